What follows belongs to an exercise in optimizing a design on an open flow for small area and a short achievable clock period; a production flow would make more cautious choices. Function was checked by simulation only, so behaviour that the tests miss may differ from the original. Runs are listed by start time; runs that overlapped did not see each other's results, and the first one shown may already differ from the original design. The series may have gaps, and a smaller design here may also do less where the tests do not look.

--- design/flow/design.v ---
module fetch(output reg [31:0] instr,
             output reg [1:0]  op,
             input [31:0]      instr_in,
             input [1:0]       op_in,
             input             rst,
             input             clk);
   always @(posedge clk) begin
      if (rst) begin
         instr <= 32'd0;
         op    <= 2'b00;
      end else begin
         instr <= instr_in;
         op    <= op_in;
      end
   end
endmodule  
module decode (output reg [4:0]  write_dest,
               output reg [31:0] read_reg_1,
               output reg [31:0] read_reg_2,
               output reg [1:0]  op_out,
               input [31:0]      instr,
               input [1:0]       op,
               input [1023:0]    regfile,
               input             rst,
               input             clk);
   always @ (posedge clk) begin
      if (rst) begin
         read_reg_1 <= 32'd0;
         read_reg_2 <= 32'd0;
         write_dest <= 5'd0;
         op_out     <= 2'b00;
      end else if (instr != 32'd0) begin
         read_reg_1 <= regfile[instr[25:21]*32 +: 32];
         read_reg_2 <= regfile[instr[20:16]*32 +: 32];
         write_dest <= instr[15:11];
         op_out     <= op;
      end
   end
endmodule  
module execute(output reg [31:0] aluresult,
               input [31:0] reg_a,
               input [31:0] reg_b,
               input [1:0]  opcode,
               input        rst,
               input        clk);
   always @ (posedge clk) begin
      if (rst)
        aluresult <= 32'd0;
      else
        case (opcode)
          2'b00: aluresult <= reg_a + reg_b;
          2'b01: aluresult <= reg_a - reg_b;
          2'b10: aluresult <= reg_a * reg_b;
          default: aluresult <= (reg_b == 32'd0) ? 32'hffffffff : reg_a / reg_b;
        endcase  
   end
endmodule  
module writeback(output [1023:0] regfile,
                 input [4:0]     write_addr,
                 input [31:0]    write_data,
                 input           rst,
                 input           clk);
   localparam [1023:0] INIT = {
      32'h45bafcea, 32'hee5789aa, 32'hea0c5a27, 32'h6f96f3f7,
      32'hf949358b, 32'h7542d788, 32'h0e2b660c, 32'hd2f99200,
      32'h9e5e40fb, 32'haf87bfe2, 32'h011635f4, 32'h786740fd,
      32'ha44e5587, 32'h87bbdd41, 32'hc75a7602, 32'hf3b1fbfa,
      32'h16de2d22, 32'h40b81c62, 32'he8064845, 32'h505200eb,
      32'h49afad3b, 32'hd369366a, 32'h5d7358e9, 32'h93d13470,
      32'h6604223b, 32'h187dfe03, 32'ha3c8a3e3, 32'haf33e6a0,
      32'h7b3cee55, 32'h2411d091, 32'h5db58acc, 32'h00000000};
   reg [1023:0] rf;
   assign regfile = rf;
   genvar i;
   generate
      for (i = 0; i < 32; i = i + 1) begin : g_reg
         always @ (posedge clk) begin
            if (rst)
              rf[i*32 +: 32] <= INIT[i*32 +: 32];
            else if (write_addr == i)
              rf[i*32 +: 32] <= write_data;
         end
      end
   endgenerate
endmodule  
module inter_reg_32b(output reg [31:0] val_out,
                     input [31:0] val_in,
                     input        rst,
                     input        clk);
   always @ (posedge clk) begin
      if (rst) val_out <= 32'd0;
      else     val_out <= val_in;
   end
endmodule  
module inter_reg_5b(output reg [4:0] val_out,
                    input [4:0] val_in,
                    input       rst,
                    input       clk);
   always @ (posedge clk) begin
      if (rst) val_out <= 5'd0;
      else     val_out <= val_in;
   end
endmodule  
module inter_reg_2b(output reg [1:0] val_out,
                    input [1:0] val_in,
                    input       rst,
                    input       clk);
   always @ (posedge clk) begin
      if (rst) val_out <= 2'd0;
      else     val_out <= val_in;
   end
endmodule  
module pa_pipeline(input         clk,
                   input         rst,
                   input [31:0]  instr_in,
                   input [1:0]   op_in,
                   output [4:0]  wb_addr,
                   output [31:0] wb_data);
   wire [31:0]   instr;
   wire [1:0]    op;
   wire [31:0]   instr_out;
   wire [1:0]    op_out;
   wire [4:0]    write_dest;
   wire [31:0]   read_reg_1;
   wire [31:0]   read_reg_2;
   wire [1:0]    dec_op;
   wire [4:0]    rd_out;
   wire [31:0]   ra_out;
   wire [31:0]   rb_out;
   wire [1:0]    opc_out;
   wire [31:0]   aluresult;
   wire [31:0]   res_out;
   wire [4:0]    rdd_out;
   wire [4:0]    rde_out;
   wire [1023:0] regfile;
   fetch m0(instr, op, instr_in, op_in, rst, clk);
   inter_reg_32b r0(instr_out, instr, rst, clk);
   inter_reg_2b  r1(op_out, op, rst, clk);
   decode m1(write_dest, read_reg_1, read_reg_2, dec_op, instr_out, op_out,
             regfile, rst, clk);
   inter_reg_5b  rd(rd_out, write_dest, rst, clk);
   inter_reg_32b rs(ra_out, read_reg_1, rst, clk);
   inter_reg_32b rt(rb_out, read_reg_2, rst, clk);
   inter_reg_2b  ro_op(opc_out, dec_op, rst, clk);
   execute m2(aluresult, ra_out, rb_out, opc_out, rst, clk);
   inter_reg_5b  rde(rde_out, rd_out, rst, clk);
   inter_reg_32b ro(res_out, aluresult, rst, clk);
   inter_reg_5b  rdd(rdd_out, rde_out, rst, clk);
   writeback m3(regfile, rdd_out, res_out, rst, clk);
   assign wb_addr = rdd_out;
   assign wb_data = res_out;
endmodule  
--- design/flow/run.sh ---
#!/bin/bash
# synth_recipe.tcl (not shown) runs the flow's synth.tcl, then flattens the netlist and writes it again
# the make line also repeats each setting of config.mk as NAME=value (left out here)
make -C /OpenROAD-flow-scripts/flow DESIGN_CONFIG=/design/flow/config.mk WORK_HOME=/design/flow/orfs CLKGATE_MAP_FILE= SYNTH_SCRIPT=/design/flow/synth_recipe.tcl finish
--- design/flow/config.mk ---
export PLATFORM = sky130hd
export DESIGN_NAME = pa_pipeline
export DESIGN_NICKNAME = pa_pipeline
export VERILOG_FILES = /design/flow/design.v
export SDC_FILE = /design/flow/constraint.sdc
export NUM_CORES = 4
export LEC_CHECK = 0
export CAP_MARGIN = 20
export CORE_MARGIN = 2
export CORE_UTILIZATION = 40
export SLEW_MARGIN = 20
--- design/flow/constraint.sdc ---
create_clock -name core_clock -period 80.0 [get_ports {clk}]
set_input_delay 16.0000 -clock core_clock [delete_from_list [all_inputs] [get_ports {clk}]]
set_output_delay 16.0000 -clock core_clock [all_outputs]
set_load 0.01 [all_outputs]
==> results of run 1 <==
## flip-flops by register name (all words and copies together) (netlist names)
| signal | flops |
|---|---|
| m1.write_dest | 5 |
| r1.val_out | 2 |
| m1.read_reg_1 | 32 |
| m3.rf | 1024 |
| m0.instr | 32 |
| m1.op_out | 2 |
| ro_op.val_out | 2 |
| ro.val_out | 32 |
| rs.val_out | 32 |
| rt.val_out | 32 |
| rd.val_out | 5 |
| m0.op | 2 |
| m1.read_reg_2 | 32 |
| r0.val_out | 32 |
| rdd.val_out | 5 |
| rde.val_out | 5 |
| m2.aluresult | 32 |
## Yosys cell counts, types with 44 or more instances
| master | instances |
|---|---|
| or2_2 | 53 |
| a221oi_1 | 55 |
| or3_1 | 78 |
| ha_1 | 687 |
| o21a_1 | 152 |
| dfxtp_1 | 1308 |
| a211oi_1 | 109 |
| nand3b_1 | 508 |
| a21oi_1 | 983 |
| mux2_2 | 57 |
| nand4_1 | 49 |
| clkbuf_1 | 780 |
| buf_1 | 99 |
| o21ai_0 | 255 |
| inv_1 | 654 |
| fa_1 | 409 |
| nor3_1 | 179 |
| nor4_1 | 44 |
| nand2_1 | 2941 |
| and2_1 | 112 |
| xnor2_1 | 309 |
| nor2_1 | 692 |
| nand2b_1 | 68 |
| nand3_1 | 128 |
| a21o_1 | 186 |
| o211ai_1 | 77 |
| mux4_2 | 551 |
| a31oi_1 | 83 |
| o31ai_1 | 52 |
| mux2i_1 | 203 |
| nor2b_1 | 254 |
| xor2_1 | 156 |
## per-stage QoR
stage	instance area [um2]	instances	setup WS, ns	utilization (%)
2_1_floorplan	107000	12840	7.01	-
3_3_place_gp	112000	15918	0.861	42.0
3_5_place_dp	112000	15919	-0.268	42.0
4_1_cts	117000	16186	0.247	43.8
5_1_grt	118000	16198	-0.0494	44.0
6_report	118000	16201	4.53	44.0
## cells by family (layout without fill, tap and decap cells)
logic type	after synthesis	after routing	synth area share, %
xor gates and xnor gates	465	465	3.79
other	0	4	0
and+or+nand+nor	5225	5226	22.4
adders and majority gates	1096	1096	15.6
AOI/OAI and AO/OA	2381	2382	14.3
muxes	811	811	14.0
DFF	1308	1308	24.4
buffers and inverters	1554	1357	5.48
## cell type report
cell class	count	area, um2
inverters	657	2470
repair buffers	433	3520
clock inverters	51	537
well taps	3552	4440
flip-flops and latches	1308	26200
diodes	4	10.0
multi-input cells	9980	76100
fillers	26382	150000
clock buffers	216	4330
## critical path, delay by kind of cell, from the launching register on
kind / cells / cell delay [ns]
muxes: 1 / 0.38
DFF: 1 / 0.62
adders and majority gates: 31 / 9.29
AOI/OAI and AO/OA: 163 / 40.86
and+or+nand+nor: 81 / 19.18
buffers and inverters: 24 / 4.76
## how the worst min path moves through the flow
| stage | endpoint | slack [ns] | from |
|---|---|---|---|
| after global routing | r0.val_out[16]$_SDFF_PP0_ | 0.44 | m0.instr[16]$_SDFF_PP0_ |
| after CTS | r0.val_out[12]$_SDFF_PP0_ | 0.43 | m0.instr[12]$_SDFF_PP0_ |
| after floorplan | r0.val_out[0]$_SDFF_PP0_ | 0.41 | m0.instr[0]$_SDFF_PP0_ |
| final | r0.val_out[26]$_SDFF_PP0_ | 0.43 | m0.instr[26]$_SDFF_PP0_ |
| after detailed placement | ro.val_out[6]$_SDFF_PP0_ | 0.43 | m2.aluresult[6]$_SDFF_PP0_ |
| after global placement | r0.val_out[2]$_SDFF_PP0_ | 0.42 | m0.instr[2]$_SDFF_PP0_ |
## metal layers
metal	part of all wire [%]	track usage, %	vias up
met2	45	48.6	5232
li1	-	-	44024
met5	0.012	0	-
met3	9.9	5.53	1219
met4	5.9	15.6	8
met1	39	39.8	47589
## timing repair
| item | CTS | global route |
|---|---|---|
| endpoints found under the setup margin | 1 | 3 |
| hold buffers | 0 | 0 |
| pin swaps | 0 | 7 |
| gates resized for setup | 3 | 73 |
| cloned | 0 | 2 |
| buffers inserted | 0 | 9 |
==> impl_results.md, run 1 <==
- Hold Fails Final Rpt: 0
- First-pass GRT wire length: 628 mm
- Initial Util: 40.2%
- Clock transition at path regs: 0.06 ns
- Max_slew headroom: roughly 15%
- Most used DFF post-synth: dfxtp_1
- CP max FO: 43
- Worst path max stage delay: around 0.77 ns
- CTS tree: built
- Commonest cells after routing, fill and taps aside: nand2_1, dfxtp_1, a21oi_1
- Post-Synthesis Cell Area: around 0.11 mm2
- Die width: 522 um
- Reg2reg setup slack: 4.53 ns
- # rows: 190
- DR pass1 iterations: 8
- Setup_tns: 0 ns
- CTS buffer count: around 150
- Share of cells above drive strength 1: 11.9%
- Synth area leaders: dfxtp_1, mux4_2, nand2_1
- Clock latency on the worst-skew pair: about 0.8 ns
- Vias: ~98k
- Slowest-stage cell, CP: or4b_2
- Area Growth Syn to Fin: 9.52%
- DRT iter0 DRCs: 12.0k
- Seq/Total Area, Yosys: 24.4%
- R2R depth: 300
- Worst R2R End: m2.aluresult[0]$_SDFF_PP0_
- Clock sinks: around 1.3k
- Commonest non-fill, non-tap cell in the layout: nand2_1
- I/O pin count: 73
- Final period util: a little over nine tenths
- Worst hold stages: 1
- Detailed Route WL: between 400 and 500 mm
- Critical path required time: ~80 ns
- Max Fclk: approximately 0.013 GHz
- EDFF count, synth: 0
- FF-to-FF Start: rt.val_out[18]$_SDFF_PP0_
- Setup-failing EPs final: 0
- Cell mode on critical path: ha_1
- Synth top area share: about 24%
- CP startpoint kind: register
- Gpl congestion: 1.03
- CTS max path bufs: 3
- IO buf count: approximately 70
- Crit end category: register
- Vias in the first global route: 93.4k
- Max_cap viols: 0
- Core ar.: 0.267 mm2
- Worst Hold Class: reg2reg
- Post-synthesis async set-or-reset flop share: 0%
- GRT overflow: 0
- Post-route ant nets: 0
- DRC viols: 0
- Vias/cell: around 6.1
- CP endpoint: m2.aluresult[0]$_SDFF_PP0_
- H-tree depth: 4
- Crit path kind: reg2reg
- Setup crit start: rt.val_out[18]$_SDFF_PP0_
- DPL Wire Length: around 280 mm
- Final hold slack: between 0.4 and 0.5 ns
- Die ar.: between 0.2 and 0.3 mm2
- Final Max Tran Viols: 0
- Die Height: about 520 um
- Clk_skew: between 0.04 and 0.05 ns
- Largest net degree at the start of global routing: around 230
- Clk root buf: clkbuf_16
- Status: finished clean
- CP arrival: roughly 76 ns
- Slew @ Worst Pin: roughly 1.3 ns
- Synth Area per Inst: approximately 8.4 um2
- Post-synth cell types: between 100 and 150
- Wire per inst: roughly 26 um
- Cells after Synth: about 13k
- Crit path time final: ~75 ns
- Synth warn: 7
- Initial antenna violation count: 17
- Final nets: around 14k
- Synth Net Count: ~14k
- Register bit total from synthesis: about 1.3k
- Area leader, netlist: dfxtp_1
- Gr usage total: between 30 and 40%
Power of run 1 is left out: the tool's default activity adds up to more than one toggle a clock period on the data nets, which glitch-free logic cannot reach.
==> run 2: changes to the inputs <==
==> design/flow/design.v (replaced) <==
module fetch(output reg [4:0] rs,
             output reg [4:0] rt,
             output reg [4:0] rd,
             output reg [1:0] op,
             output reg       valid,
             input [31:0]     instr_in,
             input [1:0]      op_in,
             input            rst,
             input            clk);
   always @(posedge clk) begin
      valid <= ~rst & (instr_in != 32'd0);
      rs    <= instr_in[25:21];
      rt    <= instr_in[20:16];
      rd    <= instr_in[15:11];
      op    <= op_in;
   end
endmodule  
module decode (output reg [31:0] a,
               output reg [31:0] b,
               output reg [4:0]  rd,
               output reg [1:0]  op,
               output reg        zero,
               input [4:0]       f_rs,
               input [4:0]       f_rt,
               input [4:0]       f_rd,
               input [1:0]       f_op,
               input             f_valid,
               input [1023:0]    regfile,
               input             rst,
               input             clk);
   always @(posedge clk) begin
      if (rst)
        zero <= 1'b1;
      else if (f_valid)
        zero <= 1'b0;
      if (f_valid) begin
         a  <= regfile[f_rs*32 +: 32];
         b  <= regfile[f_rt*32 +: 32];
         rd <= f_rd;
         op <= f_op;
      end
   end
endmodule  
module execute(output reg [4:0]  out_rd,
               output reg [31:0] out_data,
               output [4:0]      wr_addr,
               output [31:0]     wr_data,
               input [31:0]      a,
               input [31:0]      b,
               input [4:0]       rd,
               input [1:0]       op,
               input             zero,
               input             rst,
               input             clk);
   localparam J1 = 20, J2 = 12, J3 = 5;
   function [32:0] div_row;    
      input [31:0] rem;
      input [31:0] d;
      input integer j;
      reg [32:0] t, diff;
      reg        dz, ge;
      integer    k;
      begin
         t  = {1'b0, rem} >> j;
         dz = 1'b1;
         for (k = 0; k < 32; k = k + 1)
           if (k >= 32 - j && d[k]) dz = 1'b0;
         diff = t - {1'b0, d & (32'hffffffff >> j)};
         ge = ~diff[32] & dz;
         div_row[31:0] = rem;
         for (k = 0; k < 32; k = k + 1)
           if (k >= j && ge) div_row[k] = diff[k - j];
         div_row[32] = ge;
      end
   endfunction
   reg [31:0] r1, q1, res1;
   always @* begin : c1
      reg [32:0] row;
      integer j;
      r1 = a;
      q1 = 32'd0;
      for (j = 31; j >= J1; j = j - 1) begin
         row = div_row(r1, b, j);
         r1 = row[31:0];
         q1[j] = row[32];
      end
      case (op)
        2'b00, 2'b01: res1 = a + (b ^ {32{op[0]}}) + op[0];
        2'b10: res1 = a * b;
        default: res1 = b;
      endcase
   end
   reg [31:0]      s2_rem, s2_d;
   reg [31:J1]     s2_q;
   reg             s2_div, s2_zero;
   reg [4:0]       s2_rd;
   always @(posedge clk) begin
      s2_rem  <= r1;
      s2_q    <= q1[31:J1];
      s2_d    <= res1;
      s2_div  <= op == 2'b11;
      s2_rd   <= rd;
      s2_zero <= rst | zero;
   end
   reg [31:0] r2, q2;
   always @* begin : c2
      reg [32:0] row;
      integer j;
      r2 = s2_rem;
      q2 = 32'd0;
      q2[31:J1] = s2_q;
      for (j = J1 - 1; j >= J2; j = j - 1) begin
         row = div_row(r2, s2_d, j);
         r2 = row[31:0];
         q2[j] = row[32];
      end
   end
   reg [31:0]      s3_rem, s3_d;
   reg [31:J2]     s3_q;
   reg             s3_div, s3_zero;
   reg [4:0]       s3_rd;
   always @(posedge clk) begin
      s3_rem  <= r2;
      s3_q    <= q2[31:J2];
      s3_d    <= s2_d;
      s3_div  <= s2_div;
      s3_rd   <= s2_rd;
      s3_zero <= rst | s2_zero;
   end
   reg [31:0] r3, q3;
   always @* begin : c3
      reg [32:0] row;
      integer j;
      r3 = s3_rem;
      q3 = 32'd0;
      q3[31:J2] = s3_q;
      for (j = J2 - 1; j >= J3; j = j - 1) begin
         row = div_row(r3, s3_d, j);
         r3 = row[31:0];
         q3[j] = row[32];
      end
   end
   reg [31:0]      s4_rem, s4_d;
   reg [31:J3]     s4_q;
   reg             s4_div, s4_zero;
   reg [4:0]       s4_rd;
   always @(posedge clk) begin
      s4_rem  <= r3;
      s4_q    <= q3[31:J3];
      s4_d    <= s3_d;
      s4_div  <= s3_div;
      s4_rd   <= s3_rd;
      s4_zero <= rst | s3_zero;
   end
   reg [31:0] r4, q4;
   always @* begin : c4
      reg [32:0] row;
      integer j;
      r4 = s4_rem;
      q4 = 32'd0;
      q4[31:J3] = s4_q;
      for (j = J3 - 1; j >= 0; j = j - 1) begin
         row = div_row(r4, s4_d, j);
         r4 = row[31:0];
         q4[j] = row[32];
      end
   end
   assign wr_addr = s4_zero ? 5'd0 : s4_rd;
   assign wr_data = s4_zero ? 32'd0 : (s4_div ? q4 : s4_d);
   always @(posedge clk) begin
      if (rst) begin
         out_rd   <= 5'd0;
         out_data <= 32'd0;
      end else begin
         out_rd   <= wr_addr;
         out_data <= wr_data;
      end
   end
endmodule  
module writeback(output [1023:0] regfile,
                 input [4:0]     write_addr,
                 input [31:0]    write_data,
                 input           rst,
                 input           clk);
   localparam [1023:0] INIT = {
      32'h45bafcea, 32'hee5789aa, 32'hea0c5a27, 32'h6f96f3f7,
      32'hf949358b, 32'h7542d788, 32'h0e2b660c, 32'hd2f99200,
      32'h9e5e40fb, 32'haf87bfe2, 32'h011635f4, 32'h786740fd,
      32'ha44e5587, 32'h87bbdd41, 32'hc75a7602, 32'hf3b1fbfa,
      32'h16de2d22, 32'h40b81c62, 32'he8064845, 32'h505200eb,
      32'h49afad3b, 32'hd369366a, 32'h5d7358e9, 32'h93d13470,
      32'h6604223b, 32'h187dfe03, 32'ha3c8a3e3, 32'haf33e6a0,
      32'h7b3cee55, 32'h2411d091, 32'h5db58acc, 32'h00000000};
   reg [1023:0] rf;
   assign regfile = rf;
   genvar i;
   generate
      for (i = 0; i < 32; i = i + 1) begin : g_reg
         always @ (posedge clk) begin
            if (rst)
              rf[i*32 +: 32] <= INIT[i*32 +: 32];
            else if (write_addr == i)
              rf[i*32 +: 32] <= write_data;
         end
      end
   endgenerate
endmodule  
module pa_pipeline(input         clk,
                   input         rst,
                   input [31:0]  instr_in,
                   input [1:0]   op_in,
                   output [4:0]  wb_addr,
                   output [31:0] wb_data);
   wire [4:0]    f_rs, f_rt, f_rd;
   wire [1:0]    f_op;
   wire          f_valid;
   wire [31:0]   a, b;
   wire [4:0]    rd;
   wire [1:0]    op;
   wire          zero;
   wire [4:0]    wr_addr;
   wire [31:0]   wr_data;
   wire [1023:0] regfile;
   fetch m0(f_rs, f_rt, f_rd, f_op, f_valid, instr_in, op_in, rst, clk);
   decode m1(a, b, rd, op, zero, f_rs, f_rt, f_rd, f_op, f_valid,
             regfile, rst, clk);
   execute m2(wb_addr, wb_data, wr_addr, wr_data, a, b, rd, op, zero,
              rst, clk);
   writeback m3(regfile, wr_addr, wr_data, rst, clk);
endmodule  
==> run 2 against run 1 <==
Still clean. Critical path depth is 196 lower. Sequential cell count is 115 higher. Area after synthesis grew 0.73%. Worst setup slack better by 49 ns. Cell count down 5.3%. Final area is essentially flat. Clock-buffer cell count down 7. First-iteration DRC count is 25% lower. Maximum frequency grew to 2.9 times the previous value. Clock skew increased by 0.013 ns. Via count decreased by 6.4%. Critical path type unchanged. Critical endpoint is now m2.s2_rem[22]$_DFF_P_. Largest cell class unchanged. Highest routed layer unchanged.
==> impl_results.md, run 2 <==
- Detailed Route WL: 375 mm
- Crit end category: register
- Slowest-stage cell, CP: o31ai_1
- DPL Wire Length: roughly 250 mm
- Worst path max stage delay: about 0.79 ns
- Gr usage total: 26.9%
- Top cells by count, synth: nand2_1, nor2_1, dfxtp_1
- Wire per inst: about 24 um
- Post-Layout Inst Area: approximately 0.12 mm2
- Area Growth Syn to Fin: 8.79%
- CP arrival: 26.91 ns
- Critical path required time: between 80 and 90 ns
- Seq/Total Area, Yosys: between 20 and 30%
- DR pass1 iterations: 7
- Largest net degree at the start of global routing: approximately 200
- Final period util: between 30% and 40%
- Clock sinks: 1423
- Crit path kind: reg2reg
- Setup-failing EPs final: 0
- Initial antenna violation count: 23
- First-pass GRT wire length: ~560 mm
- Synth area leaders: dfxtp_1, mux4_2, fa_1
- Max_slew headroom: between 10% and 20%
- CTS tree: built
- Post-Synthesis Cell Area: between 0.1 and 0.15 mm2
- Die Height: 524 um
- Final Max Tran Viols: 0
- Vias/cell: ~6.0
- Synth Area per Inst: 9.00 um2
- Buf/Inv on CP: 9
- Die width: between 500 and 600 um
- Largest Register: m3.rf
- Max_cap viols: 0
- Final hold slack: 0.310 ns
- Post-route ant nets: 0
- Clock transition at path regs: about 0.06 ns
- Core ar.: between 0.2 and 0.3 mm2
- H-tree depth: 4
- Status: finished clean
- Cell mode on critical path: o21ai_0
- Die ar.: 0.275 mm2
- Hold bufs inserted after CTS: 0
- Area leader, netlist: dfxtp_1
- Count leader, synth: nand2_1
- CTS max path bufs: 3
- Synth Net Count: between 10k and 15k
- Post-CTS sizing: 0
- CP top delay family: compound AO/OA/AOI/OAI gates
- Slew @ Worst Pin: between 1 and 1.5 ns
- DRT iter0 DRCs: 8968
- CTS buffer count: roughly 160
- Register bit total from synthesis: 1423
- Commonest cells after routing, fill and taps aside: nand2_1, nor2_1, dfxtp_1
- Share of cells above drive strength 1: around an eighth
- Vias: around 90k
- GRT overflow: 0
- Clock latency on the worst-skew pair: about 0.84 ns
- Max FFs per register: 1024
- Post-synth cell types: 100
- Worst Hold Class: reg2reg
- Most used DFF post-synth: dfxtp_1
- CP startpoint kind: register
- # rows: 190
- Post-placement cell area: about 0.11 mm2
- Synth top area share: around 25%
- IO buf count: between 70 and 80
- Initial Util: about two fifths
- EDFF count, synth: 71
- Clk root buf: clkbuf_16
- I/O pin count: 73
- Synth warn: 500
- Hold Fails Final Rpt: 0
- Clk_skew: roughly 0.055 ns
- Commonest non-fill, non-tap cell in the layout: nand2_1
- Setup_tns: 0 ns
- CP max FO: 22
- Crit path time final: ~26 ns
- Vias in the first global route: about 90k
- Max Fclk: about 0.038 GHz
- # Post-CTS Setup Buffers: 0
- Final nets: about 13k
- Post-synthesis async set-or-reset flop share: 0%
- Unrepaired setup endpoints after global routing: no
- Gpl congestion: 0.945
- Cells after Synth: 12.0k
- DRC viols: 0
run 2: cell count changes in the layout (fill, tap and decap cells not counted), moves of 89 or more:
cell      change
buf_4       -186
mux2i_1     -127
nand3b_1    -500
o21ai_0     +143
nor2_1      +696
nor2b_1     -165
nand2_1    -1479
inv_1       +230
a21oi_1      -91
mux4_2       +89
mux2_2      +194
o211ai_1    +433
run 2: layout make-up:
class	instances	area, um2
timing repair buffer	244	2090
inverter	882	3320
multi-input combinational	8948	73100
clock inverter	80	1030
antenna	11	27.5
sequential	1423	29200
tap	3552	4440
fill	25604	151000
clock buffer	209	4430
run 2: final timing paths:
path	startpoint	end	slack, ns	cells after the start
worst max-delay path	m1.b[13]$_DFFE_PP_	m2.s2_rem[22]$_DFF_P_	53.78	104
worst min-delay path	m2.s2_div$_DFF_P_	m2.s3_div$_DFF_P_	0.31	0
worst max register to register	m1.b[13]$_DFFE_PP_	m2.s2_rem[22]$_DFF_P_	53.78	104
worst min register to register	m2.s2_div$_DFF_P_	m2.s3_div$_DFF_P_	0.31	0
run 2: through the flow:
stage	util [%]	setup slack [ns]	instances
global placement	41.8	53.95	15048
global route	43.8	51.27	15339
CTS	43.8	53.90	15337
detailed placement	41.8	54.04	15048
finish	43.8	53.78	15349
floorplan	-	59.01	12015
run 2: cells by family (layout without fill, tap and decap cells):
group / after synthesis / in the layout / share of synthesized area, %
buf+inv: 1644 / 1415 / 5.74
simple gates: 3662 / 3662 / 14.5
xor+xnor: 448 / 448 / 3.63
flops: 1423 / 1423 / 27.0
other cells: 0 / 11 / 0
fa+ha+maj: 1130 / 1130 / 16.1
mux: 971 / 971 / 16.7
compound gates: 2737 / 2737 / 16.4
run 2: layer usage:
layer / vias to the layer above / global-route usage [%] / routed length [um]
li1: 41801 / - / -
met1: 45154 / 34.5 / 151000
met2: 3927 / 43.9 / 174000
met3: 897 / 4.45 / 29900
met4: 18 / 13.0 / 19700
met5: - / 0 / 124
run 2: worst reg2reg max path, delay by kind of cell, from the launching register on:
family	cells	cell delay [ns]
compound gates	55	12.98
simple gates	22	4.42
flops	1	0.77
fa+ha+maj	11	3.81
mux	7	2.79
buf+inv	9	1.42
Power of run 2 is not shown: the default activity estimate is doubtful for this run.
==> run 3: changes to the inputs <==
==> design/flow/design.v (replaced) <==
module fetch(output reg [4:0] rs,
             output reg [4:0] rt,
             output reg [4:0] rd,
             output reg [1:0] op,
             output reg       valid,
             input [31:0]     instr_in,
             input [1:0]      op_in,
             input            rst,
             input            clk);
   always @(posedge clk) begin
      valid <= ~rst & (instr_in != 32'd0);
      rs    <= instr_in[25:21];
      rt    <= instr_in[20:16];
      rd    <= instr_in[15:11];
      op    <= op_in;
   end
endmodule  
module decode (output [31:0]  read_a,
               output [31:0]  read_b,
               input [4:0]    f_rs,
               input [4:0]    f_rt,
               input [1023:0] regfile);
   reg [31:0] a, b;
   integer    i;
   always @* begin
      a = 32'd0;
      b = 32'd0;
      for (i = 0; i < 32; i = i + 1) begin
         a = a | (regfile[i*32 +: 32] & {32{f_rs == i}});
         b = b | (regfile[i*32 +: 32] & {32{f_rt == i}});
      end
   end
   assign read_a = a;
   assign read_b = b;
endmodule  
module execute(output reg [4:0]  out_rd,
               output reg [31:0] out_data,
               output [4:0]      wr_addr,
               output [31:0]     wr_data,
               input [31:0]      read_a,
               input [31:0]      read_b,
               input [4:0]       f_rd,
               input [1:0]       f_op,
               input             f_valid,
               input             rst,
               input             clk);
   localparam J0 = 24, J1 = 17, J2 = 11, J3 = 5;
   localparam WBK = 18;    
   function automatic [32:0] div_row;    
      input [31:0] rem;
      input [31:0] d;
      input integer j;
      input integer kind;
      reg [31:0] t, G, P, Gn, Pn;
      reg        dz, ge;
      integer    k, s, w, l;
      begin
         w = 32 - j;
         t = rem >> j;
         dz = 1'b1;
         for (k = 0; k < 32; k = k + 1)
           if (k >= w && d[k]) dz = 1'b0;
         for (k = 0; k < 32; k = k + 1) begin
            G[k] = ~t[k] & d[k];
            P[k] = ~t[k] | d[k];
         end
         if (kind == 0) begin
            for (s = 1; s < 32; s = s * 2) begin
               Gn = G; Pn = P;
               for (k = 0; k < 32; k = k + 1)
                 if (k >= s && k < w) begin
                    Gn[k] = G[k] | (P[k] & G[k-s]);
                    Pn[k] = P[k] & P[k-s];
                 end
               G = Gn; P = Pn;
            end
         end else if (kind == 1) begin
            for (s = 1; s < 32; s = s * 2)
              for (k = 2*s - 1; k < 32; k = k + 2*s)
                if (k < w) begin
                   G[k] = G[k] | (P[k] & G[k-s]);
                   P[k] = P[k] & P[k-s];
                end
            for (s = 8; s >= 1; s = s / 2)
              for (k = 3*s - 1; k < 32; k = k + 2*s)
                if (k < w) begin
                   G[k] = G[k] | (P[k] & G[k-s]);
                   P[k] = P[k] & P[k-s];
                end
         end else if (kind == 2) begin
            for (k = 1; k < 32; k = k + 1)
              if (k < w) begin
                 G[k] = G[k] | (P[k] & G[k-1]);
                 P[k] = P[k] & P[k-1];
              end
         end else begin
            for (s = 1; s < 32; s = s * 2)
              for (k = 0; k < 32; k = k + 1)
                if ((k & s) && k < w) begin
                   G[k] = G[k] | (P[k] & G[(k & ~(s-1)) - 1]);
                   P[k] = P[k] & P[(k & ~(s-1)) - 1];
                end
         end
         ge = dz & ~G[w-1];
         div_row[31:0] = rem;
         for (k = 0; k < 32; k = k + 1)
           if (k < w)
             div_row[j+k] = t[k] ^ (ge & (d[k] ^ (k == 0 ? 1'b0 : G[k-1])));
         div_row[32] = ge;
      end
   endfunction
   reg [31:0] r0, q0;
   always @* begin : c0
      reg [32:0] row;
      integer j;
      r0 = read_a;
      q0 = 32'd0;
      for (j = 31; j >= J0; j = j - 1) begin
         row = div_row(r0, read_b, j, 32 - j >= WBK ? 1 : 2);
         r0 = row[31:0];
         q0[j] = row[32];
      end
      if (f_op != 2'b11)
        r0 = read_a;
   end
   reg [31:0]  s1_rem, s1_b;
   reg [31:J0] s1_q;
   reg [1:0]   s1_op;
   reg [4:0]   s1_rd;
   reg         s1_zero;
   always @(posedge clk) begin
      if (rst)
        s1_zero <= 1'b1;
      else if (f_valid)
        s1_zero <= 1'b0;
      if (f_valid) begin
         s1_rem <= r0;
         s1_q   <= q0[31:J0];
         s1_b   <= read_b;
         s1_op  <= f_op;
         s1_rd  <= f_rd;
      end
   end
   reg [31:0] r1, q1, res1;
   always @* begin : c1
      reg [32:0] row;
      integer j;
      r1 = s1_rem;
      q1 = 32'd0;
      q1[31:J0] = s1_q;
      for (j = J0 - 1; j >= J1; j = j - 1) begin
         row = div_row(r1, s1_b, j, 32 - j >= WBK ? 1 : 2);
         r1 = row[31:0];
         q1[j] = row[32];
      end
      case (s1_op)
        2'b00, 2'b01: res1 = s1_rem + (s1_b ^ {32{s1_op[0]}}) + s1_op[0];
        2'b10: res1 = s1_rem * s1_b;
        default: res1 = s1_b;
      endcase
   end
   reg [31:0]  s2_rem, s2_d;
   reg [31:J1] s2_q;
   reg         s2_div, s2_zero;
   reg [4:0]   s2_rd;
   always @(posedge clk) begin
      s2_rem  <= r1;
      s2_q    <= q1[31:J1];
      s2_d    <= res1;
      s2_div  <= s1_op == 2'b11;
      s2_rd   <= s1_rd;
      s2_zero <= rst | s1_zero;
   end
   reg [31:0] r2, q2;
   always @* begin : c2
      reg [32:0] row;
      integer j;
      r2 = s2_rem;
      q2 = 32'd0;
      q2[31:J1] = s2_q;
      for (j = J1 - 1; j >= J2; j = j - 1) begin
         row = div_row(r2, s2_d, j, 32 - j >= WBK ? 1 : 2);
         r2 = row[31:0];
         q2[j] = row[32];
      end
   end
   reg [31:0]  s3_rem, s3_d;
   reg [31:J2] s3_q;
   reg         s3_div, s3_zero;
   reg [4:0]   s3_rd;
   always @(posedge clk) begin
      s3_rem  <= r2;
      s3_q    <= q2[31:J2];
      s3_d    <= s2_d;
      s3_div  <= s2_div;
      s3_rd   <= s2_rd;
      s3_zero <= rst | s2_zero;
   end
   reg [31:0] r3, q3;
   always @* begin : c3
      reg [32:0] row;
      integer j;
      r3 = s3_rem;
      q3 = 32'd0;
      q3[31:J2] = s3_q;
      for (j = J2 - 1; j >= J3; j = j - 1) begin
         row = div_row(r3, s3_d, j, 32 - j >= WBK ? 1 : 2);
         r3 = row[31:0];
         q3[j] = row[32];
      end
   end
   reg [31:0]  s4_rem, s4_d;
   reg [31:J3] s4_q;
   reg         s4_div, s4_zero;
   reg [4:0]   s4_rd;
   always @(posedge clk) begin
      s4_rem  <= r3;
      s4_q    <= q3[31:J3];
      s4_d    <= s3_d;
      s4_div  <= s3_div;
      s4_rd   <= s3_rd;
      s4_zero <= rst | s3_zero;
   end
   reg [31:0] r4, q4;
   always @* begin : c4
      reg [32:0] row;
      integer j;
      r4 = s4_rem;
      q4 = 32'd0;
      q4[31:J3] = s4_q;
      for (j = J3 - 1; j >= 0; j = j - 1) begin
         row = div_row(r4, s4_d, j, 32 - j >= WBK ? 1 : 2);
         r4 = row[31:0];
         q4[j] = row[32];
      end
   end
   assign wr_addr = s4_zero ? 5'd0 : s4_rd;
   assign wr_data = s4_zero ? 32'd0 : (s4_div ? q4 : s4_d);
   always @(posedge clk) begin
      if (rst) begin
         out_rd   <= 5'd0;
         out_data <= 32'd0;
      end else begin
         out_rd   <= wr_addr;
         out_data <= wr_data;
      end
   end
endmodule  
module writeback(output [1023:0] regfile,
                 input [4:0]     write_addr,
                 input [31:0]    write_data,
                 input           rst,
                 input           clk);
   localparam [1023:0] INIT = {
      32'h45bafcea, 32'hee5789aa, 32'hea0c5a27, 32'h6f96f3f7,
      32'hf949358b, 32'h7542d788, 32'h0e2b660c, 32'hd2f99200,
      32'h9e5e40fb, 32'haf87bfe2, 32'h011635f4, 32'h786740fd,
      32'ha44e5587, 32'h87bbdd41, 32'hc75a7602, 32'hf3b1fbfa,
      32'h16de2d22, 32'h40b81c62, 32'he8064845, 32'h505200eb,
      32'h49afad3b, 32'hd369366a, 32'h5d7358e9, 32'h93d13470,
      32'h6604223b, 32'h187dfe03, 32'ha3c8a3e3, 32'haf33e6a0,
      32'h7b3cee55, 32'h2411d091, 32'h5db58acc, 32'h00000000};
   reg          rst_q;
   reg [1023:0] rf;
   assign regfile = rf;
   always @(posedge clk)
     rst_q <= rst;
   wire [31:0] data1 = write_data | {32{rst_q}};
   wire [31:0] data0 = write_data & ~{32{rst_q}};
   genvar i, b;
   generate
      for (i = 0; i < 32; i = i + 1) begin : g_reg
         wire en = rst_q | (write_addr == i);
         for (b = 0; b < 32; b = b + 1) begin : g_bit
            always @(posedge clk)
              if (en)
                rf[i*32 + b] <= INIT[i*32 + b] ? data1[b] : data0[b];
         end
      end
   endgenerate
endmodule  
module pa_pipeline(input         clk,
                   input         rst,
                   input [31:0]  instr_in,
                   input [1:0]   op_in,
                   output [4:0]  wb_addr,
                   output [31:0] wb_data);
   wire [4:0]    f_rs, f_rt, f_rd;
   wire [1:0]    f_op;
   wire          f_valid;
   wire [31:0]   read_a, read_b;
   wire [4:0]    wr_addr;
   wire [31:0]   wr_data;
   wire [1023:0] regfile;
   fetch m0(f_rs, f_rt, f_rd, f_op, f_valid, instr_in, op_in, rst, clk);
   decode m1(read_a, read_b, f_rs, f_rt, regfile);
   execute m2(wb_addr, wb_data, wr_addr, wr_data, read_a, read_b, f_rd,
              f_op, f_valid, rst, clk);
   writeback m3(regfile, wr_addr, wr_data, rst, clk);
endmodule  
==> run 3 against run 2 <==
Hold slack lost 0.040 ns. Synthesized cell count shrank 9.8%. Clock skew grew 0.063 ns. Still clean. Critical path type unchanged. Clock-buffer cell count shrank 26.
==> impl_results.md, run 3 <==
- Clock latency on the worst-skew pair: just under 0.9 ns
- Final hold slack: around 0.27 ns
- Max FFs per register: a little over 1k
- Fillers: roughly 25k
- Synth Net Count: about 11k
- Crit path kind: reg2reg
- CP max FO: 30
- DR pass1 iterations: 12
- Worst hold stages: 0
- IO buf count: 72
- Post-Synthesis Cell Area: 0.105 mm2
- CTS buffer count: around 150
- Hold bufs inserted after CTS: 0
- Reg2reg setup slack: around 59 ns
- First-pass GRT wire length: approximately 650 mm
- Final period util: a little over a quarter
- Seq/Total Area, Yosys: between 30% and 40%
- Area Growth Syn to Fin: 9.52%
- Die Height: slightly above 500 um
- Top cells by count, synth: edfxtp_1, nand2_1, xnor2_1
- Worst Hold Class: reg2reg
- Synth top area share: about a third
- Worst path max stage delay: around 0.84 ns
- DRC viols: 0
- Vias in the first global route: 91.2k
- Most used DFF post-synth: edfxtp_1
- GRT overflow: 0
- Hold endpoint: m2.s3_q[27]$_DFF_P_
- Largest Register: m3.rf
- DPL Wire Length: between 200 and 300 mm
- Die width: just over 500 um
- Unrepaired setup endpoints after global routing: no
- CTS tree: built
- Detailed Route WL: between 400 and 500 mm
- Hold path start: m2.s2_q[27]$_DFF_P_
- Area leader, netlist: edfxtp_1
- Crit path time final: about 21 ns
- CTS max path bufs: 3
- Synth area leaders: edfxtp_1, fa_1, dfxtp_1
- Final Max Tran Viols: 0
- Max_cap viols: 0
- Max_slew headroom: around 5.4%
- Post-route ant nets: 0
- Post-synthesis async set-or-reset flop share: 0%
- Vias: 96.5k
- Status: finished clean
- Register bit total from synthesis: approximately 1.4k
- Clock transition at path regs: approximately 0.060 ns
- Largest net degree at the start of global routing: 66
- Die ar.: about 0.27 mm2
- Vias/cell: 6.74
- Cells after Synth: 10.8k
- R2R depth: ~60
- Initial antenna violation count: 36
- Synth warn: 1399
- Final nets: 11.2k
- Post-CTS sizing: 0
- CP startpoint kind: register
- FF-to-FF Start: m2.s4_d[2]$_DFF_P_
- Hold Fails Final Rpt: 0
- # Post-CTS Setup Buffers: 0
- Share of cells above drive strength 1: a little over a tenth
- Critical path required time: between 80 and 90 ns
- Commonest cells after routing, fill and taps aside: edfxtp_1, nand2_1, xnor2_1
- Commonest non-fill, non-tap cell in the layout: edfxtp_1
- I/O pin count: between 70 and 80
- Count leader, synth: edfxtp_1
- Gr usage total: 33.5%
- Slowest-stage cell, CP: a2111oi_2
- Core ar.: between 0.2 and 0.3 mm2
- EDFF count, synth: ~1.1k
- DRT iter0 DRCs: 15.3k
- Slew @ Worst Pin: between 1 and 1.5 ns
- CP arrival: 21.56 ns
- Setup-failing EPs final: 0
- Gpl congestion: between 0.9 and 1
- Wire per inst: roughly 32 um
- H-tree depth: 4
- Clk root buf: clkbuf_16
- Clk_skew: approximately 0.12 ns
- Post-synth cell types: 176
- Synth Area per Inst: ~9.7 um2
- Worst R2R End: m3.rf[640]$_DFFE_PP_
- Initial Util: between 40 and 50%
- Crit end category: register
- Max Fclk: between 0.04 and 0.05 GHz
- Setup_tns: 0 ns
- Clock sinks: roughly 1.4k
- # rows: approximately 190
run 3: stage by stage:
| stage | setup WS (ns) | utilization [%] | instance area (um2) | instances |
|---|---|---|---|---|
| finish | 58.87 | 44.0 | 115000 | 14330 |
| global route | 57.42 | 43.9 | 115000 | 14295 |
| CTS | 59.06 | 43.8 | 115000 | 14291 |
| detailed placement | 59.16 | 41.8 | 110000 | 14005 |
| global placement | 59.29 | 41.8 | 109000 | 14002 |
| floorplan | 63.02 | - | 105000 | 10838 |
run 3: worst max-delay path by stage:
| stage | startpoint | endpoint | slack, ns | cells past startpoint |
|---|---|---|---|---|
| global route | m2.s4_d[2]$_DFF_P_ | m3.rf[160]$_DFFE_PP_ | 57.42 | 62 |
| finish | m2.s4_d[2]$_DFF_P_ | m3.rf[640]$_DFFE_PP_ | 58.87 | 61 |
| global placement | m2.s4_d[2]$_DFF_P_ | m3.rf[224]$_DFFE_PP_ | 59.29 | 61 |
| CTS | m2.s4_d[2]$_DFF_P_ | m3.rf[160]$_DFFE_PP_ | 59.06 | 61 |
| detailed placement | m2.s4_d[2]$_DFF_P_ | m3.rf[224]$_DFFE_PP_ | 59.16 | 61 |
| floorplan | rst | m2.out_data[10]$_SDFF_PP0_ | 63.02 | 5 |
run 3: layout make-up:
type | instances | area [um2] | share of cell area [%]
flip-flops and latches | 1436 | 39800 | 34.6
clock inverters | 103 | 1280 | 1.11
multi-input cells | 7961 | 59800 | 51.9
diodes | 36 | 90.1 | 0.0782
clock buffers | 183 | 4090 | 3.55
well taps | 3515 | 4400 | 3.82
inverters | 716 | 2690 | 2.34
repair buffers | 380 | 3070 | 2.66
run 3: metal layers:
layer	track usage [%]	part of all wire (%)	up-vias
met4	20.9	7.9	22
met3	12.5	14	2185
met2	49.3	42	7816
met5	0.288	0.043	-
li1	-	-	39456
met1	41.4	36	47036
run 3: critical path: cells and delay by family (launching register included):
family | cells | cell delay (ns)
AOI/OAI and AO/OA | 37 | 12.40
and+or+nand+nor | 13 | 4.09
buffers and inverters | 6 | 1.87
adders and majority gates | 4 | 1.50
DFF | 1 | 0.64
xor gates and xnor gates | 1 | 0.15
run 3: kinds of logic (layout without fill, tap and decap cells):
group	after synthesis	in the layout	synth area share (%)
AND/OR/NAND/NOR	3445	3445	16.5
AO/OA/AOI/OAI	2754	2754	19.6
other	0	36	0
multiplexers	104	104	1.02
flip-flops	1436	1436	37.8
buffers and inverters	1441	1382	5.90
XOR/XNOR	888	888	7.47
adder cells (fa/ha/maj)	770	770	11.7
Power of run 3 is not shown: the default activity estimate is doubtful for this run.
==> run 4: changes to the inputs <==
--- a/design/flow/design.v
+++ b/design/flow/design.v
@@ -109,6 +109,31 @@
          div_row[32] = ge;
       end
    endfunction
+   function automatic [31:0] booth_mul;
+      input [31:0] a;
+      input [31:0] b;
+      reg [32:0] bx;
+      reg [31:0] pp, sum;
+      reg [2:0]  dig;
+      reg        one, two, neg;
+      integer    i, k;
+      begin
+         bx = {b, 1'b0};
+         sum = 32'd0;
+         for (i = 0; i < 16; i = i + 1) begin
+            dig = bx[2*i +: 3];
+            one = dig[0] ^ dig[1];
+            two = (dig == 3'b011) | (dig == 3'b100);
+            neg = dig[2] & ~(dig[1] & dig[0]);
+            pp = 32'd0;
+            for (k = 0; k < 32; k = k + 1)
+              if (k >= 2*i)
+                pp[k] = ((one & a[k-2*i]) | (two & (k > 2*i ? a[k-2*i-1] : 1'b0))) ^ neg;
+            sum = sum + pp + ({31'd0, neg} << (2*i));
+         end
+         booth_mul = sum;
+      end
+   endfunction
    reg [31:0] r0, q0;
    always @* begin : c0
       reg [32:0] row;
@@ -155,7 +180,7 @@
       end
       case (s1_op)
         2'b00, 2'b01: res1 = s1_rem + (s1_b ^ {32{s1_op[0]}}) + s1_op[0];
-        2'b10: res1 = s1_rem * s1_b;
+        2'b10: res1 = booth_mul(s1_rem, s1_b);
         default: res1 = s1_b;
       endcase
    end
==> design/flow/flow/run.sh (new file) <==
#!/bin/bash
# Own flow: the standard layout (standard synthesis, same clock and
# constraints), with the timing repair steps asked to leave 62 ns of setup
# slack at the 80 ns clock, so that they size and buffer the logic instead
# of stopping as soon as the 80 ns clock is met.
cp standard.sh standard_sh.txt
export SETUP_SLACK_MARGIN=62
echo "export SETUP_SLACK_MARGIN = 62" >> config.mk
bash standard.sh > standard.log 2>&1
status=$?
cp config.mk config_used.txt
exit $status
==> design/flow/standard.sh (new file) <==
#!/bin/bash
# synth_recipe.tcl (not shown) runs the flow's synth.tcl, then flattens the netlist and writes it again
# the make line also repeats each setting of config.mk as NAME=value (left out here)
make -C /OpenROAD-flow-scripts/flow DESIGN_CONFIG=/design/flow/config.mk WORK_HOME=/design/flow/orfs CLKGATE_MAP_FILE= SYNTH_SCRIPT=/design/flow/synth_recipe.tcl "${@:-finish}"
--- a/design/flow/config.mk
+++ b/design/flow/config.mk
@@ -7,5 +7,6 @@
 export LEC_CHECK = 0
 export CAP_MARGIN = 20
 export CORE_MARGIN = 2
-export CORE_UTILIZATION = 40
+export CORE_UTILIZATION = 50
 export SLEW_MARGIN = 20
+export SETUP_SLACK_MARGIN = 62
removed: design/flow/run.sh
==> run 4 against run 3 <==
Sequential share of layout area up 0.55 points. Critical path depth down 60. Hold slack better by 0.053 ns. Final area down 1.5%. Non-clock buffer count up 46. Routed wire length down 0.11%. Critical path type is now reg2out.
==> impl_results.md, run 4 <==
- Status: finished clean
- Hold Fails Final Rpt: 0
- Placed cell count: roughly 13k
- Core ar.: 0.206 mm2
- Largest net degree at the start of global routing: roughly 140
- CTS max path bufs: 3
- Gr usage total: a little over two fifths
- Clock sinks: ~1.4k
- Final Max Tran Viols: 0
- CTS buffer count: between 150 and 200
- Max Fclk: ~0.056 GHz
- Post-synthesis async set-or-reset flop share: 0%
- Die ar.: roughly 0.21 mm2
- I/O pin count: 73
- Largest family of logic cells by synthesized area: compound AO/OA/AOI/OAI gates
- Post-Synthesis Cell Area: approximately 0.10 mm2
- Commonest cells after routing, fill and taps aside: edfxtp_1, nand2_1, xnor2_1
- Worst path max stage delay: a little over 0.6 ns
- Worst Hold Class: reg2reg
- H-tree depth: 4
- Seq/Total Area, Yosys: 38.4%
- Area leader, netlist: edfxtp_1
- Clock transition at path regs: 0.06 ns
- Commonest non-fill, non-tap cell in the layout: edfxtp_1
- Crit end category: output port
- Die Height: around 460 um
- CP startpoint kind: register
- Post-placement cell area: 0.107 mm2
- Post-route ant nets: 0
- Final period util: ~22%
- DPL Wire Length: a little over 300 mm
- Register bit total from synthesis: between 1k and 1.5k
- Post-synth cell types: approximately 160
- Compound-Gate Fraction of Synth Area: between 20% and 30%
- DRC viols: 0
- Top cells by count, synth: edfxtp_1, nand2_1, xnor2_1
- Xor-xnor portion of the synthesized cell area: 8.37%
- IO buf count: 72
- Synth Area per Inst: 9.44 um2
- CP max FO: 1
- Vias in the first global route: 92.1k
- Synth warn: ~1.4k
- Synth Net Count: about 11k
- Clk root buf: clkbuf_16
- Post-Layout Inst Area: between 0.1 and 0.15 mm2
- Crit path time final: around 18 ns
- Multiplexer area fraction after synthesis: between 1 and 1.5%
- Slew @ Worst Pin: 1.30 ns
- Hold bufs inserted after CTS: 0
- Vias/cell: just over 7
- EDFF count, synth: 1103
- Final nets: between 10k and 15k
- Post-synthesis adder-cell area fraction: 7.64%
- DRT iter0 DRCs: about 15k
- Fillers: 18.4k
- Cells after Synth: ~11k
- Die width: about 460 um
- Simple-gate share of the synthesized area: 17.8%
- Max_cap viols: 0
- # rows: 167
- Critical Path, Cell by Cell: clkdlybuf4s50_1
- Most used DFF post-synth: edfxtp_1
- Detailed Route WL: about 460 mm
- Slowest-stage cell, CP: clkdlybuf4s50_1
- Max_slew headroom: between 10% and 20%
- CP top delay family: buffers and inverters
- Count leader, synth: edfxtp_1
- Initial antenna violation count: 25
- Initial Util: roughly half
- Gpl congestion: roughly 0.98
- Max FFs per register: 1024
- Setup_tns: 0 ns
- Critical path required time: roughly 64 ns
- Area Growth Syn to Fin: 9.57%
- CP arrival: roughly 1.9 ns
- Buf/Inv on CP: 1
- Share of cells above drive strength 1: approximately 11%
- GRT overflow: 0
- Crit path kind: reg2out
- Unrepaired setup endpoints after global routing: yes
- Wire per inst: approximately 34 um
- DR pass1 iterations: 7
- Vias: 98.2k
- Setup-failing EPs final: 0
- Synth area leaders: edfxtp_1, xnor2_1, dfxtp_1
- Clk_skew: roughly 0.071 ns
- Largest Register: m3.rf
- Clock latency on the worst-skew pair: about 0.89 ns
- Synth top area share: around a third
- Final non-filler cell total: ~14k
- CTS tree: built
- First-pass GRT wire length: around 660 mm
-- run 4: layout make-up --
type,instances,area (um2),area share (%)
multi-input combinational,8337,59800,52.7
sequential,1436,39800,35.1
clock buffer,207,4380,3.86
timing repair buffer,426,3420,3.02
tap,2704,3380,2.98
inverter,385,1470,1.30
clock inverter,90,1060,0.939
antenna,26,65.1,0.0574
-- run 4: per-stage QoR --
step                      hold slack [ns]  setup WS, ns  utilization, %
after floorplan                     0.310         62.75               -
after global placement              0.311         60.68            51.7
after detailed placement            0.312         60.22            51.7
after CTS                           0.323         61.85            54.4
after global routing                0.327         61.95            54.9
final                               0.323         62.06            54.9
-- run 4: final timing paths --
check	from	endpoint	slack, ns	depth (start not counted)
worst max register to register	m0.rt[4]$_DFF_P_	m2.s1_rem[25]$_DFFE_PP_	62.52	59
worst max-delay path	m2.out_data[21]$_SDFF_PP0_	wb_data[21]	62.06	1
worst min-delay path	m2.s2_rem[5]$_DFF_P_	m2.s3_rem[5]$_DFF_P_	0.32	0
worst min register to register	m2.s2_rem[5]$_DFF_P_	m2.s3_rem[5]$_DFF_P_	0.32	0
-- run 4: routing by layer --
layer  vias to the layer above  global-route usage [%]  routed length, um
met5                         -                   0.184                103
met4                        14                    27.1              37000
met3                      1922                    13.0              61300
met2                      7467                    64.3             198000
met1                     47602                    52.6             167000
li1                      41173                       -                  -
-- run 4: kinds of logic (layout without fill, tap and decap cells) --
logic type | Yosys count | count (layout)
mux | 129 | 129
compound gates | 2982 | 2984
other cells | 0 | 26
flops | 1436 | 1436
fa+ha+maj | 558 | 558
simple gates | 3677 | 3678
buf+inv | 1195 | 1108
xor+xnor | 988 | 988
-- run 4: repair_timing --
action                                 in CTS  in global routing
resized for setup                          39                117
pin swaps                                   4                 13
setup endpoints to repair                 111                108
endpoints found under the hold margin       0                  0
cloned                                      0                  3
setup buffers                              10                 27
Power of run 4 is not shown: the default activity estimate is doubtful for this run.
==> run 5: changes to the inputs <==
--- a/design/flow/design.v
+++ b/design/flow/design.v
@@ -1,19 +1,23 @@
-module fetch(output reg [4:0] rs,
-             output reg [4:0] rt,
-             output reg [4:0] rd,
+module fetch(output [4:0]     rs,
+             output [4:0]     rt,
+             output [4:0]     rd,
              output reg [1:0] op,
-             output reg       valid,
+             output           valid,
              input [31:0]     instr_in,
              input [1:0]      op_in,
              input            rst,
              input            clk);
+   reg [31:0] instr;
+   reg        live;
    always @(posedge clk) begin
-      valid <= ~rst & (instr_in != 32'd0);
-      rs    <= instr_in[25:21];
-      rt    <= instr_in[20:16];
-      rd    <= instr_in[15:11];
+      live  <= ~rst;
+      instr <= instr_in;
       op    <= op_in;
    end
+   assign valid = live & (instr != 32'd0);
+   assign rs = instr[25:21];
+   assign rt = instr[20:16];
+   assign rd = instr[15:11];
 endmodule  
 module decode (output [31:0]  read_a,
                output [31:0]  read_b,
@@ -35,6 +39,7 @@
 endmodule  
 module execute(output reg [4:0]  out_rd,
                output reg [31:0] out_data,
+               output            wr_en,
                output [4:0]      wr_addr,
                output [31:0]     wr_data,
                input [31:0]      read_a,
@@ -44,7 +49,7 @@
                input             f_valid,
                input             rst,
                input             clk);
-   localparam J0 = 24, J1 = 17, J2 = 11, J3 = 5;
+   localparam J0 = 25, J1 = 17, J2 = 11, J3 = 5;
    localparam WBK = 18;    
    function automatic [32:0] div_row;    
       input [31:0] rem;
@@ -152,19 +157,14 @@
    reg [31:J0] s1_q;
    reg [1:0]   s1_op;
    reg [4:0]   s1_rd;
-   reg         s1_zero;
+   reg         s1_v;
    always @(posedge clk) begin
-      if (rst)
-        s1_zero <= 1'b1;
-      else if (f_valid)
-        s1_zero <= 1'b0;
-      if (f_valid) begin
-         s1_rem <= r0;
-         s1_q   <= q0[31:J0];
-         s1_b   <= read_b;
-         s1_op  <= f_op;
-         s1_rd  <= f_rd;
-      end
+      s1_v   <= f_valid & ~rst;
+      s1_rem <= r0;
+      s1_q   <= q0[31:J0];
+      s1_b   <= read_b;
+      s1_op  <= f_op;
+      s1_rd  <= f_rd;
    end
    reg [31:0] r1, q1, res1;
    always @* begin : c1
@@ -186,7 +186,7 @@
    end
    reg [31:0]  s2_rem, s2_d;
    reg [31:J1] s2_q;
-   reg         s2_div, s2_zero;
+   reg         s2_div, s2_v;
    reg [4:0]   s2_rd;
    always @(posedge clk) begin
       s2_rem  <= r1;
@@ -194,7 +194,7 @@
       s2_d    <= res1;
       s2_div  <= s1_op == 2'b11;
       s2_rd   <= s1_rd;
-      s2_zero <= rst | s1_zero;
+      s2_v    <= s1_v & ~rst;
    end
    reg [31:0] r2, q2;
    always @* begin : c2
@@ -211,7 +211,7 @@
    end
    reg [31:0]  s3_rem, s3_d;
    reg [31:J2] s3_q;
-   reg         s3_div, s3_zero;
+   reg         s3_div, s3_v;
    reg [4:0]   s3_rd;
    always @(posedge clk) begin
       s3_rem  <= r2;
@@ -219,7 +219,7 @@
       s3_d    <= s2_d;
       s3_div  <= s2_div;
       s3_rd   <= s2_rd;
-      s3_zero <= rst | s2_zero;
+      s3_v    <= s2_v & ~rst;
    end
    reg [31:0] r3, q3;
    always @* begin : c3
@@ -236,7 +236,7 @@
    end
    reg [31:0]  s4_rem, s4_d;
    reg [31:J3] s4_q;
-   reg         s4_div, s4_zero;
+   reg         s4_div, s4_v;
    reg [4:0]   s4_rd;
    always @(posedge clk) begin
       s4_rem  <= r3;
@@ -244,7 +244,7 @@
       s4_d    <= s3_d;
       s4_div  <= s3_div;
       s4_rd   <= s3_rd;
-      s4_zero <= rst | s3_zero;
+      s4_v    <= s3_v & ~rst;
    end
    reg [31:0] r4, q4;
    always @* begin : c4
@@ -259,19 +259,21 @@
          q4[j] = row[32];
       end
    end
-   assign wr_addr = s4_zero ? 5'd0 : s4_rd;
-   assign wr_data = s4_zero ? 32'd0 : (s4_div ? q4 : s4_d);
+   assign wr_en   = s4_v;
+   assign wr_addr = s4_rd;
+   assign wr_data = s4_div ? q4 : s4_d;
    always @(posedge clk) begin
       if (rst) begin
          out_rd   <= 5'd0;
          out_data <= 32'd0;
-      end else begin
+      end else if (s4_v) begin
          out_rd   <= wr_addr;
          out_data <= wr_data;
       end
    end
 endmodule  
 module writeback(output [1023:0] regfile,
+                 input           write_en,
                  input [4:0]     write_addr,
                  input [31:0]    write_data,
                  input           rst,
@@ -295,7 +297,7 @@
    genvar i, b;
    generate
       for (i = 0; i < 32; i = i + 1) begin : g_reg
-         wire en = rst_q | (write_addr == i);
+         wire en = rst_q | (write_en & (write_addr == i));
          for (b = 0; b < 32; b = b + 1) begin : g_bit
             always @(posedge clk)
               if (en)
@@ -314,12 +316,13 @@
    wire [1:0]    f_op;
    wire          f_valid;
    wire [31:0]   read_a, read_b;
+   wire          wr_en;
    wire [4:0]    wr_addr;
    wire [31:0]   wr_data;
    wire [1023:0] regfile;
    fetch m0(f_rs, f_rt, f_rd, f_op, f_valid, instr_in, op_in, rst, clk);
    decode m1(read_a, read_b, f_rs, f_rt, regfile);
-   execute m2(wb_addr, wb_data, wr_addr, wr_data, read_a, read_b, f_rd,
+   execute m2(wb_addr, wb_data, wr_en, wr_addr, wr_data, read_a, read_b, f_rd,
               f_op, f_valid, rst, clk);
-   writeback m3(regfile, wr_addr, wr_data, rst, clk);
+   writeback m3(regfile, wr_en, wr_addr, wr_data, rst, clk);
 endmodule  
==> design/flow/flow/run.sh (replaced) <==
#!/bin/bash
# Own flow: the standard layout (standard synthesis, same clock and
# constraints), with the timing repair steps asked to leave 62.5 ns of
# setup slack at the 80 ns clock, so that they size and buffer the logic
# instead of stopping as soon as the 80 ns clock is met, and with plain
# buffers (buf_4) as the port buffers.
export SETUP_SLACK_MARGIN=62.5
echo "export SETUP_SLACK_MARGIN = 62.5" >> config.mk
echo "export BUFFER_PORTS_ARGS = -buffer_cell sky130_fd_sc_hd__buf_4" >> config.mk
cp config.mk config_used.txt
bash standard.sh > standard.log 2>&1
--- a/design/flow/config.mk
+++ b/design/flow/config.mk
@@ -5,8 +5,10 @@
 export SDC_FILE = /design/flow/constraint.sdc
 export NUM_CORES = 4
 export LEC_CHECK = 0
+export ABC_AREA = 1
 export CAP_MARGIN = 20
 export CORE_MARGIN = 2
 export CORE_UTILIZATION = 50
 export SLEW_MARGIN = 20
-export SETUP_SLACK_MARGIN = 62
+export SETUP_SLACK_MARGIN = 62.5
+export BUFFER_PORTS_ARGS = -buffer_cell sky130_fd_sc_hd__buf_4
==> run 5 against run 4 <==
Maximum frequency up 3.5%. Via count down 13%. Critical endpoint is now wb_data[4]. Largest cell class unchanged. Clock-buffer cell count up 11. Worst setup slack better by 0.61 ns. Still clean on timing, DRC and antenna.
==> impl_results.md, run 5 <==
- Status: finished clean
- Met2 Use GR: 60.5%
- Clk_skew: ~0.052 ns
- Die width: about 440 um
- Clock latency on the worst-skew pair: roughly 0.86 ns
- Max_cap viols: 0
- # rows: around 160
- EDFF count, synth: a little over 1k
- Post-synthesis async set-or-reset flop share: 0%
- Buf/Inv on CP: 1
- Vias/cell: around 6.2
- Commonest cells after routing, fill and taps aside: nand2_1, inv_1, edfxtp_1
- CP max FO: 2
- Die Height: roughly 440 um
- CTS tree: built
- Initial antenna violation count: 19
- Commonest non-fill, non-tap cell in the layout: nand2_1
- Clk root buf: clkbuf_16
- Max Fclk: ~0.058 GHz
- Final non-filler cell total: around 14k
- Multi-input combinational cell area: 0.0465 mm2
- CP top delay family: flip-flops
- Crit end category: output port
- Gpl congestion: 0.998
- Vias: between 80k and 90k
- CP startpoint kind: register
- Placed cell count: around 14k
- DPL Wire Length: about 270 mm
- Area leader, netlist: edfxtp_1
- Gr usage total: between 30 and 40%
- Register bit total from synthesis: ~1.5k
- Die ar.: around 0.19 mm2
- Final nets: ~12k
- Synth Area per Inst: about 8.3 um2
- Critical Path, Cell by Cell: buf_4
- Max_slew headroom: about 8.6%
- Top cells by count, synth: nand2_1, inv_1, edfxtp_1
- GRT busiest layer: met2
- Clock transition at path regs: approximately 0.06 ns
- IO buf count: 72
- Post-route ant nets: 0
- DRT iter0 DRCs: between 10k and 15k
- Post-Synthesis Cell Area: 0.0930 mm2
- Share of cells above drive strength 1: ~9%
- Worst path max stage delay: 0.34 ns
- DRC viols: 0
- Final period util: between 20% and 30%
- Unrepaired setup endpoints after global routing: no
- Setup-failing EPs final: 0
- Synth warn: around 1.4k
- Core ar.: between 0.15 and 0.2 mm2
- Final Max Tran Viols: 0
- Post-synth cell types: 84
- Largest net degree at the start of global routing: 65
- CTS max path bufs: 3
- I/O pin count: 73
- Crit path time final: approximately 17 ns
- Hold bufs inserted after CTS: 0
- Initial Util: 50.2%
- Count leader, synth: nand2_1
- DR pass1 iterations: 7
- Wire per inst: ~28 um
- Area Growth Syn to Fin: 10.3%
- Synth Net Count: about 12k
- Cells after Synth: 11.2k
- Worst Hold Class: reg2reg
- Slew @ Worst Pin: approximately 1.4 ns
- CTS buffer count: around 160
- Detailed Route WL: ~390 mm
- Fillers: 17.1k
- Setup_tns: 0 ns
- GRT overflow: 0
- CP arrival: around 1.3 ns
- H-tree depth: 4
- Synth area leaders: edfxtp_1, nand2_1, dfxtp_1
- Seq/Total Area, Yosys: a little over two fifths
- First-pass GRT wire length: between 500 and 600 mm
- Synth top area share: 33.1%
- Clock sinks: around 1.5k
- Most used DFF post-synth: edfxtp_1
- Max FFs per register: about 1.0k
- M3 GR Usage: ~9.8%
- FF+latch area: between 0.03 and 0.04 mm2
- Crit path kind: reg2out
- GR Layer Usage met1: 49.2%
- Hold Fails Final Rpt: 0
- Critical path required time: between 60 and 70 ns
- Largest Register: m3.rf
- Final hold slack: just over 0.3 ns
- Vias in the first global route: approximately 79k
- Slowest-stage cell, CP: dfxtp_1
run 5: final cells by class:
| type | count | share of cell area, % |
|---|---|---|
| repair buffers | 336 | 2.48 |
| flip-flops and latches | 1452 | 38.3 |
| well taps | 2480 | 3.02 |
| clock buffers | 218 | 4.31 |
| clock inverters | 71 | 0.770 |
| inverters | 1555 | 5.71 |
| multi-input cells | 7714 | 45.3 |
| diodes | 7 | 0.0171 |
run 5: final timing paths:
path	from	endpoint	slack [ns]	cells after the start
setup / recovery	m2.out_data[4]$_SDFFE_PP0P_	wb_data[4]	62.68	1
hold / removal	m2.s2_q[20]$_DFF_P_	m2.s3_q[20]$_DFF_P_	0.31	0
setup reg to reg	m2.s1_b[28]$_DFF_P_	m2.s2_rem[17]$_DFF_P_	64.10	110
hold reg to reg	m2.s2_q[20]$_DFF_P_	m2.s3_q[20]$_DFF_P_	0.31	0
run 5: cell families (layout without fill, tap and decap cells):
family / after synthesis / count (layout) / share of synthesized area (%)
buffers and inverters: 2000 / 2180 / 8.48
AOI/OAI and AO/OA: 1993 / 1994 / 14.3
and+or+nand+nor: 4541 / 4542 / 20.9
DFF: 1452 / 1452 / 42.3
adders and majority gates: 358 / 358 / 6.31
muxes: 19 / 19 / 0.215
other: 0 / 7 / 0
xor gates and xnor gates: 801 / 801 / 7.56
run 5: per-layer routing:
layer	vias up	wire length (um)
li1	38055	-
met1	40593	144000
met2	5358	167000
met3	1483	43400
met4	18	31500
met5	-	112
run 5: through the flow:
step	instance area, um2	setup slack, ns	utilization (%)
after floorplan	93000	63.37	-
after global placement	97100	63.02	52.4
after detailed placement	97100	62.68	52.4
after CTS	102000	62.60	55.2
after global routing	103000	62.51	55.4
final	103000	62.68	55.4
run 5: what timing repair did:
item,4_1_cts,5_1_grt
endpoints found under the setup margin,0,84
gates resized for setup,0,25
buffers inserted,0,6
Power of run 5 is left out: the tool's default activity adds up to more than one toggle a clock period on the data nets, which glitch-free logic cannot reach.
==> run 6: changes to the inputs <==
--- a/design/flow/config.mk
+++ b/design/flow/config.mk
@@ -6,9 +6,10 @@
 export NUM_CORES = 4
 export LEC_CHECK = 0
 export ABC_AREA = 1
-export CAP_MARGIN = 20
+export CAP_MARGIN = 40
 export CORE_MARGIN = 2
 export CORE_UTILIZATION = 50
-export SLEW_MARGIN = 20
+export CTS_BUF_LIST = sky130_fd_sc_hd__clkbuf_8
+export SLEW_MARGIN = 40
 export SETUP_SLACK_MARGIN = 62.5
 export BUFFER_PORTS_ARGS = -buffer_cell sky130_fd_sc_hd__buf_4
==> run 6 against run 5 <==
Hold slack lost 0.0072 ns. Worst setup slack lost 0.16 ns. Area after synthesis is the same. Still clean on timing, DRC and antenna. Final area grew 0.12%. Critical endpoint is now wb_addr[4]. Synthesized cell count is the same.
==> impl_results.md, run 6 <==
- Status: finished clean
- Die Height: between 400 and 500 um
- Clk_skew: 0.0996 ns
- CTS tree: built
- Unrepaired setup endpoints after global routing: yes
- EDFF count, synth: a little over 1k
- First-pass GRT wire length: roughly 550 mm
- Final non-filler cell total: roughly 14k
- Hold path start: m2.s3_q[15]$_DFF_P_
- CP max FO: 2
- CP arrival: ~1.5 ns
- Fillers: around 17k
- CP endpoint: wb_addr[4]
- Share of cells above drive strength 1: approximately 10%
- Largest Register: m3.rf
- Post-synth cell types: 84
- Synth area leaders: edfxtp_1, nand2_1, dfxtp_1
- Clk root buf: clkbuf_8
- Post-placement cell area: between 0.09 and 0.1 mm2
- Initial Util: approximately 50%
- Synth top area share: between 30% and 40%
- Critical path depth: 1
- Die width: between 400 and 500 um
- Largest net degree at the start of global routing: 65
- Wire per inst: approximately 28 um
- Setup crit start: m2.out_rd[4]$_SDFFE_PP0P_
- Post-synthesis async set-or-reset flop share: 0%
- Hold bufs inserted after CTS: 0
- Final period util: between 20% and 30%
- Crit path kind: reg2out
- Synth Net Count: around 12k
- IO buf count: 72
- Worst R2R End: m2.s2_rem[17]$_DFF_P_
- FF-to-FF Start: m2.s1_b[28]$_DFF_P_
- Detailed Route WL: 387 mm
- Max Fclk: 0.0572 GHz
- Most used DFF post-synth: edfxtp_1
- Crit path time final: about 17 ns
- Max FFs per register: between 1k and 1.5k
- Reg2reg setup slack: 64.00 ns
- Synth Area per Inst: 8.33 um2
- DRT iter0 DRCs: between 10k and 15k
- Setup_tns: 0 ns
- Placed cell count: 13.5k
- Hold Fails Final Rpt: 0
- Buf/Inv on CP: 1
- Commonest cells after routing, fill and taps aside: nand2_1, inv_1, edfxtp_1
- Post-Synthesis Cell Area: slightly above 0.09 mm2
- Critical path required time: 64.00 ns
- DPL Wire Length: around 270 mm
- Count leader, synth: nand2_1
- Clock sinks: ~1.5k
- Slew @ Worst Pin: around 0.99 ns
- CP startpoint kind: register
- Slowest-stage cell, CP: dfxtp_2
- CTS max path bufs: 3
- DR pass1 iterations: 9
- Max_slew headroom: approximately a third
- Critical Path, Cell by Cell: buf_6
- Vias/cell: 6.16
- Initial antenna violation count: 14
- Clock transition at path regs: 0.06 ns
- R2R depth: 110
- Vias: roughly 86k
- DRC viols: 0
- Final Max Tran Viols: 0
- Final nets: 11.7k
- # rows: approximately 160
- Post-Layout Inst Area: approximately 0.1 mm2
- Cells after Synth: around 11k
- CP top delay family: flip-flops
- GRT overflow: 0
- Gr usage total: 39.6%
- Synth warn: 1399
- H-tree depth: 4
- Seq/Total Area, Yosys: a little over two fifths
- Crit end category: output port
- Gpl congestion: approximately 1
- Commonest non-fill, non-tap cell in the layout: nand2_1
- Area leader, netlist: edfxtp_1
- Post-route ant nets: 0
- Core ar.: around 0.19 mm2
- Die ar.: 0.190 mm2
- Vias in the first global route: 79.8k
- Register bit total from synthesis: 1452
- Clock latency on the worst-skew pair: around 1.1 ns
- Worst Hold Class: reg2reg
- Top cells by count, synth: nand2_1, inv_1, edfxtp_1
- Area Growth Syn to Fin: 10.4%
- Core Util, Final: 55.4%
- Max_cap viols: 0
- CTS buffer count: 238
- I/O pin count: 73
- Setup-failing EPs final: 0
- Worst path max stage delay: 0.33 ns
==> run 6: cell counts after synthesis <==
No cell type changed its count.
==> run 6: layer usage <==
| layer | share of wire [%] | global-route usage (%) | up-vias |
|---|---|---|---|
| met4 | 7.7 | 25.2 | 6 |
| met2 | 44 | 61.0 | 5575 |
| met1 | 37 | 50.0 | 41109 |
| met5 | 0.015 | 0 | - |
| li1 | - | - | 38312 |
| met3 | 11 | 9.31 | 1391 |
==> run 6: what timing repair did <==
action | 4_1_cts | 5_1_grt
buffers inserted | 6 | 6
cloned | 0 | 2
pin swaps | 0 | 3
resized for setup | 63 | 26
endpoints found under the setup margin | 32 | 80
==> run 6: worst min path at each step <==
stage | cells after the start | slack [ns] | endpoint
CTS | 0 | 0.31 | m2.s4_q[15]$_DFF_P_
detailed placement | 0 | 0.31 | m2.s3_rem[10]$_DFF_P_
finish | 0 | 0.30 | m2.s4_q[15]$_DFF_P_
global placement | 0 | 0.31 | m2.s3_rd[4]$_DFF_P_
global route | 0 | 0.31 | m2.s4_q[15]$_DFF_P_
floorplan | 0 | 0.31 | m2.s2_q[25]$_DFF_P_
==> run 6: stage by stage <==
step           hold WS [ns]  setup slack (ns)
6_report              0.300             62.51
5_1_grt               0.307             62.48
4_1_cts               0.306             62.45
3_5_place_dp          0.312             62.98
3_3_place_gp          0.310             63.02
2_1_floorplan         0.310             63.37
==> run 6: layout make-up <==
type | count | area [um2] | area share [%]
Multi-Input combinational cell | 7714 | 46600 | 45.4
Sequential cell | 1452 | 39400 | 38.3
Inverter | 1555 | 5860 | 5.71
Clock buffer | 265 | 3650 | 3.55
Tap cell | 2480 | 3100 | 3.02
Timing Repair Buffer | 353 | 2790 | 2.72
Clock inverter | 183 | 1290 | 1.26
Antenna cell | 20 | 50.0 | 0.0487
==> run 6: cell families (layout without fill, tap and decap cells) <==
logic type | Yosys count | count (layout) | share of synthesized area (%)
AND/OR/NAND/NOR | 4541 | 4542 | 20.9
buffers and inverters | 2000 | 2356 | 8.48
flip-flops | 1452 | 1452 | 42.3
multiplexers | 19 | 19 | 0.215
XOR/XNOR | 801 | 801 | 7.56
AO/OA/AOI/OAI | 1993 | 1994 | 14.3
adder cells (fa/ha/maj) | 358 | 358 | 6.31
other | 0 | 20 | 0
Power of run 6 is left out for the same reason.
==> run 7: changes to the inputs <==
==> design/flow/flow/run.sh (replaced) <==
#!/bin/bash
# Own flow: the standard layout (standard synthesis, same clock and
# constraints), with the timing repair steps asked to leave 63 ns of
# setup slack at the 80 ns clock, so that they size and buffer the logic
# instead of stopping as soon as the 80 ns clock is met, and with plain
# buffers (buf_4) as the port buffers.
export SETUP_SLACK_MARGIN=63
echo "export SETUP_SLACK_MARGIN = 63" >> config.mk
echo "export BUFFER_PORTS_ARGS = -buffer_cell sky130_fd_sc_hd__buf_4" >> config.mk
cp config.mk config_used.txt
bash standard.sh > standard.log 2>&1
==> design/flow/config.mk (replaced) <==
export PLATFORM = sky130hd
export DESIGN_NAME = pa_pipeline
export DESIGN_NICKNAME = pa_pipeline
export VERILOG_FILES = /design/flow/design.v
export SDC_FILE = /design/flow/constraint.sdc
export NUM_CORES = 4
export LEC_CHECK = 0
export ABC_AREA = 1
export CAP_MARGIN = 20
export CORE_MARGIN = 2
export CORE_UTILIZATION = 60
export SLEW_MARGIN = 20
export SETUP_SLACK_MARGIN = 63
export BUFFER_PORTS_ARGS = -buffer_cell sky130_fd_sc_hd__buf_4
==> run 7 against run 6 <==
Critical endpoint is now wb_addr[0]. Hold slack better by 0.0042 ns. Synthesized cell count stayed put. Non-clock buffer count is 12 higher. Largest cell class unchanged. Still clean.
==> impl_results.md, run 7 <==
- FF-to-FF Start: m0.instr[18]$_DFF_P_
- Top cells by count, synth: nand2_1, inv_1, edfxtp_1
- Worst Hold Class: reg2reg
- Crit path time final: roughly 17 ns
- Buf/Inv on CP: 1
- Setup_tns: 0 ns
- Vias: roughly 90k
- Worst R2R End: m2.s1_rem[26]$_DFF_P_
- Hold path start: m2.s3_q[21]$_DFF_P_
- Pre-CTS setup slack: about 63 ns
- Placed cell count: between 10k and 15k
- Max_cap viols: 0
- Die ar.: between 0.15 and 0.2 mm2
- Slowest-stage cell, CP: dfxtp_2
- Slew @ Worst Pin: ~1.4 ns
- Synth Area per Inst: approximately 8.3 um2
- Register bit total from synthesis: between 1k and 1.5k
- Hold Fails Final Rpt: 0
- EDFF count, synth: around 1.0k
- Status: finished clean
- First-pass GRT wire length: around 560 mm
- Largest net degree at the start of global routing: 75
- CP startpoint kind: register
- DR pass1 iterations: 10
- Synth Net Count: between 10k and 15k
- Vias/cell: around 6.7
- Worst path max stage delay: ~0.32 ns
- Area leader, netlist: edfxtp_1
- CP top delay family: flip-flops
- Gpl congestion: between 1 and 1.5
- Final Max Tran Viols: 0
- Wire per inst: roughly 30 um
- Post-route ant nets: 0
- H-tree depth: 4
- Initial antenna violation count: 37
- Largest Register: m3.rf
- Compound-Gate Fraction of Synth Area: ~14%
- Final nets: 11.6k
- Post-synthesis adder-cell area fraction: ~6.3%
- Post-Layout Inst Area: 0.102 mm2
- Post-placement cell area: just under 0.1 mm2
- Clock latency on the worst-skew pair: roughly 0.86 ns
- DPL Wire Length: between 200 and 300 mm
- Simple-gate share of the synthesized area: between 20% and 30%
- Gr usage total: between 40% and 50%
- Worst hold stages: 0
- Post-synthesis async set-or-reset flop share: 0%
- Fillers: between 10k and 15k
- Clk root buf: clkbuf_16
- Max FFs per register: roughly 1k
- CTS buffer count: 150
- Post-Synthesis Cell Area: a little over 0.09 mm2
- Crit end category: output port
- CTS max path bufs: 3
- Count leader, synth: nand2_1
- Clk_skew: between 0.07 and 0.08 ns
- Die width: between 300 and 400 um
- Most used DFF post-synth: edfxtp_1
- Clock sinks: 1452
- Largest family of logic cells by synthesized area: simple AND/OR/NAND/NOR gates
- Cells after Synth: 11.2k
- Critical Path, Cell by Cell: buf_6
- Initial Util: 60.4%
- Share of cells above drive strength 1: about a tenth
- DRT iter0 DRCs: ~15k
- Clock transition at path regs: about 0.060 ns
- CP max FO: 2
- Final non-filler cell total: about 13k
- CTS tree: built
- IO buf count: 72
- Xor-xnor portion of the synthesized cell area: under 10%
- Hold endpoint: m2.s4_q[21]$_DFF_P_
- Die Height: approximately 400 um
- Core ar.: approximately 0.15 mm2
- Area Growth Syn to Fin: 10.1%
- CP arrival: approximately 1.3 ns
- DRC viols: 0
- Multiplexer area fraction after synthesis: less than 1%
- Max Fclk: a little under 0.06 GHz
- Final WS setup: approximately 63 ns
- GRT overflow: 0
- Synth top area share: 33.1%
- # rows: 144
- Commonest cells after routing, fill and taps aside: nand2_1, inv_1, edfxtp_1
- I/O pin count: between 70 and 80
- Setup-failing EPs final: 0
- Critical path required time: around 64 ns
- Seq/Total Area, Yosys: roughly 42%
- Max_slew headroom: under 10%
- Crit path kind: reg2out
- Commonest non-fill, non-tap cell in the layout: nand2_1
- R2R depth: 84
- Unrepaired setup endpoints after global routing: yes
- Final period util: 21.6%
- Synth warn: about 1.4k
- Vias in the first global route: approximately 83k
- Post-synth cell types: 84
- Synth area leaders: edfxtp_1, nand2_1, dfxtp_1
- Detailed Route WL: slightly above 400 mm
- Reg2reg setup slack: 63.66 ns
-- run 7: cell count changes in the layout (fill, tap and decap cells not counted), moves of 16 or more --
cell,previous run,this run
clkbuf_1,0,36
clkinv_1,93,70
buf_4,306,324
clkinv_2,38,22
clkbuf_16,0,151
clkbuf_8,265,17
diode_2,20,60
inv_1,1532,1455
-- run 7: how the worst max path moves through the flow --
| stage | start | slack [ns] | cells after the start | end |
|---|---|---|---|---|
| 2_1_floorplan | rst | 63.37 | 4 | m2.out_data[10]$_SDFFE_PP0P_ |
| 3_3_place_gp | rst | 62.68 | 4 | m2.out_data[30]$_SDFFE_PP0P_ |
| 3_5_place_dp | rst | 62.59 | 4 | m2.out_data[5]$_SDFFE_PP0P_ |
| 4_1_cts | m2.out_data[0]$_SDFFE_PP0P_ | 62.71 | 1 | wb_data[0] |
| 5_1_grt | m2.out_data[0]$_SDFFE_PP0P_ | 62.71 | 1 | wb_data[0] |
| 6_report | m2.out_rd[0]$_SDFFE_PP0P_ | 62.73 | 1 | wb_addr[0] |
-- run 7: cell families (layout without fill, tap and decap cells) --
logic type,count (synthesis),in the layout
DFF,1452,1452
adders and majority gates,358,358
xor gates and xnor gates,801,801
other,0,60
AOI/OAI and AO/OA,1993,1993
buffers and inverters,2000,2193
muxes,19,19
and+or+nand+nor,4541,4542
-- run 7: repair_timing --
item | in CTS | in global routing
hold buffers | 0 | 0
setup buffers | 11 | 5
gates resized for setup | 74 | 24
cloned | 0 | 2
endpoints found under the setup margin | 37 | 128
-- run 7: final cells by class --
type / instances / area, um2 / area share (%)
antenna: 60 / 150 / 0.147
multi-input combinational: 7713 / 46600 / 45.5
clock inverter: 69 / 865 / 0.844
tap: 2044 / 2560 / 2.50
clock buffer: 203 / 4130 / 4.04
sequential: 1452 / 39400 / 38.5
inverter: 1555 / 5860 / 5.72
timing repair inverter: 1 / 5.00 / 0.00489
timing repair buffer: 365 / 2880 / 2.82
-- run 7: metrics by stage --
stage | util [%] | hold WS, ns
final | 66.5 | 0.304
after global routing | 66.4 | 0.327
after CTS | 66.2 | 0.317
after detailed placement | 62.8 | 0.312
after global placement | 62.8 | 0.310
after floorplan | - | 0.310
-- run 7: routing by layer --
metal	share of wire, %	up-vias	track usage [%]
li1	-	38114	-
met1	35	42525	61.7
met2	39	7975	68.5
met3	17	2151	23.6
met4	8.6	44	32.3
met5	0.13	-	2.42
Power of run 7 is left out for the same reason.
==> run 8: changes to the inputs <==
==> design/flow/flow/run.sh (replaced) <==
#!/bin/bash
# Own flow: the standard layout (standard synthesis, same clock and
# constraints), with the timing repair steps asked to leave 62.5 ns of
# setup slack at the 80 ns clock, so that they size and buffer the logic
# instead of stopping as soon as the 80 ns clock is met, and with plain
# buffers (buf_4) as the port buffers.
export SETUP_SLACK_MARGIN=62.5
echo "export SETUP_SLACK_MARGIN = 62.5" >> config.mk
echo "export BUFFER_PORTS_ARGS = -buffer_cell sky130_fd_sc_hd__buf_4" >> config.mk
cp config.mk config_used.txt
bash standard.sh > standard.log 2>&1
--- a/design/flow/config.mk
+++ b/design/flow/config.mk
@@ -8,7 +8,9 @@
 export ABC_AREA = 1
 export CAP_MARGIN = 20
 export CORE_MARGIN = 2
-export CORE_UTILIZATION = 60
+export CORE_UTILIZATION = 50
+export CTS_CLUSTER_DIAMETER = 60
+export CTS_CLUSTER_SIZE = 24
 export SLEW_MARGIN = 20
-export SETUP_SLACK_MARGIN = 63
+export SETUP_SLACK_MARGIN = 62.5
 export BUFFER_PORTS_ARGS = -buffer_cell sky130_fd_sc_hd__buf_4
==> run 8 against run 7 <==
Still clean. Die area up 20%. Sequential share of layout area increased by 0.28 points. Global-route usage fell by 10 points. Clock-buffer cell count decreased by 83. Critical path type unchanged. Critical endpoint is now wb_data[9]. Highest routed layer unchanged.
==> impl_results.md, run 8 <==
- Status: finished clean
- Placed cell count: about 14k
- GRT overflow: 0
- DRT iter0 DRCs: approximately 11k
- Critical Path, Cell by Cell: buf_4
- Reg2reg setup slack: between 60 and 70 ns
- Vias in the first global route: around 78k
- Count leader, synth: nand2_1
- Synth area leaders: edfxtp_1, nand2_1, dfxtp_1
- Gr usage total: roughly 39%
- Final nets: about 12k
- Clock transition at path regs: 0.09 ns
- CP startpoint kind: register
- H-tree depth: 3
- Vias/cell: 6.17
- Top cells by count, synth: nand2_1, inv_1, edfxtp_1
- CP arrival: about 1.3 ns
- Die ar.: around 0.19 mm2
- Worst path max stage delay: between 0.3 and 0.4 ns
- Crit path time final: 17.31 ns
- Critical path required time: roughly 64 ns
- Synth top area share: 33.1%
- Setup-failing EPs final: 0
- Max_cap viols: 0
- Area Growth Syn to Fin: 9.10%
- DPL Wire Length: approximately 270 mm
- Crit path kind: reg2out
- Clk_skew: roughly 0.12 ns
- Core ar.: roughly 0.19 mm2
- CTS buffer count: about 110
- CP max FO: 2
- Cells after Synth: between 10k and 15k
- Post-synthesis async set-or-reset flop share: 0%
- Largest Register: m3.rf
- EDFF count, synth: about 1.0k
- Worst Hold Class: reg2reg
- Post-Synthesis Cell Area: 0.0930 mm2
- Max_slew headroom: between 10% and 20%
- Final Max Tran Viols: 0
- CTS max path bufs: 3
- Max FFs per register: 1024
- IO buf count: a little over 70
- Most used DFF post-synth: edfxtp_1
- CP top delay family: flip-flops
- Wire per inst: about 28 um
- Hold Fails Final Rpt: 0
- First-pass GRT wire length: 545 mm
- Initial antenna violation count: 18
- Seq/Total Area, Yosys: between 40% and 50%
- CTS tree: built
- Clock latency on the worst-skew pair: between 0.8 and 0.9 ns
- DRC viols: 0
- CP endpoint: wb_data[9]
- FF-to-FF Start: m2.s3_d[0]$_DFF_P_
- Buf/Inv on CP: 1
- Vias: around 85k
- Synth Net Count: around 12k
- Die width: ~440 um
- Final period util: 21.6%
- Setup crit start: m2.out_data[9]$_SDFFE_PP0P_
- Slew @ Worst Pin: between 1 and 1.5 ns
- Clk root buf: clkbuf_16
- I/O pin count: 73
- WL met3: ~42 mm
- R2R depth: 104
- Crit end category: output port
- Clock sinks: around 1.5k
- Commonest cells after routing, fill and taps aside: nand2_1, inv_1, edfxtp_1
- Area leader, netlist: edfxtp_1
- WL met1: around 140 mm
- Post-route ant nets: 0
- Slowest-stage cell, CP: dfxtp_1
- Largest net degree at the start of global routing: 65
- Detailed Route WL: about 380 mm
- Met2 Wirelength: 166 mm
- Die Height: 435 um
- Setup_tns: 0 ns
- Max Fclk: about 0.058 GHz
- Initial Util: 50.2%
- Gpl congestion: 0.998
- # rows: roughly 160
- DR pass1 iterations: 7
- Share of cells above drive strength 1: approximately 8.7%
- Register bit total from synthesis: roughly 1.5k
- Final non-filler cell total: between 10k and 15k
- DR top layer: met5
- Unrepaired setup endpoints after global routing: no
- Worst R2R End: m2.s4_rem[28]$_DFF_P_
- Synth warn: 1399
- Synth Area per Inst: about 8.3 um2
- Critical path depth: 1
- Commonest non-fill, non-tap cell in the layout: nand2_1
- Post-synth cell types: 84
## run 8: cell counts after synthesis
Identical to the previous run, type by type.
## run 8: layout make-up
type | instances | area, um2
fillers | 17179 | 83700
multi-input cells | 7714 | 46500
flip-flops and latches | 1452 | 39300
inverters | 1555 | 5860
well taps | 2480 | 3100
clock buffers | 120 | 2850
repair buffers | 336 | 2540
clock inverters | 91 | 1270
diodes | 13 | 32.5
## run 8: worst min path at each step
| stage | from | end | slack, ns | cells past startpoint |
|---|---|---|---|---|
| 5_1_grt | m2.s3_q[27]$_DFF_P_ | m2.s4_q[27]$_DFF_P_ | 0.32 | 0 |
| 4_1_cts | m2.s3_q[27]$_DFF_P_ | m2.s4_q[27]$_DFF_P_ | 0.31 | 0 |
| 6_report | m2.s2_rem[0]$_DFF_P_ | m2.s3_rem[0]$_DFF_P_ | 0.31 | 0 |
| 3_5_place_dp | m2.s2_div$_DFF_P_ | m2.s3_div$_DFF_P_ | 0.31 | 0 |
| 3_3_place_gp | m2.s2_rd[4]$_DFF_P_ | m2.s3_rd[4]$_DFF_P_ | 0.31 | 0 |
| 2_1_floorplan | m2.s1_q[25]$_DFF_P_ | m2.s2_q[25]$_DFF_P_ | 0.31 | 0 |
## run 8: metal layers
layer / global-route usage, % / up-vias
li1: - / 37916
met1: 49.5 / 40276
met2: 60.3 / 5273
met3: 8.97 / 1387
met4: 25.8 / 16
met5: 0 / -
## run 8: through the flow
stage | cell area [um2] | hold WS, ns | utilization, % | worst slack [ns]
5_1_grt | 101000 | 0.323 | 54.8 | 62.50
3_5_place_dp | 97100 | 0.312 | 52.4 | 62.68
3_3_place_gp | 97100 | 0.310 | 52.4 | 63.02
2_1_floorplan | 93000 | 0.310 | - | 63.37
6_report | 102000 | 0.310 | 54.8 | 62.69
4_1_cts | 101000 | 0.307 | 54.7 | 62.64
## run 8: cell families (layout without fill, tap and decap cells)
family / Yosys count / count (layout) / synth area share (%)
other: 0 / 13 / 0
and+or+nand+nor: 4541 / 4542 / 20.9
AOI/OAI and AO/OA: 1993 / 1994 / 14.3
adders and majority gates: 358 / 358 / 6.31
buffers and inverters: 2000 / 2102 / 8.48
DFF: 1452 / 1452 / 42.3
muxes: 19 / 19 / 0.215
xor gates and xnor gates: 801 / 801 / 7.56
## run 8: timing repair
item                       CTS  global route
resized for setup            0            25
hold buffers                 0             0
setup endpoints to repair    0            84
buffers inserted             0             6
hold endpoints to repair     0             0
Power of run 8 is left out for the same reason.
==> run 9: changes to the inputs <==
==> design/flow/run.sh (new file) <==
#!/bin/bash
# synth_recipe.tcl (not shown) runs the flow's synth.tcl, then flattens the netlist and writes it again
# the make line also repeats each setting of config.mk as NAME=value (left out here)
make -C /OpenROAD-flow-scripts/flow DESIGN_CONFIG=/design/flow/config.mk WORK_HOME=/design/flow/orfs CLKGATE_MAP_FILE= SYNTH_SCRIPT=/design/flow/synth_recipe.tcl finish
--- a/design/flow/config.mk
+++ b/design/flow/config.mk
@@ -12,5 +12,3 @@
 export CTS_CLUSTER_DIAMETER = 60
 export CTS_CLUSTER_SIZE = 24
 export SLEW_MARGIN = 20
-export SETUP_SLACK_MARGIN = 62.5
-export BUFFER_PORTS_ARGS = -buffer_cell sky130_fd_sc_hd__buf_4
removed: design/flow/flow/run.sh
removed: design/flow/standard.sh
==> run 9 against run 8 <==
Still clean on timing, DRC and antenna. Via count increased by 0.80%. Non-clock buffer count is 3 higher. Hold slack improved by 0.014 ns. Critical path depth stayed put. Cell count about the same. Worst setup slack worse by 0.40 ns. Area after synthesis unchanged. Core utilization grew 0.071 points. First-iteration DRC count decreased by 2.3%. Largest cell class unchanged.
==> impl_results.md, run 9 <==
- Clock sinks: between 1k and 1.5k
- # Post-CTS Setup Buffers: 0
- Synth top area share: roughly a third
- Clock latency on the worst-skew pair: 0.86 ns
- CP top delay family: buffers and inverters
- Crit path kind: reg2out
- CTS max path bufs: 3
- Gr usage total: slightly below 40%
- DR pass1 iterations: 9
- Area leader, netlist: edfxtp_1
- Setup-failing EPs final: 0
- Slowest-stage cell, CP: clkdlybuf4s50_1
- EDFF count, synth: slightly above 1k
- Post-CTS sizing: 0
- Pre-CTS setup slack: about 63 ns
- Clk root buf: clkbuf_16
- Vias: around 86k
- Synth Area per Inst: roughly 8.3 um2
- Share of cells above drive strength 1: about 8.0%
- Core ar.: between 0.15 and 0.2 mm2
- Max_slew headroom: 12.5%
- Crit end category: output port
- H-tree depth: 3
- Worst Hold Class: reg2reg
- Hold bufs inserted after CTS: 0
- CP startpoint kind: register
- DPL Wire Length: approximately 270 mm
- Synth warn: roughly 1.4k
- Die width: around 440 um
- Seq/Total Area, Yosys: 42.3%
- Critical Path, Cell by Cell: clkdlybuf4s50_1
- Buf/Inv on CP: 1
- # rows: roughly 160
- Top cells by count, synth: nand2_1, inv_1, edfxtp_1
- Vias in the first global route: 79.7k
- Synth area leaders: edfxtp_1, nand2_1, dfxtp_1
- Post-synthesis async set-or-reset flop share: 0%
- IO buf count: between 70 and 80
- Max FFs per register: slightly above 1k
- Die ar.: around 0.19 mm2
- I/O pin count: 73
- Commonest cells after routing, fill and taps aside: nand2_1, inv_1, edfxtp_1
- Initial Util: between 50% and 60%
- CP arrival: roughly 1.7 ns
- Unrepaired setup endpoints after global routing: no
- Die Height: roughly 440 um
- Wire per inst: about 28 um
- Post-synth cell types: 84
- DRT iter0 DRCs: ~11k
- CTS buffer count: between 100 and 150
- Count leader, synth: nand2_1
- GRT overflow: 0
- Largest Register: m3.rf
- Final period util: 22.1%
- Setup_tns: 0 ns
- Vias/cell: roughly 6.2
- CP max FO: 2
- First-pass GRT wire length: between 500 and 600 mm
- CTS tree: built
- Worst path max stage delay: approximately 0.53 ns
- Largest net degree at the start of global routing: 76
- Hold Fails Final Rpt: 0
- Max Fclk: roughly 0.056 GHz
- DRC viols: 0
- Crit path time final: between 15 and 20 ns
- Critical path required time: around 64 ns
- Max_cap viols: 0
- Fillers: about 17k
- Post-Synthesis Cell Area: 0.0930 mm2
- Slew @ Worst Pin: 1.31 ns
- Commonest non-fill, non-tap cell in the layout: nand2_1
- Most used DFF post-synth: edfxtp_1
- Register bit total from synthesis: 1452
- Clk_skew: 0.121 ns
- Final Max Tran Viols: 0
- Synth Net Count: between 10k and 15k
- Clock transition at path regs: roughly 0.09 ns
- Post-route ant nets: 0
- Detailed Route WL: a little under 400 mm
- Status: finished clean
- Area Growth Syn to Fin: 9.24%
- Final nets: 11.6k
- Final WS setup: between 60 and 70 ns
- Initial antenna violation count: 19
- Cells after Synth: 11.2k
- Gpl congestion: between 0.9 and 1
## run 9: area by class of cell
class	instances	area (um2)	area share, %
tap	2480	3100	3.05
timing repair buffer	339	2730	2.68
sequential	1452	39300	38.7
antenna	8	20.0	0.0197
multi-input combinational	7712	46400	45.7
clock buffer	117	2890	2.84
clock inverter	99	1290	1.27
inverter	1555	5840	5.75
## run 9: worst paths after layout
path | end | start | slack (ns) | cells after the start
worst max-delay path | wb_data[0] | m2.out_data[0]$_SDFFE_PP0P_ | 62.29 | 1
worst min-delay path | m2.s3_rem[2]$_DFF_P_ | m2.s2_rem[2]$_DFF_P_ | 0.32 | 0
worst max register to register | m3.rf[160]$_DFFE_PP_ | m2.s4_d[0]$_DFF_P_ | 63.02 | 102
worst min register to register | m2.s3_rem[2]$_DFF_P_ | m2.s2_rem[2]$_DFF_P_ | 0.32 | 0
## run 9: cell families after synthesis
family	after synthesis	share of synthesized area, %
XOR/XNOR	801	7.56
buffers and inverters	2000	8.48
multiplexers	19	0.215
flip-flops	1452	42.3
AND/OR/NAND/NOR	4541	20.9
AO/OA/AOI/OAI	1993	14.3
adder cells (fa/ha/maj)	358	6.31
## run 9: per-layer routing
layer | up-vias | GRT usage, % | share of wire, %
li1 | 37898 | - | -
met1 | 40672 | 48.0 | 36
met2 | 5429 | 62.1 | 44
met3 | 1531 | 10.0 | 11
met4 | 14 | 26.5 | 8.5
met5 | - | 0 | 0.025
## run 9: through the flow
step / util [%] / std cells / hold WS [ns] / area (um2)
after floorplan: - / 11164 / 0.310 / 93000
after global placement: 52.6 / 13537 / 0.310 / 97400
after detailed placement: 52.6 / 13537 / 0.312 / 97400
after CTS: 54.8 / 13753 / 0.325 / 102000
after global routing: 54.9 / 13755 / 0.329 / 102000
final: 54.9 / 13762 / 0.323 / 102000
Power of run 9 is left out for the same reason.
==> run 10: changes to the inputs <==
==> design/flow/flow/run.sh (new file) <==
#!/bin/bash
# Own flow: the standard layout (standard synthesis, same clock and
# constraints), with the timing repair steps asked to leave 62.5 ns of
# setup slack at the 80 ns clock, so that they size and buffer the logic
# instead of stopping as soon as the 80 ns clock is met, and with plain
# buffers (buf_4) as the port buffers.
export SETUP_SLACK_MARGIN=62.5
echo "export SETUP_SLACK_MARGIN = 62.5" >> config.mk
echo "export BUFFER_PORTS_ARGS = -buffer_cell sky130_fd_sc_hd__buf_4" >> config.mk
cp config.mk config_used.txt
bash standard.sh > standard.log 2>&1
==> design/flow/standard.sh (new file) <==
#!/bin/bash
# synth_recipe.tcl (not shown) runs the flow's synth.tcl, then flattens the netlist and writes it again
# the make line also repeats each setting of config.mk as NAME=value (left out here)
make -C /OpenROAD-flow-scripts/flow DESIGN_CONFIG=/design/flow/config.mk WORK_HOME=/design/flow/orfs CLKGATE_MAP_FILE= SYNTH_SCRIPT=/design/flow/synth_recipe.tcl "${@:-finish}"
--- a/design/flow/config.mk
+++ b/design/flow/config.mk
@@ -9,6 +9,8 @@
 export CAP_MARGIN = 20
 export CORE_MARGIN = 2
 export CORE_UTILIZATION = 50
-export CTS_CLUSTER_DIAMETER = 60
-export CTS_CLUSTER_SIZE = 24
+export CTS_CLUSTER_DIAMETER = 90
+export CTS_CLUSTER_SIZE = 20
 export SLEW_MARGIN = 20
+export SETUP_SLACK_MARGIN = 62.5
+export BUFFER_PORTS_ARGS = -buffer_cell sky130_fd_sc_hd__buf_4
removed: design/flow/run.sh
==> run 10 against run 9 <==
Cell count is 0.40% lower. Critical path depth stayed put. Sequential share of layout area is 0.51 points higher. Highest routed layer unchanged. Via count is 0.75% lower. Core utilization is 0.71 points lower. Maximum frequency is 2.4% higher. Area after synthesis stayed put. Sequential cell count stayed put. First-iteration DRC count is 1.6% higher. Still clean. Global-route usage is 0.34 points lower.
==> impl_results.md, run 10 <==
- Synth warn: approximately 1.4k
- Largest Register: m3.rf
- Hold Fails Final Rpt: 0
- Max_slew headroom: a little under an eighth
- Slowest-stage cell, CP: dfxtp_1
- Seq/Total Area, Yosys: about 42%
- Slew @ Worst Pin: between 1 and 1.5 ns
- Clock sinks: between 1k and 1.5k
- Unrepaired setup endpoints after global routing: no
- DRT iter0 DRCs: ~11k
- Final Max Tran Viols: 0
- Detailed Route WL: ~380 mm
- Post-synth cell types: 84
- Critical Path, Cell by Cell: buf_4
- Gr usage total: 39.2%
- Max_cap viols: 0
- DRC viols: 0
- Status: finished clean
- Synth Net Count: approximately 12k
- H-tree depth: 3
- Count leader, synth: nand2_1
- Post-route ant nets: 0
- DR pass1 iterations: 10
- Area Growth Syn to Fin: 7.81%
- Multi-input combinational cell area: approximately 0.047 mm2
- CP max FO: 2
- Post-Synthesis Cell Area: 0.0930 mm2
- CP endpoint: wb_data[9]
- Critical path depth: 1
- Compound-Gate Fraction of Synth Area: 14.3%
- Die width: 435 um
- Vias: roughly 85k
- Initial antenna violation count: 19
- Clock latency on the worst-skew pair: roughly 0.8 ns
- CTS buffer count: roughly 90
- Wire per inst: around 28 um
- DPL Wire Length: around 270 mm
- Initial Util: roughly 50%
- Die ar.: between 0.15 and 0.2 mm2
- Worst R2R End: m2.s3_rem[14]$_DFF_P_
- Cells after Synth: between 10k and 15k
- Commonest non-fill, non-tap cell in the layout: nand2_1
- R2R depth: approximately 110
- Worst path max stage delay: around 0.38 ns
- Commonest cells after routing, fill and taps aside: nand2_1, inv_1, edfxtp_1
- CTS tree: built
- # rows: 158
- Simple-gate share of the synthesized area: a little over a fifth
- EDFF count, synth: about 1.0k
- CP startpoint kind: register
- Final nets: between 10k and 15k
- Setup-failing EPs final: 0
- I/O pin count: between 70 and 80
- Core ar.: approximately 0.19 mm2
- First-pass GRT wire length: roughly 550 mm
- Most used DFF post-synth: edfxtp_1
- Fillers: around 17k
- Setup crit start: m2.out_data[9]$_SDFFE_PP0P_
- Largest family of logic cells by synthesized area: simple AND/OR/NAND/NOR gates
- Final period util: a little over a fifth
- Worst Hold Class: reg2reg
- Post-synthesis async set-or-reset flop share: 0%
- Top cells by count, synth: nand2_1, inv_1, edfxtp_1
- CP arrival: approximately 1.3 ns
- Xor-xnor portion of the synthesized cell area: between 7 and 8%
- Vias in the first global route: 78.1k
- FF+latch area: approximately 0.039 mm2
- Gpl congestion: 0.998
- Clk root buf: clkbuf_16
- Multiplexer area fraction after synthesis: less than 1%
- GRT overflow: 0
- Hold bufs inserted after CTS: 0
- Max Fclk: around 0.058 GHz
- Register bit total from synthesis: roughly 1.5k
- Crit path time final: 17.30 ns
- Reg2reg setup slack: about 64 ns
- CTS max path bufs: 3
- Clk_skew: around 0.063 ns
- Largest net degree at the start of global routing: 65
- IO buf count: between 70 and 80
- Die Height: between 400 and 500 um
- Setup_tns: 0 ns
- Synth area leaders: edfxtp_1, nand2_1, dfxtp_1
- Crit path kind: reg2out
- Clock transition at path regs: roughly 0.09 ns
- CP top delay family: flip-flops
- Buf/Inv on CP: 1
- Synth Area per Inst: around 8.3 um2
- Vias/cell: 6.19
- Synth top area share: between 30 and 40%
- Critical path required time: around 64 ns
- FF-to-FF Start: m2.s2_d[2]$_DFF_P_
- Area leader, netlist: edfxtp_1
- Max FFs per register: 1024
- Post-synthesis adder-cell area fraction: 6.31%
- Share of cells above drive strength 1: ~8%
- Crit end category: output port
-- run 10: changes by cell type in the layout (fill, tap and decap cells not counted), sizes merged --
| cell | delta |
|---|---|
| a21oi | +1 |
| buf | +71 |
| clkbuf | +16 |
| clkdlybuf4s50 | -72 |
| clkinv | -42 |
| clkinvlp | -3 |
| diode | +2 |
| inv | -29 |
| nand3 | +1 |
-- run 10: metrics by stage --
step / setup slack (ns) / cell area (um2) / std cells / util (%) / hold WS [ns]
CTS: 62.62 / 100000 / 13686 / 54.0 / 0.320
finish: 62.70 / 100000 / 13707 / 54.2 / 0.320
floorplan: 63.37 / 93000 / 11164 / - / 0.310
global placement: 63.02 / 97100 / 13527 / 52.4 / 0.310
global route: 62.50 / 100000 / 13698 / 54.1 / 0.324
detailed placement: 62.68 / 97100 / 13527 / 52.4 / 0.312
-- run 10: layer usage --
| metal | vias to the layer above | GRT usage, % | routed length [um] |
|---|---|---|---|
| met2 | 5246 | 60.4 | 166000 |
| met4 | 16 | 25.7 | 31200 |
| met1 | 40424 | 49.3 | 144000 |
| li1 | 37819 | - | - |
| met3 | 1395 | 9.10 | 42800 |
| met5 | - | 0 | 112 |
-- run 10: timing repair --
item / 4_1_cts / 5_1_grt
resized for setup: 0 / 25
endpoints found under the setup margin: 0 / 83
buffers inserted: 0 / 7
-- run 10: how the worst min path moves through the flow --
stage,from,to,slack [ns],cells past startpoint
5_1_grt,m2.s2_rem[7]$_DFF_P_,m2.s3_rem[7]$_DFF_P_,0.32,0
6_report,m2.s2_rem[7]$_DFF_P_,m2.s3_rem[7]$_DFF_P_,0.32,0
2_1_floorplan,m2.s1_q[25]$_DFF_P_,m2.s2_q[25]$_DFF_P_,0.31,0
4_1_cts,m2.s2_rem[7]$_DFF_P_,m2.s3_rem[7]$_DFF_P_,0.32,0
3_5_place_dp,m2.s2_div$_DFF_P_,m2.s3_div$_DFF_P_,0.31,0
3_3_place_gp,m2.s2_rd[4]$_DFF_P_,m2.s3_rd[4]$_DFF_P_,0.31,0
-- run 10: layout make-up --
cell class	instances	area share, %
diodes	10	0.0249
clock buffers	134	2.51
clock inverters	25	0.403
inverters	1555	5.84
multi-input cells	7714	46.4
flip-flops and latches	1452	39.2
well taps	2480	3.09
repair buffers	337	2.54
-- run 10: cell families (layout without fill, tap and decap cells) --
| logic type | count (synthesis) | count (layout) |
|---|---|---|
| other | 0 | 10 |
| adder cells (fa/ha/maj) | 358 | 358 |
| flip-flops | 1452 | 1452 |
| AND/OR/NAND/NOR | 4541 | 4542 |
| XOR/XNOR | 801 | 801 |
| buffers and inverters | 2000 | 2051 |
| AO/OA/AOI/OAI | 1993 | 1994 |
| multiplexers | 19 | 19 |
Power of run 10 is left out for the same reason.

## port drivers added, routing unchanged
The flow's constraints put no driver on any port. The routed layouts listed below were extracted and timed again, unchanged, in two steps.
Step 1 assumes that a clkbuf_16 drives the clock port and a buf_2 every other input.
Step 2 adds t to the input delays and takes it off the output delays; t is the mean of the earliest and latest rising clock arrival at the registers after step 1. Input paths then give back, and output paths get back, about the clock's delay inside the block.
Three values: no drivers, after step 1, after step 2; two values: the first two.
run	shift t [ns]	setup WS [ns]	worst hold slack (ns)	clock arrival spread, ns	worst register clock-pin slew, ns
run 1	0.891	4.528 / 4.528 / 4.528	0.430 / 0.430 / 0.430	0.045 / 0.045	0.07 / 0.07
run 2	0.912	53.780 / 53.780 / 53.780	0.310 / 0.310 / 0.310	0.059 / 0.059	0.08 / 0.08
run 3	0.918	58.868 / 58.868 / 58.868	0.270 / 0.270 / 0.270	0.118 / 0.118	0.10 / 0.10
run 4	0.946	62.065 / 61.965 / 61.770	0.323 / 0.323 / 0.323	0.078 / 0.078	0.07 / 0.07
run 5	0.930	62.676 / 62.576 / 62.951	0.307 / 0.307 / 0.307	0.055 / 0.055	0.07 / 0.07
run 6	1.094	62.514 / 62.432 / 62.914	0.300 / 0.300 / 0.300	0.108 / 0.107	0.07 / 0.07
run 7	0.911	62.730 / 62.636 / 62.535	0.304 / 0.304 / 0.304	0.078 / 0.078	0.07 / 0.07
run 8	0.879	62.693 / 62.603 / 62.961	0.310 / 0.310 / 0.310	0.125 / 0.124	0.10 / 0.10
run 9	0.893	62.292 / 62.203 / 62.522	0.323 / 0.323 / 0.323	0.121 / 0.121	0.09 / 0.09
run 10	0.853	62.700 / 62.611 / 62.959	0.320 / 0.320 / 0.320	0.068 / 0.067	0.10 / 0.10
After both steps setup and hold are still met in every run listed. The setup slack of run 4, which loses most, moves by -0.100 ns with the drivers and by -0.295 ns with both steps.
